What follows belongs to an exercise in optimizing a design on an open flow for small area, a short achievable clock period and few clock cycles; a production flow would make more cautious choices.
At most, simulation tests tie the RTL to the original design; equivalence was not proved.
The runs stand in the order in which they began. Some may have run side by side, so a run need not build on the results above it, and the first need not be the original design.
Not every run is shown, and edits may drop behaviour that the tests do not exercise.
For runs 3 to 8, only the layout was checked, not whether the RTL still works.
Power figures rest on the tool's default switching activity, not on a simulated workload.

`flow/run.sh`:
```
#!/bin/bash
# synth_recipe.tcl (not shown) runs the flow's synth.tcl, then flattens the netlist and writes it again
# the make line also repeats each setting of config.mk as NAME=value (left out here)
make -C /OpenROAD-flow-scripts/flow DESIGN_CONFIG=/design/flow/config.mk WORK_HOME=/design/flow/orfs CLKGATE_MAP_FILE= SYNTH_SCRIPT=/design/flow/synth_recipe.tcl finish
```
`flow/config.mk`:
```
export PLATFORM = sky130hd
export DESIGN_NAME = rle
export DESIGN_NICKNAME = rle
export VERILOG_FILES = /design/flow/design.v
export SDC_FILE = /design/flow/constraint.sdc
export NUM_CORES = 4
export LEC_CHECK = 0
export CAP_MARGIN = 20
export CORE_MARGIN = 2
export CORE_UTILIZATION = 40
export SLEW_MARGIN = 20
```
`flow/constraint.sdc`:
```
create_clock -name core_clock -period 6.0 [get_ports {clk}]
set_input_delay 1.2000 -clock core_clock [delete_from_list [all_inputs] [get_ports {clk}]]
set_output_delay 1.2000 -clock core_clock [all_outputs]
set_load 0.01 [all_outputs]
```
`flow/design.v`:
```
module rle (
	clk,
	nreset,
	start,
	message_addr,
	message_size,
	rle_addr,
	rle_size,
	done,
    port_A_data_in,
    port_A_data_out,
    port_A_addr,
    port_A_we
	);
input	clk;
input	nreset;
input	start;
input 	[31:0] message_addr;
input	[31:0] message_size;
input	[31:0] rle_addr;
input   [31:0] port_A_data_out;
output  [31:0] port_A_data_in;
output  [15:0] port_A_addr;
output  port_A_we;
output	[31:0] rle_size;
output	done;  
reg [2:0] STATE;
parameter [2:0] s_finish = 0,
				s_read = 1,
				s_compress = 2,
				s_write = 3,
				s_idle = 4,
				s_fetch = 5,
				s_flush = 6;
reg [15:0] read_offset;  
reg [15:0] write_offset;  
reg [31:0] to_ram;   
reg [7:0] current_total;  
reg [7:0] current_value;  
reg first;  
reg empty;  
reg last;  
reg flushed;  
reg [1:0] read_count;  
reg [31:0] byte_count;  
reg delay;  
reg [7:0] curr_char;  
reg [7:0] char3, char2, char1, char0;  
reg [31:0] rle_size;  
reg which;  
reg done;
assign port_A_we = (STATE==s_write)?1:0;  
assign port_A_addr = (STATE==s_write)?(rle_addr[15:0] + write_offset):(message_addr[15:0] + read_offset);  
assign port_A_data_in = to_ram;  
always @ (posedge clk)
begin
	if(!nreset)
		begin
			STATE <= s_idle;
			read_offset <= 0;
			write_offset <= 0;
			done <= 0;
		end
	else if(start)
		begin
			STATE <= s_fetch;
			read_offset <= 0;
			write_offset <= 0;
			first <= 1;
			current_value <= 0;
			current_total <= 0;
			empty <= 0;
			last <= 0;
			flushed <= 0;
			to_ram <= 0;
			read_count <= 0;
			byte_count <= 0;
			rle_size <= 0;
			delay <= 0;
			curr_char <= 0;
			{char3, char2, char1, char0} <= 0;
			which <= 0;
			done <= 0;
		end
	else
		begin
			case(STATE)
				s_fetch:
					begin
						STATE <= s_read;
					end
				s_read:
					begin
						read_offset <= read_offset + 4;
						{char3, char2, char1, char0} <= port_A_data_out;
						empty <= 0;
						read_count <= 0;
						STATE <= s_compress;
					end
				s_compress:
					begin
						if(first)
							begin
								current_value <= char0;
								current_total <= 1;
								read_count <= 1;
								byte_count <= 1;
								first <= 0;
								if(message_size == 1)
									begin
										last <= 1;
										STATE <= s_flush;
									end
							end
						else
							begin
								if(!delay)
									begin
										delay <= 1;
										case(read_count)
											0: curr_char <= char0;
											1: curr_char <= char1;
											2: curr_char <= char2;
											3: curr_char <= char3;
										endcase
									end
								else
									begin
										delay <= 0;
										byte_count <= byte_count + 1;
										read_count <= read_count + 1;
										if((curr_char == current_value) & (current_total != 8'hff))
											begin
												current_total <= current_total + 1;
											end
										else
											begin
												current_value <= curr_char;
												current_total <= 1;
												if(!which)
													begin
														to_ram[15:0] <= {current_value, current_total};
														which <= 1;
													end
												else
													begin
														to_ram[31:16] <= {current_value, current_total};
														STATE <= s_write;
													end
												rle_size <= rle_size + 2;
											end
										if(byte_count + 1 == message_size)
											begin
												last <= 1;
												if(!((curr_char != current_value) | (current_total == 8'hff)) | !which)
													STATE <= s_flush;
											end
										else if(read_count == 3)
											begin
												empty <= 1;
												if(!((curr_char != current_value) | (current_total == 8'hff)) | !which)
													STATE <= s_read;
											end
									end
							end
					end
				s_flush:
					begin
						if(!which)
							to_ram[15:0] <= {current_value, current_total};
						else
							to_ram[31:16] <= {current_value, current_total};
						rle_size <= rle_size + 2;
						flushed <= 1;
						STATE <= s_write;
					end
				s_write:
					begin
						write_offset <= write_offset + 4;
						to_ram <= 0;
						which <= 0;
						if(flushed)
							STATE <= s_finish;
						else if(last)
							STATE <= s_flush;
						else if(empty)
							STATE <= s_read;
						else
							STATE <= s_compress;
					end
				s_finish:
					begin
						done <= 1;
					end
				default:
					begin
					end
			endcase
		end
end
endmodule
```
==> results of run 1 <==
[final cells by class]
| cell class | instances | area, um^2 | share of cell area |
|---|---|---|---|
| inverter | 33 | 123.9 | 0.008828 |
| sequential | 191 | 5415 | 0.3859 |
| clock inverter | 14 | 110.1 | 0.007847 |
| timing repair buffer | 187 | 1867 | 0.1330 |
| clock buffer | 18 | 429.2 | 0.03059 |
| multi-input combinational | 861 | 5613 | 0.4000 |
| tap | 378 | 473.0 | 0.03371 |
[kinds of logic after synthesis]
family,Yosys count,synth area share
buf+inv,82,0.03022
mux,48,0.04235
simple gates,482,0.2050
xor+xnor,142,0.1171
compound gates,151,0.08558
fa+ha+maj,37,0.04213
flops,191,0.4773
other cells,1,0.0003305
[synthesized netlist by cell type (all sizes together) (4+ instances only)]
cell / number / share of area
nor2: 188 / 0.062
edfxtp: 159 / 0.42
nand2: 84 / 0.028
xnor2: 71 / 0.055
xor2: 65 / 0.050
a21oi: 55 / 0.024
mux2i: 48 / 0.042
nand3: 47 / 0.022
nor2b: 44 / 0.024
ha: 35 / 0.039
inv: 33 / 0.011
o21ai: 33 / 0.015
dfxtp: 32 / 0.056
clkbuf: 31 / 0.010
and3: 24 / 0.014
nand4: 24 / 0.013
buf: 18 / 0.0090
nor3: 18 / 0.0088
nor4: 14 / 0.0077
or3: 13 / 0.0076
a222oi: 8 / 0.0071
and4: 7 / 0.0054
o31ai: 6 / 0.0044
a211oi: 5 / 0.0037
a21boi: 5 / 0.0033
a31oi: 5 / 0.0028
nand2b: 5 / 0.0028
and2: 4 / 0.0022
o21bai: 4 / 0.0026
or4: 4 / 0.0030
xnor3: 4 / 0.0079
[per-stage QoR]
stage,power [W],std cells,util
after floorplan,0.001747,1134,-
after global placement,0.001923,1649,0.4833
after detailed placement,0.001929,1650,0.4843
after CTS,0.003009,1682,0.5037
final,0.002971,1682,0.5037
after global routing,0.003093,1682,0.5037
[worst max-delay path: stages]
cell and delay [ns]:
clkdlybuf4s50_1 0.46, ha_1 0.34, a211oi_1 0.39, o21ai_0 0.20, a31oi_1 0.25, o21ai_0 0.17, o41ai_1 0.41, o21ai_0 0.19
xnor2_1 0.16, mux2i_1 0.13, clkdlybuf4s50_1 0.56
[flip-flops by register name, summed over array words and instances, names as in the netlist, 2 cells and up]
name	cells
rle_size	31
char0	8
byte_count	32
STATE	3
char3	8
read_offset	14
char2	8
write_offset	14
current_total	8
curr_char	8
read_count	2
current_value	8
char1	8
to_ram	32
[power groups by stage]
stage | clock, W | combinational [W] | sequential [W]
2_1_floorplan | 0 | 0.000184 | 0.00156
3_3_place_gp | 0 | 0.000348 | 0.00157
3_5_place_dp | 0 | 0.000354 | 0.00157
4_1_cts | 0.00111 | 0.000355 | 0.00155
5_1_grt | 0.00115 | 0.000386 | 0.00155
6_report | 0.00107 | 0.000351 | 0.00155
[layer usage]
| layer | global-route usage | wire length, um | vias to the layer above |
|---|---|---|---|
| met3 | 0.03342 | 1496 | 21 |
| met5 | 0 | 0 | - |
| li1 | - | - | 4363 |
| met2 | 0.2857 | 12000 | 240 |
| met1 | 0.2876 | 14110 | 4103 |
| met4 | 0.04457 | 327 | 0 |
[worst max-delay path by stage]
stage | start | end | slack [ns] | cells after the start
after floorplan | message_addr[3] | port_A_addr[15] | 1.70 | 9
after global placement | message_addr[3] | port_A_addr[15] | 0.44 | 11
after detailed placement | message_addr[3] | port_A_addr[15] | 0.42 | 11
after CTS | message_addr[3] | port_A_addr[15] | 0.39 | 11
after global routing | rle_addr[3] | port_A_addr[15] | 0.03 | 11
final | message_addr[3] | port_A_addr[15] | 0.33 | 11
==> summary.md, run 1 <==
| Metric | Value |
|---|---|
| Outcome | complete, no violations |
| Peak VDD IR | 0.0001485 V |
| Post-CTS Setup Bufs | 0 |
| PortBufs | 179 |
| Worst hold slack | ~0.51 ns |
| Crit path DAT | between 4 and 5 ns |
| Die area | 0.02973 mm^2 |
| Synth Warn # | 1 |
| DP Wirelength | 20,620 um |
| TritonRoute pass-1 iters | 5 |
| Syn_area_per_cell | 10.01 um^2 |
| CTS tree | done |
| Clock buffer depth | 2 |
| Final max-slew violation count | 0 |
| CP required | approximately 4.8 ns |
| CTS sink cnt | 191 |
| DR vias/cell | 5.188 |
| I/O pins | 213 |
| Clock Tree Root | clkbuf_16 |
| Most common cell after layout, fill and taps aside | nor2_1 |
| Count of unique library cells instantiated by Yosys | between 60 and 70 |
| Worst slack at placement | 0.4233 ns |
| Vias in the first global route | 8,152 |
| Peak Freq | approximately 0.18 GHz |
| Worst Hold Endpoint | write_offset[12] |
| Crit end category | output pin |
| Antenna violations before repair | 0 |
| Hold path start | write_offset[12] |
| Worst Path Max Fanout | 2 |
| Most frequent cells in the layout | 186 x nor2_1, 178 x clkdlybuf4s50_1, 159 x edfxtp_1 |
| Slew @ Worst Pin | between 1 and 1.5 ns |
| Worst reg2reg startpoint | byte_count[8] |
| Max-cap violation count | 0 |
| Psw | around 0.00075 W |
| Sum Neg Setup Slack | 0 ns |
| Startpoint Class | input port |
| Mapped cell area | 0.01135 mm^2 |
| Row count | 61 |
| Min Tclk post-route | 5.674 ns |
| Comb power frac | 0.118 |
| Die span in x | 172.4 um |
| Post-route ant nets | 0 |
| Core area | 0.02786 mm^2 |
| Cts repair resizes | 0 |
| Dpl cell area | 0.01349 mm^2 |
| GPL Wtd Cong | roughly 0.9 |
| Fin area | around 0.014 mm^2 |
| Fin. Hold Viols | 0 |
| Reg-to-reg setup timing slack | 2.37 ns |
| Clock latency (worst-skew pair) | roughly 0.43 ns |
| # diodes | 0 |
| Sw frac | 0.2528 |
| Final WS setup | 0.3264 ns |
| Hold Path Depth | 2 |
| Initial core utilization | 0.4073 |
| Gr ovfl total | 0 |
| Mean routed wirelength per cell | 16.61 um |
| # fillers | 2,584 |
| Power per cell area | ~210 mW/mm^2 |
| Vias after detailed routing | between 8,000 and 9,000 |
| Wirelength, routed | 27,940 um |
| Layout Nets | 1,459 |
| HP Class | reg -> reg |
| 1st-iter DRT viols | 619 |
| Largest net degree at the start of global routing | 55 |
| Setup violators final | 0 |
| Seq/Total Area, Yosys | 0.4773 |
| GRT Overall Usage | 0.1913 |
| Area Overhead vs Synth | 23.67% |
| Gate Count Post-Synth | 1,134 |
| Die H | 172.4 um |
| Pint | between 0.002 and 0.0025 W |
| Clk pin slew, worst setup/hold paths | 0.08 ns |
| Final period utilization | 0.9456 |
| Clock Skew | 0.01086 ns |
| Global-route wire length before repair | ~44,000 um |
| CTS H-Tree Depth | 4 |
| CTS buffer count | 17 |
| Seq cells post-synth | between 150 and 200 |
| Clock share of power | 0.361 |
| Synth Flop Type | edfxtp_1 |
| Post-synth EDFFs | between 150 and 200 |
| Reg power frac | 0.520 |
| Drt drc | 0 |
| Crit Path Class | in -> out |
| Cts hold-fix bufs | 0 |
| Relative slew slack | 0.3063 |
| Leak pwr | 5.029 nW |
| Critical R2R Capture | last |
| RSZ-0062 raised after global routing | no |
| R2R cell count | 8 |
| Layout cells sized above 1 | 0.04218 |
| Ys async rst share | 0 |
Testbench counts, summed over its fixed seeds: cycles 128,309.
==> run 2: changes to the inputs <==
==> flow/design.v (replaced) <==
module rle (
	clk,
	nreset,
	start,
	message_addr,
	message_size,
	rle_addr,
	rle_size,
	done,
	port_A_data_in,
	port_A_data_out,
	port_A_addr,
	port_A_we
	);
input         clk;
input         nreset;
input         start;
input  [31:0] message_addr;
input  [31:0] message_size;
input  [31:0] rle_addr;
input  [31:0] port_A_data_out;
output [31:0] port_A_data_in;
output [15:0] port_A_addr;
output        port_A_we;
output [31:0] rle_size;
output        done;
reg        run;       
reg        done_r;
reg        we;        
reg [13:0] ra;        
reg [13:0] wa;        
reg [31:0] wdata;
reg        half;      
reg [14:0] ntok;      
reg [12:0] wl;        
reg        lastw;     
reg        first;     
reg [7:0]  prev;      
reg [7:0]  cnt;       
reg [2:0]  p;         
reg        dvalid;    
reg        off;       
reg        hp;        
reg        fcyc;      
assign port_A_we      = we;
assign port_A_addr    = {(we ? wa : ra), 2'b00};
assign port_A_data_in = wdata;
assign rle_size       = {16'd0, ntok, 1'b0};
assign done           = done_r;
wire [7:0] b0 = port_A_data_out[7:0];
wire [7:0] b1 = port_A_data_out[15:8];
wire [7:0] b2 = port_A_data_out[23:16];
wire [7:0] b3 = port_A_data_out[31:24];
wire [1:0] lp = message_size[1:0];
wire [2:0] E = (lastw && lp != 2'd0) ? {1'b0, lp} : 3'd4;
wire [3:0] brk;
assign brk[0] = !first && (b0 != prev);
assign brk[1] = (b1 != b0);
assign brk[2] = (b2 != b1);
assign brk[3] = (b3 != b2);
reg [4:0] m;
integer i;
always @* begin
	for (i = 0; i < 4; i = i + 1)
		m[i] = (i >= p) && ((i < E && brk[i]) || (lastw && i == E));
	m[4] = lastw && (E == 3'd4);
end
reg [2:0] q1, q2;
reg       n0, n1;
always @* begin
	casez (m)
		5'b????1: q1 = 3'd0;
		5'b???10: q1 = 3'd1;
		5'b??100: q1 = 3'd2;
		5'b?1000: q1 = 3'd3;
		default:  q1 = 3'd4;
	endcase
	casez (m)
		5'b???11: q2 = 3'd1;
		5'b??101, 5'b??110: q2 = 3'd2;
		5'b?1001, 5'b?1010, 5'b?1100: q2 = 3'd3;
		default:  q2 = 3'd4;
	endcase
	n0 = (m == 5'd0);
	n1 = (m == 5'b00001) || (m == 5'b00010) || (m == 5'b00100) ||
	     (m == 5'b01000) || (m == 5'b10000);
end
wire n2 = !n0 && !n1 && (q2 == 3'd4 || (m >> (q2 + 3'd1)) == 5'd0);
wire [2:0] delta = n0 ? (E - p) : (q1 - p);
wire [8:0] sum   = {1'b0, cnt} + {6'd0, delta};
wire       ovf   = sum[8];
reg [7:0] pval;    
always @*
	case (p[1:0])
		2'd0: pval = b0;
		2'd1: pval = b1;
		2'd2: pval = b2;
		default: pval = b3;
	endcase
reg [7:0] qval;    
always @*
	case (q1)
		3'd0: qval = prev;
		3'd1: qval = b0;
		3'd2: qval = b1;
		3'd3: qval = b2;
		default: qval = b3;
	endcase
wire act   = run && dvalid;
wire emit  = act && (!n0 || ovf);
wire flush = act && !ovf && lastw && (q1 == E);
wire fin   = act && !lastw && (ovf ? n0 : (n0 || n1));
wire [15:0] tok = ovf ? {pval, 8'd255} : {qval, sum[7:0]};
wire nextlast = (lp == 2'd0) ? (wl == 13'd2) : (wl == 13'd1);
wire rd      = !we;
wire dvalid_n = rd ? (!dvalid || off == fin) : (dvalid && !fin);
wire hp_n    = fin ? fcyc : hp;
wire pred_n  = (act && !fin) ? (n2 && !ovf && !lastw) :
               fin ? (fcyc && !nextlast) : (hp && !lastw);
wire off_n   = dvalid_n && pred_n;
always @(posedge clk) begin
	if (!nreset) begin
		run    <= 1'b0;
		done_r <= 1'b0;
		we     <= 1'b0;
	end else if (start) begin
		run    <= 1'b1;
		done_r <= 1'b0;
		we     <= 1'b0;
		ra     <= message_addr[15:2];
		wa     <= rle_addr[15:2];
		half   <= 1'b0;
		ntok   <= 15'd0;
		wl     <= message_size[14:2];
		lastw  <= (message_size[1:0] == 2'd0) ? (message_size[14:2] == 13'd1)
		                                      : (message_size[14:2] == 13'd0);
		first  <= 1'b1;
		cnt    <= 8'd0;
		p      <= 3'd0;
		dvalid <= 1'b0;
		off    <= 1'b0;
		hp     <= 1'b1;
		fcyc   <= 1'b1;
	end else begin
		if (we)
			wa <= wa + 14'd1;
		we <= 1'b0;
		if (run) begin
			dvalid <= dvalid_n;
			off    <= off_n;
			hp     <= hp_n;
			case ({fin, off_n, off})
				3'b001:                 ra <= ra - 14'd1;
				3'b010, 3'b100, 3'b111: ra <= ra + 14'd1;
				default: ;
			endcase
			if (emit) begin
				ntok <= ntok + 15'd1;
				if (half) begin
					wdata[31:16] <= tok;
					we <= 1'b1;
				end else
					wdata[15:0] <= tok;
				half <= !half;
			end
			if (flush) begin
				we     <= 1'b1;
				run    <= 1'b0;
				done_r <= 1'b1;
			end
			if (act) begin
				fcyc <= fin;
				if (fin) begin
					p     <= 3'd0;
					prev  <= b3;
					first <= 1'b0;
					wl    <= wl - 13'd1;
					lastw <= nextlast;
				end else if (ovf)
					p <= q1;
				else
					p <= q2;
				if (ovf)
					cnt <= {5'd0, sum[2:0] + 3'd1};
				else if (n0)
					cnt <= sum[7:0];
				else if (n1)
					cnt <= {5'd0, E - q1};
				else
					cnt <= {5'd0, q2 - q1};
			end
		end
	end
end
endmodule
==> run 2 against run 1 <==
- now fails the layout checks on negative setup slack
- final area down 17%
- register-to-register slack worse by 3.1 ns
- global-route usage is 3.9 points higher
- sequential share of layout area down 8.9 points
- critical path depth increased by 26
- synthesized area fell by 31%
- total power down 7.6%
- routed wire length shrank 14%
- count of clock-buffer cells in the layout down 1
- first-iteration DRC count is 19% lower
- critical endpoint is now ra[13]
- largest cell class unchanged
- largest power group unchanged
==> summary.md, run 2 <==
| Metric | Value |
|---|---|
| Vias in the first global route | between 7,000 and 8,000 |
| Core area | around 0.019 mm^2 |
| Final WS setup | -1.460 ns |
| Seq cells post-synth | 117 |
| DP Wirelength | 16,850 um |
| Gr ovfl total | 0 |
| Slew @ Worst Pin | slightly below 1 ns |
| Antenna violations before repair | 0 |
| Mapped cell area | approximately 0.0078 mm^2 |
| Outcome | finished with violations |
| Max stage delay cell, worst path | fa_2 |
| Hold path start | done_r |
| Placed cell count | approximately 1,300 |
| I/O pins | 213 |
| Crit Path Class | in -> reg |
| Seq/Total Area, Yosys | 0.4466 |
| Synth area leaders | edfxtp_1 44%, xnor2_1 5.1%, xor2_1 4.9% |
| Initial core utilization | 0.4048 |
| Post-synth EDFFs | 114 |
| Layout Nets | around 1,200 |
| Syn_area_per_cell | 10.37 um^2 |
| DR vias/cell | about 5.3 |
| Die H | 143.6 um |
| Clock buffer depth | 2 |
| # fillers | 1,645 |
| Peak Freq | 0.1341 GHz |
| Most used cell, CP | buf_6 |
| Fin cells | around 1,300 |
| Fin. Hold Viols | 0 |
| HP Class | reg -> reg |
| GRT Overall Usage | 0.2299 |
| Post-route ant nets | 0 |
| Final period utilization | 1.243 |
| Largest net degree at the start of global routing | between 50 and 60 |
| Die span in x | 143.6 um |
| Cell taking the most area after synthesis | edfxtp_1 |
| Area Overhead vs Synth | 50.19% |
| Min Tclk post-route | 7.460 ns |
| TritonRoute pass-1 iters | 5 |
| GPL Wtd Cong | around 0.9 |
| Die area | 0.02063 mm^2 |
| Synth Warn # | 1 |
| Top post-synthesis cells by count | 114 x edfxtp_1, 85 x nand2_1, 65 x nor2_1, 52 x o21ai_0, 45 x xnor2_1 |
| Crit path DAT | 7.72 ns |
| Vias after detailed routing | 7,049 |
| Clk pin slew, worst setup/hold paths | 0.06 ns |
| RSZ-0062 raised after global routing | yes |
| Crit-path max cell delay | about 0.40 ns |
| Mean routed wirelength per cell | 17.93 um |
| Most common cell after layout, fill and taps aside | buf_4 |
| Wirelength, routed | 23,960 um |
| Max-cap violation count | 0 |
| Largest register FFs | 32 |
| CTS buffer count | 17 |
| Clock Tree Root | clkbuf_16 |
| Blocking Checks | negative setup slack |
| Global-route wire length before repair | 36,320 um |
| PortBufs | 140 |
| Peak VDD IR | 0.0002230 V |
| # diodes | 0 |
| Startpoint Class | input port |
| Power per cell area | 234.4 mW/mm^2 |
| Count leader, synth | edfxtp_1 |
| Crit end category | register |
| CTS sink cnt | approximately 120 |
| Leak pwr | 4.471 nW |
| Gate Count Post-Synth | approximately 750 |
| Clock latency (worst-skew pair) | between 0.4 and 0.5 ns |
| Worst hold slack | 0.4778 ns |
| CTS tree | done |
| Largest Register | wdata |
| CP required | 6.26 ns |
| Largest registers | wdata: 32 flops, ntok: 15 flops |
| 1st-iter DRT viols | between 500 and 600 |
| Count of unique library cells instantiated by Yosys | between 80 and 90 |
| Worst Path Max Fanout | 5 |
| Layout cells sized above 1 | 0.3175 |
| Worst Setup SP | port_A_data_out[18] |
| Clock Skew | 0.008755 ns |
| CTS H-Tree Depth | 4 |
| Ys async rst share | 0 |
| Setup violators final | 13 |
| Post-synth top area share | 0.4389 |
| Row count | 51 |
| Synth Flop Type | edfxtp_1 |
| Final max-slew violation count | 0 |
| Relative slew slack | 0.3423 |
| Drt drc | 0 |
| Most frequent cells in the layout | 163 x buf_4, 114 x edfxtp_1, 105 x clkdlybuf4s50_1 |
| Worst reg2reg startpoint | lastw |
## run 2: cell count changes in the layout (fill, tap and decap cells not counted), sizes merged, moves of 26 or more
cell,change
xnor2,-26
mux2i,-47
edfxtp,-45
clkdlybuf4s50,-73
nor2b,-39
o21ai,+28
dfxtp,-29
nor2,-122
buf,+186
a21oi,-32
## run 2: cell type report
cell class	count	area, um^2	area share
sequential	117	3483	0.2973
timing repair buffer	317	2754	0.2351
clock buffer	17	425.4	0.03631
multi-input combinational	588	4552	0.3886
clock inverter	15	105.1	0.008971
tap	265	331.6	0.02830
inverter	17	63.81	0.005447
## run 2: where the power goes
| part | total [W] | internal (W) | leakage [nW] | switching (W) |
|---|---|---|---|---|
| registers | 0.000997 | 0.000961 | 1.09 | 0.0000362 |
| clock network | 0.000931 | 0.000526 | 0.241 | 0.000405 |
| logic | 0.000817 | 0.000425 | 3.14 | 0.000392 |
## run 2: worst max-delay path, delay by kind of cell
family                     cells  cell delay, ns
AOI/OAI and AO/OA             13            2.10
adders and majority gates      5            1.45
and+or+nand+nor                8            1.50
buffers and inverters          7            0.91
xor gates and xnor gates       4            0.54
## run 2: routing by layer
| layer | share of wire | vias to the layer above | track usage |
|---|---|---|---|
| li1 | - | 3358 | - |
| met1 | 0.41 | 3388 | 0.2698 |
| met2 | 0.51 | 240 | 0.4055 |
| met3 | 0.050 | 63 | 0.04965 |
| met4 | 0.031 | 0 | 0.09804 |
| met5 | 0 | - | 0 |
## run 2: stage by stage
stage / power, W / instance area (um^2) / setup TNS (ns) / worst slack [ns] / utilization
5_1_grt: 0.002872 / 11720 / -15.88 / -1.799 / 0.6079
3_5_place_dp: 0.001703 / 10450 / -26.65 / -2.066 / 0.5425
4_1_cts: 0.002709 / 11450 / -10.82 / -1.200 / 0.5942
2_1_floorplan: 0.001393 / 7959 / -9.731 / -1.417 / -
6_report: 0.002746 / 11720 / -11.61 / -1.460 / 0.6079
3_3_place_gp: 0.001690 / 10450 / -23.76 / -1.908 / 0.5425
## run 2: worst paths after layout
check | end | slack (ns) | depth (start not counted)
max | ra[13] | -1.46 | 37
min | done_r | 0.48 | 1
max reg2reg | ra[13] | -0.76 | 34
min reg2reg | done_r | 0.48 | 1
## run 2: kinds of logic after synthesis
family,after synthesis,synth area share
buffers and inverters,65,0.04171
AND/OR/NAND/NOR,257,0.1614
XOR/XNOR,89,0.09994
AO/OA/AOI/OAI,166,0.1468
other,1,0.0004808
multiplexers,26,0.04892
adder cells (fa/ha/maj),31,0.05422
flip-flops,117,0.4466
## run 2: what timing repair did
| action | in CTS | in global routing |
|---|---|---|
| hold buffers | 0 | 0 |
| pin swaps | 37 | 57 |
| setup endpoints to repair | 27 | 20 |
| resized for setup | 120 | 61 |
| buffers inserted | 46 | 20 |
Testbench counts for the RTL of run 2, summed over its fixed seeds: cycles 30,011.
==> run 3: changes to the inputs <==
==> flow/design.v (replaced) <==
module rle (
	clk,
	nreset,
	start,
	message_addr,
	message_size,
	rle_addr,
	rle_size,
	done,
	port_A_data_in,
	port_A_data_out,
	port_A_addr,
	port_A_we
	);
input         clk;
input         nreset;
input         start;
input  [31:0] message_addr;
input  [31:0] message_size;
input  [31:0] rle_addr;
input  [31:0] port_A_data_out;
output [31:0] port_A_data_in;
output [15:0] port_A_addr;
output        port_A_we;
output [31:0] rle_size;
output        done;
reg        run;       
reg        done_r;
reg        we;        
reg [13:0] ra;        
reg [13:0] wa;        
reg [31:0] wdata;
reg        half;      
reg [14:0] ntok;      
reg [12:0] wl;        
reg        lastw;     
reg        first;     
reg [7:0]  prev;      
reg signed [8:0] rs;  
reg [3:0]  pm;        
reg        dvalid;    
reg        off;       
reg        hp;        
reg        fcyc;      
assign port_A_we      = we;
assign port_A_addr    = {(we ? wa : ra), 2'b00};
assign port_A_data_in = wdata;
assign rle_size       = {16'd0, ntok, 1'b0};
assign done           = done_r;
wire [7:0] b0 = port_A_data_out[7:0];
wire [7:0] b1 = port_A_data_out[15:8];
wire [7:0] b2 = port_A_data_out[23:16];
wire [7:0] b3 = port_A_data_out[31:24];
wire [1:0] lp = message_size[1:0];
wire [3:0] vm = !lastw ? 4'b1111 :
                (lp == 2'd1) ? 4'b0001 : (lp == 2'd2) ? 4'b0011 :
                (lp == 2'd3) ? 4'b0111 : 4'b1111;
wire [4:0] em = !lastw ? 5'b00000 :
                (lp == 2'd1) ? 5'b00010 : (lp == 2'd2) ? 5'b00100 :
                (lp == 2'd3) ? 5'b01000 : 5'b10000;
wire [3:0] brk;
assign brk[0] = !first && (b0 != prev);
assign brk[1] = (b1 != b0);
assign brk[2] = (b2 != b1);
assign brk[3] = (b3 != b2);
wire [4:0] m = {em[4], pm & ((brk & vm) | em[3:0])};
wire [4:0] q1h = m & ~{m[3:0] | {m[2:0],1'b0} | {m[1:0],2'b0} | {m[0],3'b0}, 1'b0};
wire [4:0] m1  = m & ~q1h;
wire [4:0] q2h = m1 & ~{m1[3:0] | {m1[2:0],1'b0} | {m1[1:0],2'b0} | {m1[0],3'b0}, 1'b0};
wire [4:0] m2  = m1 & ~q2h;
wire n0 = (m == 5'd0);
wire n1 = !n0 && (m1 == 5'd0);
wire n2 = (m1 != 5'd0) && (m2 == 5'd0);
wire signed [8:0] c0 = rs;
wire signed [8:0] c1 = rs + 9'sd1;
wire signed [8:0] c2 = rs + 9'sd2;
wire signed [8:0] c3 = rs + 9'sd3;
wire signed [8:0] c4 = rs + 9'sd4;
wire [4:0] o;
assign o[0] = 1'b0;
assign o[1] = !rs[8] && (rs[7:0] == 8'd255);
assign o[2] = !rs[8] && (rs[7:0] >= 8'd254);
assign o[3] = !rs[8] && (rs[7:0] >= 8'd253);
assign o[4] = !rs[8] && (rs[7:0] >= 8'd252);
wire ovf = |(q1h & o) | (n0 & o[4]);
wire [7:0] len = ({8{q1h[0]}} & c0[7:0]) | ({8{q1h[1]}} & c1[7:0]) |
                 ({8{q1h[2]}} & c2[7:0]) | ({8{q1h[3]}} & c3[7:0]) |
                 ({8{q1h[4]}} & c4[7:0]);
wire [7:0] val = ({8{q1h[0]}} & prev) | ({8{q1h[1]}} & b0) |
                 ({8{q1h[2]}} & b1)   | ({8{q1h[3]}} & b2) |
                 ({8{q1h[4] | n0}} & b3);
wire [15:0] tok = {val, ovf ? 8'd255 : len};
wire act   = run && dvalid;
wire emit  = act && (!n0 || ovf);
wire flush = act && !ovf && |(q1h & em);
wire fin   = act && !ovf && !lastw && (n0 || n1);
wire signed [8:0] rs_fin  = n0 ? c4 :
	{6'd0, ({3{q1h[0]}} & 3'd4) | ({3{q1h[1]}} & 3'd3) | ({3{q1h[2]}} & 3'd2) | ({3{q1h[3]}} & 3'd1)};
wire signed [8:0] rs_cont = ({9{q1h[1]}} & -9'sd1) | ({9{q1h[2]}} & -9'sd2) | ({9{q1h[3]}} & -9'sd3);
wire [3:0] pm_cont = {q2h[3] | q2h[2] | q2h[1], q2h[2] | q2h[1], q2h[1], 1'b0};
wire nextlast = (lp == 2'd0) ? (wl == 13'd2) : (wl == 13'd1);
wire rd       = !we;
wire dvalid_n = rd ? (!dvalid || off == fin) : (dvalid && !fin);
wire pred_n   = fin ? (fcyc && !nextlast) :
                act ? (!lastw && (ovf ? n1 : n2)) : (hp && !lastw);
wire off_n    = dvalid_n && pred_n;
always @(posedge clk) begin
	if (!nreset) begin
		run    <= 1'b0;
		done_r <= 1'b0;
		we     <= 1'b0;
	end else if (start) begin
		run    <= 1'b1;
		done_r <= 1'b0;
		we     <= 1'b0;
		ra     <= message_addr[15:2];
		wa     <= rle_addr[15:2];
		half   <= 1'b0;
		ntok   <= 15'd0;
		wl     <= message_size[14:2];
		lastw  <= (message_size[1:0] == 2'd0) ? (message_size[14:2] == 13'd1)
		                                      : (message_size[14:2] == 13'd0);
		first  <= 1'b1;
		rs     <= 9'sd0;
		pm     <= 4'b1111;
		dvalid <= 1'b0;
		off    <= 1'b0;
		hp     <= 1'b1;
		fcyc   <= 1'b1;
	end else begin
		if (we)
			wa <= wa + 14'd1;
		we <= 1'b0;
		if (run) begin
			dvalid <= dvalid_n;
			off    <= off_n;
			case ({fin, off_n, off})
				3'b001:                 ra <= ra - 14'd1;
				3'b010, 3'b100, 3'b111: ra <= ra + 14'd1;
				default: ;
			endcase
			if (emit) begin
				ntok <= ntok + 15'd1;
				if (half) begin
					wdata[31:16] <= tok;
					we <= 1'b1;
				end else
					wdata[15:0] <= tok;
				half <= !half;
			end
			if (flush) begin
				we     <= 1'b1;
				run    <= 1'b0;
				done_r <= 1'b1;
			end
			if (act) begin
				if (ovf)
					rs <= rs - 9'sd255;
				else if (fin) begin
					rs    <= rs_fin;
					pm    <= 4'b1111;
					prev  <= b3;
					first <= 1'b0;
					wl    <= wl - 13'd1;
					lastw <= nextlast;
					hp    <= fcyc;
				end else begin
					rs    <= rs_cont;
					pm    <= pm_cont;
				end
				fcyc <= fin;
			end
		end
	end
end
endmodule
==> run 3 against run 2 <==
- now clean on timing, DRC and antenna
- sequential share of layout area rose by 3.5 points
- first-iteration DRC count fell by 3.0%
- synthesized cell count rose by 4.9%
- hold slack got worse by 0.0050 ns
- total power fell by 10%
==> summary.md, run 3 <==
| Metric | Value |
|---|---|
| Crit-path max cell delay | 0.53 ns |
| Cts hold-fix bufs | 0 |
| Layout cells sized above 1 | 0.1584 |
| Largest Register | wdata |
| Cell taking the most area after synthesis | edfxtp_1 |
| Most common cell after layout, fill and taps aside | clkdlybuf4s50_1 |
| Fin area | 0.01065 mm^2 |
| Min Tclk post-route | between 5 and 6 ns |
| Core area | 0.01946 mm^2 |
| PortBufs | 140 |
| Synth Flop Type | edfxtp_1 |
| Die area | 0.02096 mm^2 |
| HP Class | reg -> reg |
| Mapped cell area | 0.007928 mm^2 |
| Max-cap violation count | 0 |
| Clock buffer depth | 2 |
| Worst reg2reg startpoint | rs[1] |
| Dpl cell area | 0.01004 mm^2 |
| Placed cell count | 1,236 |
| Compound-Gate Fraction of Synth Area | 0.1634 |
| Final period utilization | 0.9756 |
| Gate Count Post-Synth | 789 |
| Layout Nets | between 1,000 and 1,500 |
| R2R cell count | 21 |
| Top post-synthesis cells by count | 116 x edfxtp_1, 92 x nand2_1, 71 x o21ai_0, 44 x nor2_1 |
| Drt drc | 0 |
| Clk pin slew, worst setup/hold paths | around 0.060 ns |
| Hold path start | done_r |
| Post-route ant nets | 0 |
| Relative slew slack | 0.3164 |
| Startpoint Class | input port |
| Fin. Hold Viols | 0 |
| Wirelength, routed | 20,790 um |
| Peak VDD IR | 0.0002074 V |
| Peak Freq | 0.1708 GHz |
| Clock Tree Root | clkbuf_16 |
| Syn_area_per_cell | 10.05 um^2 |
| GPL Wtd Cong | a little under 0.9 |
| Setup violators final | 0 |
| Crit Path Class | in -> reg |
| Largest family of logic cells by synthesized area | compound AO/OA/AOI/OAI gates |
| Hold Path Depth | 1 |
| Simple-gate share of the synthesized area | 0.1503 |
| Crit path DAT | 6.03 ns |
| CP required | approximately 6 ns |
| Seq/Total Area, Yosys | 0.4470 |
| Die span in x | about 140 um |
| CP Cell Sequence | clkdlybuf4s50_1 -> inv_1 -> ha_1 -> a2111oi_4 -> buf_4 -> a31oi_4 -> a221o_2 -> a21o_4 -> o22ai_2 -> a21oi_4 -> fa_1 -> a21o_1 -> a21oi_2 -> o21bai_1 -> a21oi_1 -> o21ai_0 -> a21oi_1 -> o21bai_1 -> a2111oi_2 -> buf_4 -> o21ai_0 -> o311a_1 |
| Ys async rst share | 0 |
| Count leader, synth | edfxtp_1 |
| Post-synth EDFFs | 116 |
| Synth Area in XOR/XNOR | 0.09280 |
| Synth area leaders | edfxtp_1 44%, ha_1 4.7%, xnor2_1 4.6% |
| Leak pwr | 3.947 nW |
| GRT Overall Usage | 0.2006 |
| Power per cell area | roughly 230 mW/mm^2 |
| Post-Synth Adder-Cell Area | 0.05114 |
| Crit end category | register |
| Slew @ Worst Pin | 1.022 ns |
| DR vias/cell | 5.275 |
| Area Overhead vs Synth | 34.34% |
| CTS buffer count | 17 |
| Row count | 51 |
| I/O pins | 213 |
| Util after Layout | 0.5472 |
| Largest register FFs | 32 |
| Post-synthesis mux area share | 0.04672 |
| CTS tree | done |
| Die H | 144.8 um |
| TritonRoute pass-1 iters | 5 |
| Synth Warn # | 1 |
| RSZ-0062 raised after global routing | yes |
| Worst Hold Endpoint | done_r |
| Clock latency (worst-skew pair) | 0.42 ns |
| Most frequent cells in the layout | 139 x clkdlybuf4s50_1, 116 x edfxtp_1, 92 x nand2_1 |
| Post-synth top area share | 0.4394 |
| Final max-slew violation count | 0 |
| DP Wirelength | 14,980 um |
| Largest registers | wdata: 32 flops, ntok: 15 flops |
| CTS sink cnt | 119 |
| Largest net degree at the start of global routing | 77 |
| Gr ovfl total | 0 |
| Worst Path Max Fanout | 5 |
| Antenna violations before repair | 0 |
| Critical R2R Capture | ra[12] |
| Count of unique library cells instantiated by Yosys | 75 |
| # diodes | 0 |
| Global-route wire length before repair | 32,550 um |
| Mean routed wirelength per cell | 16.38 um |
| Fin cells | roughly 1,300 |
| Seq cells post-synth | 119 |
| Max stage delay cell, worst path | clkdlybuf4s50_1 |
| Clock Skew | 0.008730 ns |
| Initial core utilization | 0.4073 |
| Vias in the first global route | roughly 6,400 |
| Final WS setup | 0.1462 ns |
| Reg-to-reg setup timing slack | 0.99 ns |
| Worst slack at placement | -0.3539 ns |
| 1st-iter DRT viols | 488 |
| Outcome | complete, no violations |
| CTS H-Tree Depth | 4 |
| Vias after detailed routing | 6,694 |
[run 3: cell types whose count changed after synthesis, moves of 8 or more]
cell,delta
a22o_1,+8
mux2i_1,+18
o21ai_0,+19
o21ai_1,-8
a21oi_1,+11
mux4_2,-8
nor2_1,-21
a221oi_1,+8
[run 3: repair_timing]
action	CTS	global route
resized for setup	0	9
setup buffers	0	1
setup endpoints to repair	0	3
[run 3: how the worst max path moves through the flow]
stage | from | to | slack [ns] | cells after the start
3_3_place_gp | message_size[0] | ra[12] | -0.36 | 24
4_1_cts | message_size[0] | ra[12] | 0.07 | 24
6_report | message_size[0] | ra[12] | 0.15 | 22
3_5_place_dp | message_size[0] | ra[12] | -0.35 | 24
2_1_floorplan | message_size[0] | ra[12] | 0.32 | 21
5_1_grt | message_size[0] | ra[12] | -0.13 | 22
[run 3: cell families (layout without fill, tap and decap cells)]
logic type                 Yosys count  count (layout)
and+or+nand+nor                    250             250
AOI/OAI and AO/OA                  189             189
DFF                                119             119
xor gates and xnor gates            84              84
buffers and inverters               79             276
muxes                               35              35
adders and majority gates           32              32
other                                1              19
[run 3: through the flow]
| stage | setup TNS [ns] | power, W | hold WS (ns) |
|---|---|---|---|
| after global placement | -0.8392 | 0.001486 | 0.4577 |
| after detailed placement | -0.8796 | 0.001491 | 0.4652 |
| after floorplan | 0 | 0.001282 | 0.5073 |
| final | 0 | 0.002471 | 0.4728 |
| after global routing | -0.1332 | 0.002576 | 0.4923 |
| after CTS | 0 | 0.002479 | 0.4778 |
[run 3: final cells by class]
cell class | instances | area (um^2)
tap | 265 | 331.6
fill | 1806 | 8812
multi-input combinational | 609 | 4110
sequential | 119 | 3543
clock buffer | 18 | 429.2
timing repair buffer | 223 | 2022
clock inverter | 14 | 135.1
inverter | 21 | 78.83
[run 3: power by group]
part	internal [W]	switching [W]
registers	0.000964	0.0000335
logic	0.000244	0.000244
clock network	0.000605	0.000380
[run 3: per-layer routing]
layer / GRT usage / up-vias / part of all wire / wire (um)
li1: - / 3281 / - / -
met1: 0.2671 / 3149 / 0.46 / 9635
met2: 0.3267 / 234 / 0.46 / 9515
met3: 0.04245 / 30 / 0.060 / 1248
met4: 0.06541 / 0 / 0.019 / 386
met5: 0 / - / 0 / 0
[run 3: worst max-delay path: cells and delay by family]
family | cells | cell delay, ns
fa+ha+maj | 2 | 0.67
compound gates | 16 | 3.17
buf+inv | 4 | 0.97
==> run 4: changes to the inputs <==
--- a/flow/config.mk
+++ b/flow/config.mk
@@ -9,3 +9,4 @@
 export CORE_MARGIN = 2
 export CORE_UTILIZATION = 40
+export SETUP_SLACK_MARGIN = 3.6
 export SLEW_MARGIN = 20
==> run 4 against run 3 <==
- still clean on timing, DRC and antenna
- clock skew grew 0.0028 ns
- core utilization grew 7.6 points
- die area stayed put
- clock power rose by 9.6%
- fmax up 17%
- register-to-register slack improved by 0.31 ns
- final area increased by 14%
- global-route usage grew 1.6 points
==> summary.md, run 4 <==
| Metric | Value |
|---|---|
| Outcome | complete, no violations |
| Most frequent cells in the layout | 116 x edfxtp_1, 86 x nand2_1, 82 x buf_4 |
| Count leader, synth | edfxtp_1 |
| Power per cell area | between 200 and 250 mW/mm^2 |
| Crit path DAT | 5.16 ns |
| Clk pin slew, worst setup/hold paths | about 0.060 ns |
| Seq cells post-synth | 119 |
| Most common cell after layout, fill and taps aside | edfxtp_1 |
| Clock buffer depth | 2 |
| Util after Layout | 0.6230 |
| DR vias/cell | approximately 5.3 |
| Cts hold-fix bufs | 0 |
| Die area | 0.02096 mm^2 |
| Comb power frac | 0.242 |
| Clock Skew | ~0.012 ns |
| Post-synth top area share | 0.4394 |
| Die span in x | 144.8 um |
| Worst Setup SP | message_size[0] |
| Peak VDD IR | 0.0002116 V |
| Synth Warn # | 1 |
| Worst Path Max Fanout | 5 |
| GRT Overall Usage | 0.2165 |
| Post-route ant nets | 0 |
| Dpl cell area | between 0.009 and 0.01 mm^2 |
| CTS H-Tree Depth | 4 |
| Fin area | ~0.012 mm^2 |
| Layout Nets | approximately 1,200 |
| Drt drc | 0 |
| Leak pwr | 4.664 nW |
| Vias after detailed routing | 7,050 |
| Hold path start | done_r |
| Synth Flop Type | edfxtp_1 |
| Mapped cell area | 0.007928 mm^2 |
| Crit-path max cell delay | about 0.34 ns |
| CTS sink cnt | 119 |
| Largest registers | wdata: 32 flops, ntok: 15 flops |
| Fin. Hold Viols | 0 |
| 1st-iter DRT viols | between 400 and 500 |
| TritonRoute pass-1 iters | 7 |
| Worst path bufs/invs | 5 |
| Vias in the first global route | 6,973 |
| Slew @ Worst Pin | 0.6219 ns |
| Initial core utilization | 0.4073 |
| Reg power frac | 0.364 |
| I/O pins | ~210 |
| Row count | 51 |
| Sw frac | 0.2627 |
| Psw | between 0.0007 and 0.0008 W |
| HP Class | reg -> reg |
| Global-route wire length before repair | 34,910 um |
| Top post-synthesis cells by count | 116 x edfxtp_1, 92 x nand2_1, 71 x o21ai_0, 44 x nor2_1 |
| CP required | 6.18 ns |
| Clock Tree Root | clkbuf_16 |
| Count of unique library cells instantiated by Yosys | 75 |
| Max-cap violation count | 0 |
| Relative slew slack | 0.5854 |
| Antenna violations before repair | 0 |
| DP Wirelength | 14,500 um |
| RSZ-0062 raised after global routing | yes |
| Worst reg2reg startpoint | rs[2] |
| Most used cell, CP | a21oi_2 |
| CTS buffer count | 17 |
| CP Cell Sequence | buf_6 -> buf_8 -> inv_12 -> ha_4 -> a2111oi_4 -> buf_4 -> a31oi_4 -> nor4_2 -> a221o_2 -> a211oi_4 -> o21a_1 -> a21oi_4 -> buf_6 -> ha_4 -> a21o_1 -> a21oi_2 -> o21bai_1 -> a21oi_2 -> o21ai_1 -> a21oi_2 -> o21bai_2 -> a2111oi_4 -> o21ai_1 -> o311a_1 |
| Core area | a little under 0.02 mm^2 |
| Pint | about 0.0020 W |
| Synth area leaders | edfxtp_1 44%, ha_1 4.7%, xnor2_1 4.6% |
| Max stage delay cell, worst path | a2111oi_4 |
| Layout cells sized above 1 | 0.3396 |
| Post-synth EDFFs | 116 |
| Area Overhead vs Synth | 52.94% |
| Setup violators final | 0 |
| Cell taking the most area after synthesis | edfxtp_1 |
| Seq/Total Area, Yosys | 0.4470 |
| PortBufs | 140 |
| Largest net degree at the start of global routing | between 80 and 90 |
| Largest Register | wdata |
| Final period utilization | 0.8314 |
| Crit Path Class | in -> reg |
| Die H | between 100 and 150 um |
| Syn_area_per_cell | 10.05 um^2 |
| Worst hold slack | 0.4754 ns |
| Gate Count Post-Synth | 789 |
| Sum Neg Setup Slack | 0 ns |
| Largest register FFs | 32 |
| Crit end category | register |
| Clock latency (worst-skew pair) | 0.43 ns |
| Final max-slew violation count | 0 |
| Mean routed wirelength per cell | 17.64 um |
| Peak Freq | 0.2005 GHz |
| GPL Wtd Cong | 0.8490 |
| Startpoint Class | input port |
| Clock share of power | 0.394 |
| Min Tclk post-route | roughly 5.0 ns |
| Wirelength, routed | 23,330 um |
| Gr ovfl total | 0 |
| CTS tree | done |
| Top cell family by delay on the critical path | compound AO/OA/AOI/OAI gates |
| Ys async rst share | 0 |
| # diodes | 0 |
==> run 4: changes by cell type in the layout (fill, tap and decap cells not counted), moves of 9 or more <==
cell             delta
xnor2_2            +11
dlygate4sd2_1      +50
nor2_4              +9
clkbuf_2           +12
xnor2_1            -12
clkdlybuf4s50_1    -97
o21ai_0            -23
buf_6              +47
o21ai_1            +11
buf_2              +17
==> run 4: final cells by class <==
type	count	area (um^2)
timing repair buffer	275	2542
inverter	21	93.84
clock inverter	12	182.7
sequential	119	3547
clock buffer	19	432.9
tap	265	331.6
fill	1600	7338
multi-input combinational	611	4994
==> run 4: metal layers <==
metal	up-vias	GRT usage	share of wire
met4	0	0.08074	0.020
li1	3394	-	-
met3	42	0.04738	0.055
met5	-	0	0
met2	232	0.3674	0.50
met1	3382	0.2706	0.42
==> run 4: what timing repair did <==
item                       4_1_cts  5_1_grt
setup buffers                   75       34
pin swaps                       78       56
cloned                           2        2
gates resized for setup        321       89
setup endpoints to repair      235      174
==> run 4: power by group through the flow <==
stage,clock network (W),logic (W),registers [W]
floorplan,0,0.000308,0.00100
global placement,0,0.000460,0.00102
detailed placement,0,0.000462,0.00102
CTS,0.00110,0.000586,0.000999
global route,0.00113,0.000715,0.00100
finish,0.00108,0.000664,0.00100
==> run 4: worst paths after layout <==
kind,to,slack (ns),cells after the start
worst min-delay path,done_r,0.48,1
worst min register to register,done_r,0.48,1
worst max-delay path,ra[12],1.01,24
worst max register to register,ra[12],1.30,21
==> run 4: kinds of logic after synthesis <==
logic type	count (synthesis)	synth area share
xor gates and xnor gates	84	0.09280
muxes	35	0.04672
DFF	119	0.4470
buffers and inverters	79	0.04830
other	1	0.0004730
and+or+nand+nor	250	0.1503
adders and majority gates	32	0.05114
AOI/OAI and AO/OA	189	0.1634
==> run 4: through the flow <==
step	power (W)	worst slack, ns	std cells
floorplan	0.001312	0.7868	807
CTS	0.002686	1.046	1286
global placement	0.001477	-0.005246	1178
global route	0.002849	0.8084	1322
detailed placement	0.001480	-0.04245	1178
finish	0.002748	1.012	1322
==> run 5: changes to the inputs <==
--- a/flow/design.v
+++ b/flow/design.v
@@ -59,4 +59,8 @@
                 (lp == 2'd1) ? 5'b00010 : (lp == 2'd2) ? 5'b00100 :
                 (lp == 2'd3) ? 5'b01000 : 5'b10000;
+function [6:0] inc7;
+	input [6:0] x;
+	inc7 = x + 7'd1;
+endfunction
 wire [3:0] brk;
 assign brk[0] = !first && (b0 != prev);
@@ -65,43 +69,51 @@
 assign brk[3] = (b3 != b2);
 wire [4:0] m = {em[4], pm & ((brk & vm) | em[3:0])};
-wire [4:0] q1h = m & ~{m[3:0] | {m[2:0],1'b0} | {m[1:0],2'b0} | {m[0],3'b0}, 1'b0};
-wire [4:0] m1  = m & ~q1h;
-wire [4:0] q2h = m1 & ~{m1[3:0] | {m1[2:0],1'b0} | {m1[1:0],2'b0} | {m1[0],3'b0}, 1'b0};
-wire [4:0] m2  = m1 & ~q2h;
-wire n0 = (m == 5'd0);
-wire n1 = !n0 && (m1 == 5'd0);
-wire n2 = (m1 != 5'd0) && (m2 == 5'd0);
-wire signed [8:0] c0 = rs;
-wire signed [8:0] c1 = rs + 9'sd1;
-wire signed [8:0] c2 = rs + 9'sd2;
-wire signed [8:0] c3 = rs + 9'sd3;
-wire signed [8:0] c4 = rs + 9'sd4;
-wire [4:0] o;
-assign o[0] = 1'b0;
-assign o[1] = !rs[8] && (rs[7:0] == 8'd255);
-assign o[2] = !rs[8] && (rs[7:0] >= 8'd254);
-assign o[3] = !rs[8] && (rs[7:0] >= 8'd253);
-assign o[4] = !rs[8] && (rs[7:0] >= 8'd252);
-wire ovf = |(q1h & o) | (n0 & o[4]);
-wire [7:0] len = ({8{q1h[0]}} & c0[7:0]) | ({8{q1h[1]}} & c1[7:0]) |
-                 ({8{q1h[2]}} & c2[7:0]) | ({8{q1h[3]}} & c3[7:0]) |
-                 ({8{q1h[4]}} & c4[7:0]);
+wire [6:0] hi0 = rs[8:2];
+wire [6:0] hi1 = inc7(rs[8:2]);
+wire [7:0] c0 = rs[7:0];
+wire [7:0] c1 = {(rs[1:0] == 2'd3) ? hi1[5:0] : hi0[5:0], rs[1:0] + 2'd1};
+wire [7:0] c2 = {rs[1]             ? hi1[5:0] : hi0[5:0], rs[1:0] + 2'd2};
+wire [7:0] c3 = {(rs[1:0] != 2'd0) ? hi1[5:0] : hi0[5:0], rs[1:0] + 2'd3};
+wire [7:0] c4 = {hi1[5:0], rs[1:0]};
+wire       capz = !rs[8] && (rs[7:2] == 6'b111111);    
+wire [3:0] cm   = capz ? (4'b0001 << (~rs[1:0])) : 4'b0000;
+wire [4:0] M   = m | {1'b0, cm};
+wire [4:0] q1h = M & ~{M[3:0] | {M[2:0],1'b0} | {M[1:0],2'b0} | {M[0],3'b0}, 1'b0};
+wire [4:0] M2  = m & ~q1h;
+wire [4:0] q2h = M2 & ~{M2[3:0] | {M2[2:0],1'b0} | {M2[1:0],2'b0} | {M2[0],3'b0}, 1'b0};
+wire n0  = (M == 5'd0);
+wire le1 = (M2 == 5'd0);                  
+wire n2  = !le1 && ((M2 & ~q2h) == 5'd0);
+wire [7:0] len = ({8{q1h[0]}} & c0) | ({8{q1h[1]}} & c1) |
+                 ({8{q1h[2]}} & c2) | ({8{q1h[3]}} & c3) |
+                 ({8{q1h[4]}} & c4);
 wire [7:0] val = ({8{q1h[0]}} & prev) | ({8{q1h[1]}} & b0) |
                  ({8{q1h[2]}} & b1)   | ({8{q1h[3]}} & b2) |
-                 ({8{q1h[4] | n0}} & b3);
-wire [15:0] tok = {val, ovf ? 8'd255 : len};
+                 ({8{q1h[4]}} & b3);
+wire [15:0] tok = {val, len};
 wire act   = run && dvalid;
-wire emit  = act && (!n0 || ovf);
-wire flush = act && !ovf && |(q1h & em);
-wire fin   = act && !ovf && !lastw && (n0 || n1);
-wire signed [8:0] rs_fin  = n0 ? c4 :
+wire emit  = act && !n0;
+wire flush = act && |(q1h & em);
+wire fin   = act && !lastw && le1;
+wire signed [8:0] rs_fin  = n0 ? {hi1[6:0], rs[1:0]} :
 	{6'd0, ({3{q1h[0]}} & 3'd4) | ({3{q1h[1]}} & 3'd3) | ({3{q1h[2]}} & 3'd2) | ({3{q1h[3]}} & 3'd1)};
 wire signed [8:0] rs_cont = ({9{q1h[1]}} & -9'sd1) | ({9{q1h[2]}} & -9'sd2) | ({9{q1h[3]}} & -9'sd3);
 wire [3:0] pm_cont = {q2h[3] | q2h[2] | q2h[1], q2h[2] | q2h[1], q2h[1], 1'b0};
 wire nextlast = (lp == 2'd0) ? (wl == 13'd2) : (wl == 13'd1);
+wire [13:0] ra_inc, ra_dec;
+genvar g;
+generate for (g = 0; g < 14; g = g + 1) begin : incdec
+	if (g == 0) begin : b
+		assign ra_inc[g] = ~ra[g];
+		assign ra_dec[g] = ~ra[g];
+	end else begin : b
+		assign ra_inc[g] = ra[g] ^ (&ra[g-1:0]);
+		assign ra_dec[g] = ra[g] ^ ~(|ra[g-1:0]);
+	end
+end endgenerate
 wire rd       = !we;
 wire dvalid_n = rd ? (!dvalid || off == fin) : (dvalid && !fin);
 wire pred_n   = fin ? (fcyc && !nextlast) :
-                act ? (!lastw && (ovf ? n1 : n2)) : (hp && !lastw);
+                act ? (!lastw && n2) : (hp && !lastw);
 wire off_n    = dvalid_n && pred_n;
 always @(posedge clk) begin
@@ -136,6 +148,6 @@
 			off    <= off_n;
 			case ({fin, off_n, off})
-				3'b001:                 ra <= ra - 14'd1;
-				3'b010, 3'b100, 3'b111: ra <= ra + 14'd1;
+				3'b001:                 ra <= ra_dec;
+				3'b010, 3'b100, 3'b111: ra <= ra_inc;
 				default: ;
 			endcase
@@ -155,7 +167,5 @@
 			end
 			if (act) begin
-				if (ovf)
-					rs <= rs - 9'sd255;
-				else if (fin) begin
+				if (fin) begin
 					rs    <= rs_fin;
 					pm    <= 4'b1111;
--- a/flow/config.mk
+++ b/flow/config.mk
@@ -9,4 +9,3 @@
 export CORE_MARGIN = 2
 export CORE_UTILIZATION = 40
-export SETUP_SLACK_MARGIN = 3.6
 export SLEW_MARGIN = 20
==> run 5 against run 4 <==
- still clean
- register-to-register slack better by 0.64 ns
- sequential power hardly changed
- global-route usage is 2.3 points lower
- count of clock-buffer cells in the layout is 2 lower
- setup slack better by 0.37 ns
- cell count is 14% lower
==> summary.md, run 5 <==
| Metric | Value |
|---|---|
| Outcome | complete, no violations |
| Compound-Gate Fraction of Synth Area | 0.1357 |
| Fin area | between 0.009 and 0.01 mm^2 |
| Peak VDD IR | roughly 0.0002 V |
| Relative slew slack | 0.3083 |
| CTS tree | done |
| HP Class | reg -> reg |
| Seq/Total Area, Yosys | 0.4750 |
| Layout cells sized above 1 | 0.07752 |
| Area Overhead vs Synth | 28.69% |
| Setup violators final | 0 |
| I/O pins | 213 |
| Synth area leaders | edfxtp_1 47%, nand2_1 5.4%, xor2_1 4.5% |
| Largest family of logic cells by synthesized area | simple AND/OR/NAND/NOR gates |
| Post-Synth Adder-Cell Area | 0.02538 |
| Fin cells | 1,132 |
| Cts repair resizes | 0 |
| Final max-slew violation count | 0 |
| Hold Path Depth | 2 |
| # fillers | 1,595 |
| Post-synth EDFFs | 115 |
| Die H | 140.0 um |
| Worst hold slack | between 0.4 and 0.5 ns |
| Clk pin slew, worst setup/hold paths | about 0.06 ns |
| Startpoint Class | input port |
| Pint | ~0.0018 W |
| Row count | just under 50 |
| Power per cell area | between 200 and 250 mW/mm^2 |
| Post-route ant nets | 0 |
| Die area | 0.01959 mm^2 |
| 1st-iter DRT viols | roughly 450 |
| Psw | 0.0005898 W |
| Layout Nets | 1,036 |
| Antenna violations before repair | 0 |
| Ys async rst share | 0 |
| Mapped cell area | 0.007396 mm^2 |
| GRT Overall Usage | 0.1938 |
| Crit Path Class | in -> reg |
| Reg power frac | 0.425 |
| Largest register FFs | 32 |
| Core area | between 0.015 and 0.02 mm^2 |
| Count of unique library cells instantiated by Yosys | 67 |
| Gate Count Post-Synth | 762 |
| Most common cell after layout, fill and taps aside | clkdlybuf4s50_1 |
| Largest Register | wdata |
| Multi-input logic area | 0.003596 mm^2 |
| Clock latency (worst-skew pair) | 0.42 ns |
| Min Tclk post-route | 4.620 ns |
| Total power | between 0.002 and 0.0025 W |
| Post-synth top area share | 0.4669 |
| CTS sink cnt | ~120 |
| Cts hold-fix bufs | 0 |
| Wirelength, routed | about 19,000 um |
| Largest registers | wdata: 32 flops, ntok: 15 flops |
| CP required | 6.26 ns |
| Initial core utilization | 0.4103 |
| Final period utilization | 0.7699 |
| RSZ-0062 raised after global routing | no |
| Largest net degree at the start of global routing | 101 |
| Count leader, synth | edfxtp_1 |
| Sum Neg Setup Slack | 0 ns |
| R2R cell count | 10 |
| Gr ovfl total | 0 |
| Register area | 0.003513 mm^2 |
| Syn_area_per_cell | ~9.7 um^2 |
| Cell taking the most area after synthesis | edfxtp_1 |
| DR vias/cell | 5.491 |
| DP Wirelength | 13,500 um |
| Comb power frac | 0.136 |
| Clock Tree Root | clkbuf_16 |
| Global-route wire length before repair | 30,590 um |
| Dpl cell area | around 0.009 mm^2 |
| Leak pwr | roughly 3.3 nW |
| Crit path DAT | 4.88 ns |
| Sw frac | 0.2521 |
| TritonRoute pass-1 iters | 5 |
| Mean routed wirelength per cell | 16.88 um |
| Clock share of power | 0.439 |
| # diodes | 0 |
| Worst Path Max Fanout | 18 |
| GPL Wtd Cong | 0.8410 |
| Fin. Hold Viols | 0 |
| Slew @ Worst Pin | 1.037 ns |
| Post-CTS Setup Bufs | 0 |
| CTS H-Tree Depth | 4 |
| Peak Freq | about 0.22 GHz |
| Post-synthesis mux area share | 0.02707 |
| CTS buffer count | 17 |
| Synth Area in XOR/XNOR | 0.08171 |
| Most frequent cells in the layout | 139 x clkdlybuf4s50_1, 115 x edfxtp_1, 106 x nand2_1 |
| Simple-gate share of the synthesized area | 0.2044 |
| Max-cap violation count | 0 |
| Crit end category | register |
| Vias after detailed routing | 6,216 |
| Die span in x | 140.0 um |
| Top post-synthesis cells by count | 115 x edfxtp_1, 106 x nand2_1, 63 x o21ai_0, 51 x nor2_1, 42 x nand3_1 |
| Clock buffer depth | 2 |
| Synth Flop Type | edfxtp_1 |
| Placed cell count | roughly 1,100 |
| Clock Skew | 0.009462 ns |
| Drt drc | 0 |
| Vias in the first global route | 6,007 |
| PortBufs | 140 |
| Synth Warn # | 1 |
| Seq cells post-synth | 118 |
## run 5: cell types whose count changed after synthesis, moves of 5 or more
| cell | before | now |
|---|---|---|
| nand2_1 | 92 | 106 |
| nor2_1 | 44 | 51 |
| nor3_1 | 10 | 24 |
| nor3b_1 | 1 | 8 |
| nand3_1 | 36 | 42 |
| a221oi_1 | 8 | 1 |
| a22o_1 | 8 | 2 |
| a222oi_1 | 1 | 8 |
| o21a_1 | 8 | 3 |
| xnor2_1 | 42 | 31 |
| o21ai_0 | 71 | 63 |
| ha_1 | 30 | 15 |
| mux2i_1 | 19 | 2 |
## run 5: path summary, 6_finish.rpt
| kind | to | slack (ns) | startpoint |
|---|---|---|---|
| setup / recovery | ra[3] | 1.38 | port_A_data_out[1] |
| hold reg to reg | done_r | 0.45 | done_r |
| hold / removal | done_r | 0.45 | done_r |
| setup reg to reg | ra[3] | 1.94 | rs[2] |
## run 5: layout make-up
type / count / area share
Multi-Input combinational cell: 586 / 0.3778
Inverter: 18 / 0.007099
Sequential cell: 118 / 0.3691
Clock buffer: 17 / 0.04470
Tap cell: 229 / 0.03010
Clock inverter: 15 / 0.01709
Timing Repair Buffer: 149 / 0.1541
## run 5: critical path, stage by stage
cell             delay (ns)
clkdlybuf4s50_1        0.57
xor2_1                 0.20
nor4_1                 0.09
a21oi_1                0.49
a21o_1                 0.61
a31oi_1                0.29
o31ai_2                0.62
o31ai_1                0.11
buf_4                  0.21
or3_1                  0.37
o2111ai_1              0.10
## run 5: kinds of logic after synthesis
group / count (synthesis)
AO/OA/AOI/OAI: 155
AND/OR/NAND/NOR: 310
other: 1
buffers and inverters: 76
XOR/XNOR: 69
multiplexers: 18
adder cells (fa/ha/maj): 15
flip-flops: 118
## run 5: routing by layer
metal / wire length (um) / vias to the layer above / part of all wire / GRT usage
met4: 282 / 0 / 0.015 / 0.06947
met2: 9246 / 219 / 0.48 / 0.3173
met1: 8611 / 2964 / 0.45 / 0.2585
li1: - / 3010 / - / -
met3: 966 / 23 / 0.051 / 0.03624
met5: 0 / - / 0 / 0
## run 5: per-stage QoR
stage	util	worst slack [ns]
floorplan	-	1.924
global placement	0.4954	1.160
detailed placement	0.4954	1.108
CTS	0.5280	1.528
global route	0.5280	1.169
finish	0.5280	1.380
## run 5: power by group through the flow
stage	Sequential, W	Combinational (W)	Clock [W]
2_1_floorplan	0.000996	0.000192	0
3_3_place_gp	0.00101	0.000310	0
3_5_place_dp	0.00101	0.000316	0
4_1_cts	0.000993	0.000319	0.00104
5_1_grt	0.000999	0.000351	0.00108
6_report	0.000994	0.000319	0.00103
==> run 6: changes to the inputs <==
--- a/flow/config.mk
+++ b/flow/config.mk
@@ -9,3 +9,4 @@
 export CORE_MARGIN = 2
 export CORE_UTILIZATION = 40
+export SETUP_SLACK_MARGIN = 3.0
 export SLEW_MARGIN = 20
==> run 6 against run 5 <==
- still clean
- final area rose by 20%
- total power rose by 8.4%
- clock skew about the same
- hold slack improved by 0.043 ns
- critical path depth rose by 2
- critical path type unchanged
- largest power group unchanged
- highest routed layer unchanged
==> summary.md, run 6 <==
| Metric | Value |
|---|---|
| Outcome | complete, no violations |
| Synth Area in XOR/XNOR | 0.08171 |
| Mean routed wirelength per cell | 18.30 um |
| Post-synthesis mux area share | 0.02707 |
| Sw frac | 0.2586 |
| Mapped cell area | approximately 0.0074 mm^2 |
| Wirelength, routed | 22,450 um |
| Post-synth EDFFs | 115 |
| Min Tclk post-route | 3.467 ns |
| Row count | 49 |
| Cell taking the most area after synthesis | edfxtp_1 |
| Clock latency (worst-skew pair) | approximately 0.42 ns |
| Clock Skew | between 0.009 and 0.01 ns |
| Crit end category | register |
| Core area | 0.01802 mm^2 |
| CP required | 6.18 ns |
| Seq cells post-synth | 118 |
| Relative slew slack | 0.2986 |
| Synth Warn # | 1 |
| Final period utilization | 0.5779 |
| Leak pwr | approximately 4.2 nW |
| PortBufs | 140 |
| Drt drc | 0 |
| Most frequent cells in the layout | 115 x edfxtp_1, 102 x clkdlybuf4s50_1, 94 x nand2_1 |
| Crit Path Class | in -> reg |
| Worst reg2reg startpoint | rs[2] |
| Clock share of power | 0.422 |
| Post-synth top area share | 0.4669 |
| Most common cell after layout, fill and taps aside | edfxtp_1 |
| RSZ-0062 raised after global routing | yes |
| Peak VDD IR | 0.0002074 V |
| Crit path capture | ra[13] |
| Worst Path Max Fanout | 7 |
| Hold path start | done_r |
| Die area | just under 0.02 mm^2 |
| Largest Register | wdata |
| Largest registers | wdata: 32 flops, ntok: 15 flops |
| Layout Nets | about 1,100 |
| # diodes | 0 |
| Reg power frac | 0.392 |
| Vias in the first global route | 6,706 |
| Worst Setup SP | port_A_data_out[20] |
| Vias after detailed routing | 6,814 |
| Sum Neg Setup Slack | 0 ns |
| Gate Count Post-Synth | between 700 and 800 |
| Global-route wire length before repair | 33,870 um |
| Post-Synth Adder-Cell Area | 0.02538 |
| Comb power frac | 0.187 |
| Top post-synthesis cells by count | 115 x edfxtp_1, 106 x nand2_1, 63 x o21ai_0, 51 x nor2_1, 42 x nand3_1 |
| Pint | 0.001881 W |
| Worst hold slack | 0.4971 ns |
| Clk pin slew, worst setup/hold paths | 0.06 ns |
| Power per cell area | ~220 mW/mm^2 |
| Post-route ant nets | 0 |
| Most used cell, CP | nor3_2 |
| Psw | 0.0006558 W |
| CP Cell Sequence | buf_2 -> xnor2_1 -> nand4_1 -> o211a_1 -> or2_4 -> buf_4 -> a2bb2oi_2 -> o21ai_4 -> nor3_2 -> nor3_2 -> a21oi_4 -> buf_12 -> buf_16 |
| Slew @ Worst Pin | 1.041 ns |
| Clock Tree Root | clkbuf_16 |
| Largest net degree at the start of global routing | 80 |
| Util after Layout | 0.6349 |
| Final max-slew violation count | 0 |
| Largest family of logic cells by synthesized area | simple AND/OR/NAND/NOR gates |
| DR vias/cell | approximately 5.6 |
| Syn_area_per_cell | 9.706 um^2 |
| Startpoint Class | input port |
| Count of unique library cells instantiated by Yosys | 67 |
| CTS sink cnt | roughly 120 |
| R2R cell count | 12 |
| TritonRoute pass-1 iters | 5 |
| Clock buffer depth | 2 |
| Max-cap violation count | 0 |
| Crit path DAT | 3.65 ns |
| Cts hold-fix bufs | 0 |
| Compound-Gate Fraction of Synth Area | 0.1357 |
| GRT Overall Usage | 0.2138 |
| CTS buffer count | 17 |
| Count leader, synth | edfxtp_1 |
| Ys async rst share | 0 |
| Seq/Total Area, Yosys | 0.4750 |
| Largest register FFs | 32 |
| DP Wirelength | 13,420 um |
| Initial core utilization | 0.4103 |
| I/O pins | 213 |
| 1st-iter DRT viols | 606 |
| Die H | about 140 um |
| Max stage delay cell, worst path | o211a_1 |
| Fin. Hold Viols | 0 |
| Synth Flop Type | edfxtp_1 |
| Setup violators final | 0 |
| Layout cells sized above 1 | 0.3307 |
| Crit-path max cell delay | 0.28 ns |
| HP Class | reg -> reg |
| Gr ovfl total | 0 |
| Reg-to-reg setup timing slack | 2.62 ns |
| CTS H-Tree Depth | 4 |
| Peak Freq | 0.2884 GHz |
| GPL Wtd Cong | 0.8357 |
| Die span in x | 140.0 um |
| Critical R2R Capture | ra[13] |
| Synth area leaders | edfxtp_1 47%, nand2_1 5.4%, xor2_1 4.5% |
| Simple-gate share of the synthesized area | 0.2044 |
| Antenna violations before repair | 0 |
| Area Overhead vs Synth | 54.75% |
| CTS tree | done |
[run 6: cell types whose count changed in the layout (fill, tap and decap cells not counted), sizes merged, moves of 2 or more]
cell,delta
buf,+122
clkdlybuf4s50,-37
clkdlybuf4s15,+4
clkinv,-3
dlymetal6s2s,+3
clkbuf,+2
clkinvlp,+2
[run 6: area by class of cell]
class,instances,area (um^2)
flip-flops and latches,118,3517
clock inverters,14,183.9
repair buffers,242,2392
fillers,1381,6580
multi-input cells,588,4562
clock buffers,18,429.2
inverters,18,73.82
well taps,229,286.5
[run 6: power by group through the flow]
stage / combinational, W / clock (W) / sequential (W)
floorplan: 0.000204 / 0 / 0.000996
global placement: 0.000319 / 0 / 0.00101
detailed placement: 0.000324 / 0 / 0.00101
CTS: 0.000411 / 0.00108 / 0.000992
global route: 0.000506 / 0.00112 / 0.000999
finish: 0.000473 / 0.00107 / 0.000994
[run 6: metrics by stage]
step,cell area [um^2],instances,worst slack [ns],total power [W]
2_1_floorplan,7639,780,2.528,0.001199
3_3_place_gp,9054,1095,0.9906,0.001327
3_5_place_dp,9054,1095,0.9336,0.001335
4_1_cts,10740,1198,2.663,0.002480
5_1_grt,11440,1227,2.483,0.002627
6_report,11440,1227,2.533,0.002536
[run 6: routing by layer]
metal,track usage,wire length [um],vias to the layer above,part of all wire
met5,0,0,-,0
met4,0.07000,497,0,0.022
met3,0.04547,1342,38,0.060
met2,0.3617,11290,293,0.50
met1,0.2744,9323,3278,0.42
li1,-,-,3205,-
[run 6: what timing repair did]
action | 4_1_cts | 5_1_grt
buffers inserted | 69 | 27
setup endpoints to repair | 166 | 167
pin swaps | 70 | 50
gates cloned | 2 | 2
gates resized for setup | 261 | 107
[run 6: critical path, delay by kind of cell]
| family | cells | cell delay (ns) |
|---|---|---|
| AO/OA/AOI/OAI | 4 | 0.84 |
| AND/OR/NAND/NOR | 4 | 0.83 |
| buffers and inverters | 4 | 0.59 |
| XOR/XNOR | 1 | 0.18 |
[run 6: cells by family (layout without fill, tap and decap cells)]
kind of cell,Yosys count,count (layout)
xor+xnor,69,69
other cells,1,19
simple gates,310,312
flops,118,118
compound gates,155,155
fa+ha+maj,15,15
buf+inv,76,292
mux,18,18
[run 6: how the worst min path moves through the flow]
stage	slack [ns]	cells past startpoint	endpoint
6_report	0.50	2	done_r
5_1_grt	0.50	2	done_r
4_1_cts	0.49	2	done_r
3_5_place_dp	0.47	2	done_r
3_3_place_gp	0.45	2	done_r
2_1_floorplan	0.47	2	done_r
==> run 7: changes to the inputs <==
--- a/flow/config.mk
+++ b/flow/config.mk
@@ -9,4 +9,4 @@
 export CORE_MARGIN = 2
 export CORE_UTILIZATION = 40
-export SETUP_SLACK_MARGIN = 3.0
+export SETUP_SLACK_MARGIN = 3.6
 export SLEW_MARGIN = 20
==> run 7 against run 6 <==
- combinational power barely moved
- largest power group unchanged
- largest cell class unchanged
- hold slack worse by 0.021 ns
- clock power hardly changed
- critical path type unchanged
- sequential power is essentially flat
- still clean
==> summary.md, run 7 <==
| Metric | Value |
|---|---|
| Relative slew slack | 0.4392 |
| Ys async rst share | 0 |
| 1st-iter DRT viols | 531 |
| Layout cells sized above 1 | 0.3389 |
| R2R cell count | 9 |
| Fin. Hold Viols | 0 |
| Compound-Gate Fraction of Synth Area | 0.1357 |
| Post-Synth Adder-Cell Area | 0.02538 |
| Syn_area_per_cell | 9.706 um^2 |
| Mapped cell area | 0.007396 mm^2 |
| Power per cell area | 219.5 mW/mm^2 |
| Synth area leaders | edfxtp_1 47%, nand2_1 5.4%, xor2_1 4.5% |
| Antenna violations before repair | 0 |
| Clock Skew | 0.01047 ns |
| Sum Neg Setup Slack | 0 ns |
| CTS tree | done |
| Die span in x | approximately 140 um |
| Final WS setup | roughly 2.5 ns |
| Worst Path Max Fanout | 7 |
| CTS sink cnt | 118 |
| Outcome | complete, no violations |
| Post-synth top area share | 0.4669 |
| Largest net degree at the start of global routing | 105 |
| Gr ovfl total | 0 |
| Largest Register | wdata |
| Min Tclk post-route | 3.486 ns |
| Drt drc | 0 |
| Clock Tree Root | clkbuf_16 |
| Clk pin slew, worst setup/hold paths | roughly 0.06 ns |
| Most common cell after layout, fill and taps aside | edfxtp_1 |
| GPL Wtd Cong | around 0.84 |
| Vias after detailed routing | 6,984 |
| TritonRoute pass-1 iters | 6 |
| Die H | 140.0 um |
| Post-route ant nets | 0 |
| # fillers | 1,375 |
| Register area | 0.003517 mm^2 |
| Layout Nets | 1,154 |
| Final period utilization | 0.5810 |
| Startpoint Class | input port |
| # diodes | 0 |
| Core area | 0.01802 mm^2 |
| Crit Path Class | in -> reg |
| Post-synthesis mux area share | 0.02707 |
| Setup violators final | 0 |
| Worst slack at placement | 0.9864 ns |
| Gate Count Post-Synth | around 760 |
| Largest family of logic cells by synthesized area | simple AND/OR/NAND/NOR gates |
| Post-synth EDFFs | roughly 120 |
| Crit end category | register |
| Global-route wire length before repair | 35,520 um |
| Peak VDD IR | 0.0002072 V |
| DR vias/cell | approximately 5.6 |
| Synth Warn # | 1 |
| GRT Overall Usage | 0.2264 |
| Clock buffer depth | 2 |
| Row count | 49 |
| Largest register FFs | 32 |
| Area Overhead vs Synth | 56.64% |
| Vias in the first global route | between 6,000 and 7,000 |
| HP Class | reg -> reg |
| Top post-synthesis cells by count | 115 x edfxtp_1, 106 x nand2_1, 63 x o21ai_0, 51 x nor2_1, 42 x nand3_1 |
| PortBufs | 140 |
| I/O pins | 213 |
| Mean routed wirelength per cell | 18.51 um |
| CTS H-Tree Depth | 4 |
| Largest registers | wdata: 32 flops, ntok: 15 flops |
| CP required | between 6 and 7 ns |
| Peak Freq | 0.2868 GHz |
| Multi-input logic area | 0.004517 mm^2 |
| Seq/Total Area, Yosys | 0.4750 |
| Crit path DAT | 3.62 ns |
| Synth Flop Type | edfxtp_1 |
| Leak pwr | roughly 4.4 nW |
| Simple-gate share of the synthesized area | 0.2044 |
| Clock latency (worst-skew pair) | roughly 0.42 ns |
| Slew @ Worst Pin | about 0.83 ns |
| CTS buffer count | 17 |
| Reg-to-reg setup timing slack | 2.78 ns |
| Wirelength, routed | 23,130 um |
| Seq cells post-synth | approximately 120 |
| Hold Path Depth | 2 |
| Die area | ~0.02 mm^2 |
| Max-cap violation count | 0 |
| Synth Area in XOR/XNOR | 0.08171 |
| Most frequent cells in the layout | 115 x edfxtp_1, 101 x nand2_1, 82 x buf_4 |
| Count of unique library cells instantiated by Yosys | 67 |
| Cell taking the most area after synthesis | edfxtp_1 |
| RSZ-0062 raised after global routing | yes |
| Final max-slew violation count | 0 |
| Initial core utilization | 0.4103 |
| Count leader, synth | edfxtp_1 |
| DP Wirelength | 13,440 um |
## run 7: through the flow
stage,instances,total power (W),utilization,instance area [um^2],hold WS [ns]
6_report,1250,0.002543,0.6427,11580,0.4758
5_1_grt,1250,0.002632,0.6427,11580,0.5147
4_1_cts,1207,0.002497,0.6053,10910,0.4650
3_5_place_dp,1097,0.001336,0.5026,9059,0.4550
3_3_place_gp,1097,0.001327,0.5026,9059,0.4529
2_1_floorplan,780,0.001200,-,7652,0.4696
## run 7: area by class of cell
cell class | count | share of cell area
Multi-Input combinational cell | 589 | 0.3899
Sequential cell | 118 | 0.3036
Timing Repair Buffer | 264 | 0.2213
Clock buffer | 17 | 0.03672
Tap cell | 229 | 0.02473
Clock inverter | 15 | 0.01663
Inverter | 18 | 0.007128
## run 7: per-layer routing
| layer | global-route usage | vias to the layer above | share of wire |
|---|---|---|---|
| met1 | 0.2994 | 3383 | 0.42 |
| li1 | - | 3248 | - |
| met2 | 0.3697 | 301 | 0.50 |
| met5 | 0 | - | 0 |
| met3 | 0.04718 | 52 | 0.062 |
| met4 | 0.08211 | 0 | 0.026 |
## run 7: worst max-delay path: stages
cell	delay [ns]
buf_12	0.11
xnor2_2	0.16
nand4_1	0.18
o31a_1	0.43
or3_4	0.47
o32ai_4	0.19
buf_6	0.15
o21ai_4	0.08
a21oi_2	0.15
nor3_2	0.07
a21oi_4	0.18
buf_6	0.13
buf_12	0.12
## run 7: where the power goes
part | switching [W] | internal, W
clock network | 0.000414 | 0.000663
registers | 0.0000396 | 0.000953
logic | 0.000236 | 0.000237
total | 0.000690 | 0.00185
## run 7: repair_timing
action,in CTS,in global routing
gates cloned,5,1
buffers inserted,73,42
setup endpoints to repair,237,213
pin swaps,76,52
hold buffers,0,0
resized for setup,376,96
## run 7: final timing paths
check                     start     end
max          port_A_data_out[5]   ra[8]
max reg2reg               ra[0]  ra[13]
min reg2reg              done_r  done_r
min                      done_r  done_r
## run 7: logic make-up after synthesis
group                    count (synthesis)
other                                    1
XOR/XNOR                                69
flip-flops                             118
AO/OA/AOI/OAI                          155
AND/OR/NAND/NOR                        310
adder cells (fa/ha/maj)                 15
buffers and inverters                   76
multiplexers                            18
==> run 8: changes to the inputs <==
--- a/flow/design.v
+++ b/flow/design.v
@@ -37,5 +37,5 @@
 reg        first;     
 reg [7:0]  prev;      
-reg signed [8:0] rs;  
+reg [8:0]  rs;        
 reg [3:0]  pm;        
 reg        dvalid;    
@@ -52,4 +52,6 @@
 wire [7:0] b2 = port_A_data_out[23:16];
 wire [7:0] b3 = port_A_data_out[31:24];
+wire act = run && dvalid;
+wire rd  = !we;
 wire [1:0] lp = message_size[1:0];
 wire [3:0] vm = !lastw ? 4'b1111 :
@@ -59,8 +61,19 @@
                 (lp == 2'd1) ? 5'b00010 : (lp == 2'd2) ? 5'b00100 :
                 (lp == 2'd3) ? 5'b01000 : 5'b10000;
-function [6:0] inc7;
-	input [6:0] x;
-	inc7 = x + 7'd1;
-endfunction
+wire       capz = !rs[8] && (rs[7:2] == 6'b111111);
+wire [3:0] cm   = capz ? (4'b0001 << (~rs[1:0])) : 4'b0000;
+wire [4:0] aj   = !capz ? 5'b00000 :
+                  (rs[1:0] == 2'd3) ? 5'b11110 : (rs[1:0] == 2'd2) ? 5'b11100 :
+                  (rs[1:0] == 2'd1) ? 5'b11000 : 5'b10000;
+wire [6:0] hi1 = rs[8:2] + 7'd1;
+wire [5:0] hi0 = rs[7:2];
+wire [7:0] c0 = rs[7:0];
+wire [7:0] c1 = {(rs[1:0] == 2'd3) ? hi1[5:0] : hi0, rs[1:0] + 2'd1};
+wire [7:0] c2 = {rs[1]             ? hi1[5:0] : hi0, rs[1:0] + 2'd2};
+wire [7:0] c3 = {(rs[1:0] != 2'd0) ? hi1[5:0] : hi0, rs[1:0] + 2'd3};
+wire [7:0] c4 = {hi1[5:0], rs[1:0]};
+wire nextlast = (lp == 2'd0) ? (wl == 13'd2) : (wl == 13'd1);
+wire [13:0] ra_inc = ra + 14'd1;
+wire [13:0] ra_dec = ra - 14'd1;
 wire [3:0] brk;
 assign brk[0] = !first && (b0 != prev);
@@ -69,20 +82,17 @@
 assign brk[3] = (b3 != b2);
 wire [4:0] m = {em[4], pm & ((brk & vm) | em[3:0])};
-wire [6:0] hi0 = rs[8:2];
-wire [6:0] hi1 = inc7(rs[8:2]);
-wire [7:0] c0 = rs[7:0];
-wire [7:0] c1 = {(rs[1:0] == 2'd3) ? hi1[5:0] : hi0[5:0], rs[1:0] + 2'd1};
-wire [7:0] c2 = {rs[1]             ? hi1[5:0] : hi0[5:0], rs[1:0] + 2'd2};
-wire [7:0] c3 = {(rs[1:0] != 2'd0) ? hi1[5:0] : hi0[5:0], rs[1:0] + 2'd3};
-wire [7:0] c4 = {hi1[5:0], rs[1:0]};
-wire       capz = !rs[8] && (rs[7:2] == 6'b111111);    
-wire [3:0] cm   = capz ? (4'b0001 << (~rs[1:0])) : 4'b0000;
-wire [4:0] M   = m | {1'b0, cm};
+wire [4:0] M = m | {1'b0, cm};
+wire m_any2 = (m[0] & (m[1] | m[2] | m[3] | m[4])) | (m[1] & (m[2] | m[3] | m[4])) |
+              (m[2] & (m[3] | m[4])) | (m[3] & m[4]);
+wire m_any3 = (m[0] & m[1] & (m[2] | m[3] | m[4])) | (m[0] & m[2] & (m[3] | m[4])) |
+              (m[0] & m[3] & m[4]) | (m[1] & m[2] & (m[3] | m[4])) |
+              (m[1] & m[3] & m[4]) | (m[2] & m[3] & m[4]);
+wire le1 = !m_any2 && !(|(m & aj));
+wire n2  = m_any2 && !m_any3;
+wire fin = act && !lastw && le1;
 wire [4:0] q1h = M & ~{M[3:0] | {M[2:0],1'b0} | {M[1:0],2'b0} | {M[0],3'b0}, 1'b0};
 wire [4:0] M2  = m & ~q1h;
 wire [4:0] q2h = M2 & ~{M2[3:0] | {M2[2:0],1'b0} | {M2[1:0],2'b0} | {M2[0],3'b0}, 1'b0};
-wire n0  = (M == 5'd0);
-wire le1 = (M2 == 5'd0);                  
-wire n2  = !le1 && ((M2 & ~q2h) == 5'd0);
+wire n0 = (M == 5'd0);
 wire [7:0] len = ({8{q1h[0]}} & c0) | ({8{q1h[1]}} & c1) |
                  ({8{q1h[2]}} & c2) | ({8{q1h[3]}} & c3) |
@@ -92,29 +102,19 @@
                  ({8{q1h[4]}} & b3);
 wire [15:0] tok = {val, len};
-wire act   = run && dvalid;
 wire emit  = act && !n0;
 wire flush = act && |(q1h & em);
-wire fin   = act && !lastw && le1;
-wire signed [8:0] rs_fin  = n0 ? {hi1[6:0], rs[1:0]} :
+wire [8:0] rs_fin  = n0 ? {hi1, rs[1:0]} :
 	{6'd0, ({3{q1h[0]}} & 3'd4) | ({3{q1h[1]}} & 3'd3) | ({3{q1h[2]}} & 3'd2) | ({3{q1h[3]}} & 3'd1)};
-wire signed [8:0] rs_cont = ({9{q1h[1]}} & -9'sd1) | ({9{q1h[2]}} & -9'sd2) | ({9{q1h[3]}} & -9'sd3);
+wire [8:0] rs_cont = ({9{q1h[1]}} & 9'h1ff) | ({9{q1h[2]}} & 9'h1fe) | ({9{q1h[3]}} & 9'h1fd);
 wire [3:0] pm_cont = {q2h[3] | q2h[2] | q2h[1], q2h[2] | q2h[1], q2h[1], 1'b0};
-wire nextlast = (lp == 2'd0) ? (wl == 13'd2) : (wl == 13'd1);
-wire [13:0] ra_inc, ra_dec;
-genvar g;
-generate for (g = 0; g < 14; g = g + 1) begin : incdec
-	if (g == 0) begin : b
-		assign ra_inc[g] = ~ra[g];
-		assign ra_dec[g] = ~ra[g];
-	end else begin : b
-		assign ra_inc[g] = ra[g] ^ (&ra[g-1:0]);
-		assign ra_dec[g] = ra[g] ^ ~(|ra[g-1:0]);
-	end
-end endgenerate
-wire rd       = !we;
-wire dvalid_n = rd ? (!dvalid || off == fin) : (dvalid && !fin);
-wire pred_n   = fin ? (fcyc && !nextlast) :
-                act ? (!lastw && n2) : (hp && !lastw);
-wire off_n    = dvalid_n && pred_n;
+wire pred_f  = fcyc && !nextlast;           
+wire pred_n  = !lastw && (act ? n2 : hp);   
+wire [13:0] ra_f = (!off || (rd && pred_f)) ? ra_inc : ra;
+wire [13:0] ra_n = off ? ((!rd && pred_n) ? ra : ra_dec)
+                       : (((rd || dvalid) && pred_n) ? ra_inc : ra);
+wire dvalid_f = rd && off;
+wire dvalid_n = rd ? !off : dvalid;
+wire off_f    = dvalid_f && pred_f;
+wire off_n    = !(rd && off) && (rd || dvalid) && pred_n;
 always @(posedge clk) begin
 	if (!nreset) begin
@@ -134,5 +134,5 @@
 		                                      : (message_size[14:2] == 13'd0);
 		first  <= 1'b1;
-		rs     <= 9'sd0;
+		rs     <= 9'd0;
 		pm     <= 4'b1111;
 		dvalid <= 1'b0;
@@ -145,11 +145,13 @@
 		we <= 1'b0;
 		if (run) begin
-			dvalid <= dvalid_n;
-			off    <= off_n;
-			case ({fin, off_n, off})
-				3'b001:                 ra <= ra_dec;
-				3'b010, 3'b100, 3'b111: ra <= ra_inc;
-				default: ;
-			endcase
+			if (fin) begin
+				ra     <= ra_f;
+				dvalid <= dvalid_f;
+				off    <= off_f;
+			end else begin
+				ra     <= ra_n;
+				dvalid <= dvalid_n;
+				off    <= off_n;
+			end
 			if (emit) begin
 				ntok <= ntok + 15'd1;
--- a/flow/config.mk
+++ b/flow/config.mk
@@ -9,4 +9,4 @@
 export CORE_MARGIN = 2
 export CORE_UTILIZATION = 40
-export SETUP_SLACK_MARGIN = 3.6
+export SETUP_SLACK_MARGIN = 3.3
 export SLEW_MARGIN = 20
==> run 8 against run 7 <==
- synthesized area up 2.3%
- routed wire length down 1.9%
- critical endpoint is now ra[12]
- sequential share of layout area grew 0.23 points
- cell count fell by 0.24%
==> summary.md, run 8 <==
| Metric | Value |
|---|---|
| Fin cells | between 1,000 and 1,500 |
| Vias in the first global route | a little under 7,000 |
| Ys async rst share | 0 |
| Clk pin slew, worst setup/hold paths | 0.06 ns |
| Seq/Total Area, Yosys | 0.4643 |
| Worst reg2reg startpoint | rs[2] |
| Area Overhead vs Synth | 51.95% |
| CTS H-Tree Depth | 4 |
| Layout Nets | 1,149 |
| Total power | approximately 0.0024 W |
| Fin. Hold Viols | 0 |
| Largest register FFs | 32 |
| Util after Layout | 0.6168 |
| Crit Path Class | in -> reg |
| Seq cells post-synth | 118 |
| GRT Overall Usage | 0.2210 |
| Psw | around 0.00067 W |
| Post-route ant nets | 0 |
| Clock buffer depth | 2 |
| Min Tclk post-route | 3.456 ns |
| Final max-slew violation count | 0 |
| Clock Skew | 0.01031 ns |
| Max-cap violation count | 0 |
| HP Class | reg -> reg |
| Power per cell area | 209.8 mW/mm^2 |
| I/O pins | 213 |
| Peak VDD IR | 0.0001964 V |
| R2R cell count | 14 |
| Vias after detailed routing | 6,971 |
| Global-route wire length before repair | roughly 35,000 um |
| Count leader, synth | edfxtp_1 |
| Mapped cell area | 0.007567 mm^2 |
| CTS buffer count | 17 |
| Worst Hold Endpoint | done_r |
| Hold path start | done_r |
| Die area | 0.02004 mm^2 |
| Reg-to-reg setup timing slack | 2.79 ns |
| Largest net degree at the start of global routing | 115 |
| TritonRoute pass-1 iters | 8 |
| Initial core utilization | 0.4059 |
| Placed cell count | ~1,100 |
| Clock latency (worst-skew pair) | 0.42 ns |
| Row count | 50 |
| CTS sink cnt | 118 |
| # diodes | 0 |
| RSZ-0062 raised after global routing | yes |
| Layout cells sized above 1 | 0.3356 |
| Reg power frac | 0.410 |
| Crit path DAT | between 3 and 4 ns |
| Outcome | complete, no violations |
| Syn_area_per_cell | 9.777 um^2 |
| Most common cell after layout, fill and taps aside | edfxtp_1 |
| Critical R2R Capture | pm[3] |
| Cell taking the most area after synthesis | edfxtp_1 |
| Clock share of power | 0.405 |
| Crit end category | register |
| Antenna violations before repair | 0 |
| Synth area leaders | edfxtp_1 46%, xnor2_1 6.0%, nand2_1 5.6% |
| Die H | 141.5 um |
| Hold Path Depth | 2 |
| Peak Freq | 0.2894 GHz |
| Top post-synthesis cells by count | 115 x edfxtp_1, 112 x nand2_1, 64 x nor2_1, 52 x xnor2_1, 45 x o21ai_0 |
| Core area | 0.01864 mm^2 |
| Synth Warn # | 1 |
| Most frequent cells in the layout | 115 x edfxtp_1, 95 x nand2_1, 90 x clkdlybuf4s50_1 |
| DP Wirelength | 14,160 um |
| Relative slew slack | 0.4461 |
| Slew @ Worst Pin | approximately 0.83 ns |
| Sw frac | 0.2766 |
| Worst Path Max Fanout | 7 |
| Final period utilization | 0.5759 |
| Setup violators final | 0 |
| CP required | 6.12 ns |
| Sum Neg Setup Slack | 0 ns |
| Startpoint Class | input port |
| Clock Tree Root | clkbuf_16 |
| Largest registers | wdata: 32 flops, ntok: 15 flops |
| Synth Flop Type | edfxtp_1 |
| Drt drc | 0 |
| Leak pwr | 4.334 nW |
| DR vias/cell | 5.590 |
| Count of unique library cells instantiated by Yosys | 79 |
| Post-synth EDFFs | 115 |
| Wirelength, routed | 22,690 um |
| CTS tree | done |
| Largest Register | wdata |
| Mean routed wirelength per cell | 18.20 um |
| Gate Count Post-Synth | 774 |
| Post-synth top area share | 0.4563 |
| Gr ovfl total | 0 |
| Die span in x | ~140 um |
| Comb power frac | 0.185 |
| 1st-iter DRT viols | 557 |
| GPL Wtd Cong | roughly 0.87 |
| Pint | 0.001745 W |
| PortBufs | 140 |
==> run 8: kinds of logic after synthesis <==
family,share of synthesized area
compound gates,0.1490
mux,0.02249
other cells,0.0004956
xor+xnor,0.08218
simple gates,0.1987
fa+ha+maj,0.02976
flops,0.4643
buf+inv,0.05308
==> run 8: how the worst max path moves through the flow <==
stage                        start         to  cells after the start
5_1_grt        port_A_data_out[29]     ra[13]                     10
3_5_place_dp       message_size[1]   wdata[0]                     11
2_1_floorplan  port_A_data_out[20]      ra[0]                      9
4_1_cts        port_A_data_out[31]     ra[12]                     10
6_report       port_A_data_out[19]     ra[12]                     10
3_3_place_gp    port_A_data_out[5]  wdata[20]                      9
==> run 8: layer usage <==
| metal | GRT usage | vias to the layer above | routed length [um] |
|---|---|---|---|
| met2 | 0.3684 | 275 | 11240 |
| met4 | 0.1042 | 0 | 685 |
| met1 | 0.2774 | 3376 | 9556 |
| met3 | 0.04320 | 50 | 1215 |
| met5 | 0 | - | 0 |
| li1 | - | 3270 | - |
==> run 8: power by group through the flow <==
| stage | Combinational [W] | Sequential [W] | Clock (W) |
|---|---|---|---|
| floorplan | 0.000210 | 0.000990 | 0 |
| global placement | 0.000322 | 0.00100 | 0 |
| detailed placement | 0.000327 | 0.00101 | 0 |
| CTS | 0.000402 | 0.000989 | 0.000985 |
| global route | 0.000478 | 0.000993 | 0.00102 |
| finish | 0.000446 | 0.000988 | 0.000978 |
==> run 8: area by class of cell <==
class,count,area [um^2]
fillers,1492,7144
multi-input cells,596,4611
flip-flops and latches,118,3517
repair buffers,246,2439
clock buffers,17,425.4
well taps,234,292.8
clock inverters,15,132.6
inverters,21,81.33
==> run 8: repair_timing <==
action                                  in CTS  in global routing
gates resized for setup                    293                 68
pin swaps                                   72                 42
buffers inserted                            61                 40
endpoints found under the setup margin     181                169
cloned                                       3                  0
hold buffers                                 0                  0
==> run 8: critical path, stage by stage <==
cell,delay (ns)
buf_8,0.11
xnor2_2,0.15
nand4_1,0.24
o221a_4,0.30
o31a_1,0.29
mux2_4,0.27
a221oi_4,0.29
mux2i_2,0.12
o211ai_2,0.27
o311a_4,0.33
==> run 8: stage by stage <==
step / area (um^2) / setup WS (ns) / hold WS, ns
after global routing: 11500 / 2.486 / 0.4694
after global placement: 9191 / 1.282 / 0.4524
after CTS: 10900 / 2.448 / 0.4539
after floorplan: 7809 / 2.588 / 0.4740
after detailed placement: 9191 / 1.224 / 0.4450
final: 11500 / 2.544 / 0.4517
==> run 9: changes to the inputs <==
--- a/flow/design.v
+++ b/flow/design.v
@@ -28,17 +28,22 @@
 reg        done_r;
 reg        we;        
-reg [13:0] ra;        
 reg [13:0] wa;        
 reg [31:0] wdata;
 reg        half;      
 reg [14:0] ntok;      
+reg [1:0]  lp;        
 reg [12:0] wl;        
+reg        nomore;    
+reg        first;     
+reg [13:0] ra;        
+reg        aoff;      
+reg        dv;        
+reg [31:0] w;         
+reg [3:0]  bk;        
+reg        wv;        
 reg        lastw;     
-reg        first;     
 reg [7:0]  prev;      
 reg [8:0]  rs;        
 reg [3:0]  pm;        
-reg        dvalid;    
-reg        off;       
 reg        hp;        
 reg        fcyc;      
@@ -48,11 +53,17 @@
 assign rle_size       = {16'd0, ntok, 1'b0};
 assign done           = done_r;
-wire [7:0] b0 = port_A_data_out[7:0];
-wire [7:0] b1 = port_A_data_out[15:8];
-wire [7:0] b2 = port_A_data_out[23:16];
-wire [7:0] b3 = port_A_data_out[31:24];
-wire act = run && dvalid;
+wire [7:0] b0 = w[7:0];
+wire [7:0] b1 = w[15:8];
+wire [7:0] b2 = w[23:16];
+wire [7:0] b3 = w[31:24];
+wire [31:0] d = port_A_data_out;
+wire [3:0] brk_in;
+assign brk_in[0] = !first && (d[7:0] != (wv ? b3 : prev));
+assign brk_in[1] = (d[15:8]  != d[7:0]);
+assign brk_in[2] = (d[23:16] != d[15:8]);
+assign brk_in[3] = (d[31:24] != d[23:16]);
+wire ldlast = (lp == 2'd0) ? (wl == 13'd1) : (wl == 13'd0);
+wire act = run && wv;
 wire rd  = !we;
-wire [1:0] lp = message_size[1:0];
 wire [3:0] vm = !lastw ? 4'b1111 :
                 (lp == 2'd1) ? 4'b0001 : (lp == 2'd2) ? 4'b0011 :
@@ -73,13 +84,5 @@
 wire [7:0] c3 = {(rs[1:0] != 2'd0) ? hi1[5:0] : hi0, rs[1:0] + 2'd3};
 wire [7:0] c4 = {hi1[5:0], rs[1:0]};
-wire nextlast = (lp == 2'd0) ? (wl == 13'd2) : (wl == 13'd1);
-wire [13:0] ra_inc = ra + 14'd1;
-wire [13:0] ra_dec = ra - 14'd1;
-wire [3:0] brk;
-assign brk[0] = !first && (b0 != prev);
-assign brk[1] = (b1 != b0);
-assign brk[2] = (b2 != b1);
-assign brk[3] = (b3 != b2);
-wire [4:0] m = {em[4], pm & ((brk & vm) | em[3:0])};
+wire [4:0] m = {em[4], pm & ((bk & vm) | em[3:0])};
 wire [4:0] M = m | {1'b0, cm};
 wire m_any2 = (m[0] & (m[1] | m[2] | m[3] | m[4])) | (m[1] & (m[2] | m[3] | m[4])) |
@@ -89,5 +92,4 @@
               (m[1] & m[3] & m[4]) | (m[2] & m[3] & m[4]);
 wire le1 = !m_any2 && !(|(m & aj));
-wire n2  = m_any2 && !m_any3;
 wire fin = act && !lastw && le1;
 wire [4:0] q1h = M & ~{M[3:0] | {M[2:0],1'b0} | {M[1:0],2'b0} | {M[0],3'b0}, 1'b0};
@@ -108,13 +110,14 @@
 wire [8:0] rs_cont = ({9{q1h[1]}} & 9'h1ff) | ({9{q1h[2]}} & 9'h1fe) | ({9{q1h[3]}} & 9'h1fd);
 wire [3:0] pm_cont = {q2h[3] | q2h[2] | q2h[1], q2h[2] | q2h[1], q2h[1], 1'b0};
-wire pred_f  = fcyc && !nextlast;           
-wire pred_n  = !lastw && (act ? n2 : hp);   
-wire [13:0] ra_f = (!off || (rd && pred_f)) ? ra_inc : ra;
-wire [13:0] ra_n = off ? ((!rd && pred_n) ? ra : ra_dec)
-                       : (((rd || dvalid) && pred_n) ? ra_inc : ra);
-wire dvalid_f = rd && off;
-wire dvalid_n = rd ? !off : dvalid;
-wire off_f    = dvalid_f && pred_f;
-wire off_n    = !(rd && off) && (rd || dvalid) && pred_n;
+wire ld     = run && !nomore && dv && (fin || !wv);
+wire pl_ld  = (wv ? fcyc : hp) && !ldlast;           
+wire pl_nld = !nomore && (!wv || !m_any3);           
+wire [13:0] ra_inc = ra + 14'd1;
+wire [13:0] ra_dec = ra - 14'd1;
+wire [13:0] ra_ld  = (rd && aoff) ? (pl_ld ? ra_inc : ra) : (aoff ? ra : ra_inc);
+wire [13:0] ra_nld = rd ? (aoff ? ra_dec : (pl_nld ? ra_inc : ra))
+                        : ((dv && pl_nld) ? (aoff ? ra : ra_inc) : (aoff ? ra_dec : ra));
+wire dv_ld    = rd && aoff;
+wire dv_nld   = rd ? !aoff : dv;
 always @(posedge clk) begin
 	if (!nreset) begin
@@ -126,16 +129,17 @@
 		done_r <= 1'b0;
 		we     <= 1'b0;
-		ra     <= message_addr[15:2];
 		wa     <= rle_addr[15:2];
 		half   <= 1'b0;
 		ntok   <= 15'd0;
+		lp     <= message_size[1:0];
 		wl     <= message_size[14:2];
-		lastw  <= (message_size[1:0] == 2'd0) ? (message_size[14:2] == 13'd1)
-		                                      : (message_size[14:2] == 13'd0);
+		nomore <= 1'b0;
 		first  <= 1'b1;
+		ra     <= message_addr[15:2];
+		aoff   <= 1'b0;
+		dv     <= 1'b0;
+		wv     <= 1'b0;
 		rs     <= 9'd0;
 		pm     <= 4'b1111;
-		dvalid <= 1'b0;
-		off    <= 1'b0;
 		hp     <= 1'b1;
 		fcyc   <= 1'b1;
@@ -145,13 +149,27 @@
 		we <= 1'b0;
 		if (run) begin
-			if (fin) begin
-				ra     <= ra_f;
-				dvalid <= dvalid_f;
-				off    <= off_f;
+			if (ld) begin
+				ra   <= ra_ld;
+				dv   <= dv_ld;
+				aoff <= dv_ld && pl_ld;
 			end else begin
-				ra     <= ra_n;
-				dvalid <= dvalid_n;
-				off    <= off_n;
-			end
+				ra   <= ra_nld;
+				dv   <= dv_nld;
+				aoff <= dv_nld && pl_nld;
+			end
+			if (ld) begin
+				w      <= d;
+				bk     <= brk_in;
+				wv     <= 1'b1;
+				lastw  <= ldlast;
+				nomore <= ldlast;
+				first  <= 1'b0;
+				wl     <= wl - 13'd1;
+			end else if (fin)
+				wv <= 1'b0;
+			if (ld)
+				fcyc <= 1'b1;
+			else if (act)
+				fcyc <= 1'b0;
 			if (emit) begin
 				ntok <= ntok + 15'd1;
@@ -170,16 +188,12 @@
 			if (act) begin
 				if (fin) begin
-					rs    <= rs_fin;
-					pm    <= 4'b1111;
-					prev  <= b3;
-					first <= 1'b0;
-					wl    <= wl - 13'd1;
-					lastw <= nextlast;
-					hp    <= fcyc;
+					rs   <= rs_fin;
+					pm   <= 4'b1111;
+					prev <= b3;
+					hp   <= fcyc;
 				end else begin
-					rs    <= rs_cont;
-					pm    <= pm_cont;
+					rs   <= rs_cont;
+					pm   <= pm_cont;
 				end
-				fcyc <= fin;
 			end
 		end
--- a/flow/config.mk
+++ b/flow/config.mk
@@ -9,4 +9,4 @@
 export CORE_MARGIN = 2
 export CORE_UTILIZATION = 40
-export SETUP_SLACK_MARGIN = 3.3
+export SETUP_SLACK_MARGIN = 3.8
 export SLEW_MARGIN = 20
==> run 9 against run 8 <==
- fmax increased by 27%
- count of clock-buffer cells in the layout did not move
- total power rose by 22%
- critical endpoint unchanged
- largest cell class unchanged
- highest routed layer unchanged
==> summary.md, run 9 <==
| Metric | Value |
|---|---|
| Comb power frac | 0.189 |
| Startpoint Class | register |
| Fin. Hold Viols | 0 |
| Clock Tree Root | clkbuf_16 |
| Wirelength, routed | 31,630 um |
| Layout cells sized above 1 | 0.3849 |
| I/O pins | 213 |
| Reg power frac | 0.442 |
| Max stage delay cell, worst path | edfxtp_1 |
| Crit end category | register |
| Synth Warn # | 1 |
| Initial core utilization | 0.4088 |
| Clock latency (worst-skew pair) | 0.44 ns |
| Ys async rst share | 0 |
| Row count | 56 |
| Clock Skew | approximately 0.0093 ns |
| Mean routed wirelength per cell | 20.00 um |
| Top post-synthesis cells by count | 156 x edfxtp_1, 100 x nand2_1, 63 x nor2_1, 56 x o21ai_0, 50 x xor2_1 |
| Post-route ant nets | 0 |
| # fillers | 1,836 |
| Max-cap violation count | 0 |
| Die area | 0.02539 mm^2 |
| Peak Freq | between 0.3 and 0.4 GHz |
| Most frequent cells in the layout | 156 x edfxtp_1, 129 x buf_4, 82 x nand2_1 |
| Vias in the first global route | about 8,600 |
| Area Overhead vs Synth | 52.75% |
| Synth area leaders | edfxtp_1 49%, xor2_1 4.5%, nand2_1 3.9% |
| Gate Count Post-Synth | 946 |
| Clk pin slew, worst setup/hold paths | 0.07 ns |
| Antenna violations before repair | 1 |
| Pint | 0.002097 W |
| Crit path DAT | 2.88 ns |
| Setup violators final | 0 |
| Slew @ Worst Pin | 0.9001 ns |
| Gr ovfl total | 0 |
| Power per cell area | about 200 mW/mm^2 |
| Most common cell after layout, fill and taps aside | edfxtp_1 |
| Top cell family by delay on the critical path | compound AO/OA/AOI/OAI gates |
| DR vias/cell | 5.812 |
| TritonRoute pass-1 iters | 6 |
| Sum Neg Setup Slack | 0 ns |
| GPL Wtd Cong | approximately 0.85 |
| DP Wirelength | 17,350 um |
| Util after Layout | 0.6244 |
| Synth Flop Type | edfxtp_1 |
| CTS sink cnt | 159 |
| GRT Overall Usage | 0.2350 |
| 1st-iter DRT viols | 821 |
| Most used cell, CP | buf_6 |
| Cts hold-fix bufs | 0 |
| Worst Path Max Fanout | 7 |
| Worst path bufs/invs | 3 |
| Count of unique library cells instantiated by Yosys | 75 |
| Cell taking the most area after synthesis | edfxtp_1 |
| Layout Nets | 1,394 |
| Drt drc | 0 |
| Psw | 0.0008381 W |
| HP Class | reg -> reg |
| Clock buffer depth | 2 |
| Die span in x | 159.3 um |
| Sw frac | 0.2856 |
| Count leader, synth | edfxtp_1 |
| Largest net degree at the start of global routing | 72 |
| Crit Path Class | reg -> reg |
| Seq/Total Area, Yosys | 0.4916 |
| Peak VDD IR | 0.0001798 V |
| Vias after detailed routing | 9,189 |
| Outcome | complete, no violations |
| PortBufs | 140 |
| Core area | between 0.02 and 0.025 mm^2 |
| Crit-path max cell delay | 0.43 ns |
| Leak pwr | roughly 5.5 nW |
| Seq cells post-synth | approximately 160 |
| Global-route wire length before repair | 47,090 um |
| Mapped cell area | 0.009652 mm^2 |
| CTS H-Tree Depth | 4 |
| CP Cell Sequence | ha_2 -> and3_4 -> a31o_4 -> maj3_4 -> a31oi_4 -> buf_6 -> a21oi_4 -> a211oi_4 -> buf_6 -> buf_12 |
| Syn_area_per_cell | 10.20 um^2 |
| Post-synth top area share | 0.4854 |
| CTS tree | done |
| Min Tclk post-route | 2.729 ns |
| Die H | 159.3 um |
| Largest registers | w: 32 flops, wdata: 32 flops, ntok: 15 flops |
| CP required | 6.15 ns |
| CTS buffer count | 17 |
| Final max-slew violation count | 0 |
| Clock share of power | 0.368 |
| RSZ-0062 raised after global routing | yes |
| Relative slew slack | 0.3999 |
| Post-synth EDFFs | 156 |
| Final period utilization | 0.4548 |
-- run 9: cell count changes after synthesis, sizes merged, moves of 9 or more --
cell,change
xnor2,-13
clkbuf,+12
and3,+9
nor4,+11
mux2i,+12
xor2,+31
edfxtp,+41
nor3,+10
nand2,-13
a22oi,+11
-- run 9: layout make-up --
class                   count  area, um^2  area share
well taps                 319       399.1     0.02707
inverters                  24       97.59    0.006620
diodes                      2       5.005   0.0003395
clock inverters            15       168.9     0.01146
repair buffers            331        3138      0.2128
clock buffers              17       425.4     0.02886
multi-input cells         714        5761      0.3907
flip-flops and latches    159        4748      0.3221
-- run 9: worst register-to-register path, stage by stage, from the launching register on --
cell	delay, ns
edfxtp_1	0.43
ha_2	0.23
and3_4	0.20
a31o_4	0.22
maj3_4	0.39
a31oi_4	0.27
buf_6	0.15
a21oi_4	0.05
a211oi_4	0.20
buf_6	0.16
buf_12	0.14
-- run 9: stage by stage --
step | area (um^2) | hold slack [ns] | setup slack (ns) | power [W] | instances
after floorplan | 10170 | 0.4501 | 3.246 | 0.001558 | 964
final | 14740 | 0.4779 | 3.271 | 0.002935 | 1581
after detailed placement | 11520 | 0.4647 | 2.141 | 0.001696 | 1355
after global routing | 14740 | 0.5002 | 3.144 | 0.003033 | 1579
after global placement | 11520 | 0.4558 | 2.171 | 0.001693 | 1355
after CTS | 13910 | 0.4755 | 3.341 | 0.002879 | 1536
-- run 9: power groups by stage --
| stage | combinational [W] | sequential [W] | clock, W |
|---|---|---|---|
| 2_1_floorplan | 0.000243 | 0.00131 | 0 |
| 3_3_place_gp | 0.000353 | 0.00134 | 0 |
| 3_5_place_dp | 0.000356 | 0.00134 | 0 |
| 4_1_cts | 0.000491 | 0.00130 | 0.00109 |
| 5_1_grt | 0.000590 | 0.00130 | 0.00114 |
| 6_report | 0.000555 | 0.00130 | 0.00108 |
-- run 9: logic make-up after synthesis --
| logic type | share of synthesized area |
|---|---|
| buffers and inverters | 0.04861 |
| flip-flops | 0.4916 |
| multiplexers | 0.02502 |
| XOR/XNOR | 0.08076 |
| AND/OR/NAND/NOR | 0.1795 |
| adder cells (fa/ha/maj) | 0.02282 |
| other | 0.0003885 |
| AO/OA/AOI/OAI | 0.1513 |
-- run 9: final timing paths --
| kind | start | to | slack (ns) | depth (start not counted) |
|---|---|---|---|---|
| worst max register to register | lp[1] | ra[12] | 3.27 | 10 |
| worst min-delay path | done_r | done_r | 0.48 | 1 |
| worst max-delay path | lp[1] | ra[12] | 3.27 | 10 |
| worst min register to register | done_r | done_r | 0.48 | 1 |
-- run 9: layer usage --
| metal | wire length, um | track usage | vias up |
|---|---|---|---|
| li1 | - | - | 4134 |
| met1 | 13380 | 0.3253 | 4403 |
| met2 | 14250 | 0.3579 | 540 |
| met3 | 2935 | 0.05574 | 112 |
| met4 | 1063 | 0.08926 | 0 |
| met5 | 0 | 0.003788 | - |
-- run 9: timing repair --
action | CTS | global route
resized for setup | 414 | 91
gates cloned | 12 | 1
pin swaps | 85 | 49
endpoints found under the hold margin | 0 | 0
setup buffers | 137 | 42
setup endpoints to repair | 308 | 229
Testbench counts for the RTL of run 9, summed over its fixed seeds: cycles 27,030.

==> what the ideal ports hide <==
In the flow no input, the clock included, has a driving cell. The finished layouts below were timed again as built, in two steps.
Step 1: set_driving_cell puts a clkbuf_16 on clk and a buf_2 on each other input, an assumption about the parent block.
Step 2 also shifts input and output timing later by t, the mid clock arrival at the registers, as if the neighbouring blocks saw the same clock.
Slacks: no drivers / after step 1 / after step 2; pairs: no drivers / after step 1.
run	t, ns	setup slack, ns	latest minus earliest clock arrival (ns)	worst data-port slew with drivers (ns)	pins driven straight from the clock port
run 1	0.472	0.326 / 0.302 / 0.302	0.013 / 0.013	0.06	1
run 2	0.463	-1.460 / -1.454 / -1.917	0.011 / 0.011	0.06	1
run 3	0.464	0.146 / 0.163 / -0.301	0.011 / 0.010	0.06	1
run 4	0.463	1.012 / 1.005 / 0.542	0.011 / 0.012	0.05	1
run 5	0.456	1.380 / 1.394 / 0.938	0.012 / 0.013	0.04	1
run 6	0.453	2.533 / 2.541 / 2.088	0.010 / 0.010	0.06	1
run 7	0.464	2.514 / 2.507 / 2.044	0.011 / 0.011	0.07	1
run 8	0.466	2.544 / 2.548 / 2.082	0.011 / 0.011	0.06	1
run 9	0.477	3.271 / 3.271 / 3.152	0.011 / 0.011	0.06	1
With both steps, setup timing fails in run 3, where it was met with ideal ports.
